Context: an optimization exercise on an open-source flow, tuned for small area, a short achievable clock period and few clock cycles. The choices shown serve that exercise and are no tape-out recipe. Where RTL was checked, it was by simulation tests only, not by an equivalence proof against the original. The runs stand in the order in which they began. Some may have run side by side, so a run need not build on the results above it, and the first need not be the original design. Some runs may be left out. An edit can pass the tests and still lose a function that they never use. The RTL of runs 3 and 5 was laid out without a check of its function.

### flow/run.sh
#!/bin/bash
# synth_recipe.tcl (not shown) runs the flow's synth.tcl, then flattens the netlist and writes it again
# the make line also repeats each setting of config.mk as NAME=value (left out here)
make -C /OpenROAD-flow-scripts/flow DESIGN_CONFIG=/design/flow/config.mk WORK_HOME=/design/flow/orfs CLKGATE_MAP_FILE= SYNTH_SCRIPT=/design/flow/synth_recipe.tcl finish
### flow/config.mk
export PLATFORM = sky130hd
export DESIGN_NAME = crc_ip
export DESIGN_NICKNAME = crc_ip
export VERILOG_FILES = /design/flow/design.v
export SDC_FILE = /design/flow/constraint.sdc
export NUM_CORES = 4
export LEC_CHECK = 0
export CAP_MARGIN = 20
export CORE_MARGIN = 2
export CORE_UTILIZATION = 40
export SLEW_MARGIN = 20
### flow/constraint.sdc
create_clock -name core_clock -period 10.0 [get_ports {HCLK}]
set_input_delay 2.0000 -clock core_clock [delete_from_list [all_inputs] [get_ports {HCLK}]]
set_output_delay 2.0000 -clock core_clock [all_outputs]
set_load 0.01 [all_outputs]
### flow/design.v
module crc_ip
(
	output [31:0] HRDATA,
	output HREADYOUT,
	output HRESP,
	input [31:0] HWDATA,
	input [31:0] HADDR,
	input [ 2:0] HSIZE,
	input [ 1:0] HTRANS,
	input HWRITE,
	input HSElx,
	input HREADY,
	input HRESETn,
	input HCLK
);
wire [31:0] crc_poly_out;
wire [31:0] crc_out;
wire [31:0] crc_init_out;
wire [ 7:0] crc_idr_out;
wire buffer_full;
wire read_wait;
wire [31:0] bus_wr;
wire [ 1:0] crc_poly_size;
wire [ 1:0] bus_size;
wire [ 1:0] rev_in_type;
wire rev_out_type;
wire crc_init_en;
wire crc_idr_en;
wire crc_poly_en;
wire buffer_write_en;
wire reset_chain;
wire reset_pending;
host_interface HOST_INTERFACE
(
	.HRDATA          ( HRDATA          ),
	.HREADYOUT       ( HREADYOUT       ),
	.HRESP           ( HRESP           ),
	.bus_wr          ( bus_wr          ),
	.crc_poly_size   ( crc_poly_size   ),
	.bus_size        ( bus_size        ),
	.rev_in_type     ( rev_in_type     ),
	.rev_out_type    ( rev_out_type    ),
	.crc_init_en     ( crc_init_en     ),
	.crc_idr_en      ( crc_idr_en      ),
	.crc_poly_en     ( crc_poly_en     ),
	.buffer_write_en ( buffer_write_en ),
	.reset_chain     ( reset_chain     ),
	.reset_pending   ( reset_pending   ),
	.HWDATA          ( HWDATA          ),
	.HADDR           ( HADDR           ),
	.HSIZE           ( HSIZE           ),
	.HTRANS          ( HTRANS          ),
	.HWRITE          ( HWRITE          ),
	.HSElx           ( HSElx           ),
	.HREADY          ( HREADY          ),
	.HRESETn         ( HRESETn         ),
	.HCLK            ( HCLK            ),
	.crc_poly_out    ( crc_poly_out    ),
	.crc_out         ( crc_out         ),
	.crc_init_out    ( crc_init_out    ),
	.crc_idr_out     ( crc_idr_out     ),
	.buffer_full     ( buffer_full     ),
	.read_wait       ( read_wait       )
);
crc_unit CRC_UNIT
(
	.crc_poly_out    ( crc_poly_out    ),
	.crc_out         ( crc_out         ),
	.crc_init_out    ( crc_init_out    ),
	.crc_idr_out     ( crc_idr_out     ),
	.buffer_full     ( buffer_full     ),
	.read_wait       ( read_wait       ),
	.bus_wr          ( bus_wr          ),
	.crc_poly_size   ( crc_poly_size   ),
	.bus_size        ( bus_size        ),
	.rev_in_type     ( rev_in_type     ),
	.rev_out_type    ( rev_out_type    ),
	.crc_init_en     ( crc_init_en     ),
	.crc_idr_en      ( crc_idr_en      ),
	.crc_poly_en     ( crc_poly_en     ),
	.buffer_write_en ( buffer_write_en ),
	.reset_chain     ( reset_chain     ),
	.reset_pending   ( reset_pending   ),
	.clk             ( HCLK            ),
	.rst_n           ( HRESETn         )
);
endmodule
module host_interface
(
	output [31:0] HRDATA,
	output HREADYOUT,
	output HRESP,
	output [31:0] bus_wr,
	output [ 1:0] crc_poly_size,
	output [ 1:0] bus_size,
	output [ 1:0] rev_in_type,
	output rev_out_type,
	output crc_init_en,
	output crc_idr_en,
	output crc_poly_en,
	output buffer_write_en,
	output reset_chain,
	input [31:0] HWDATA,
	input [31:0] HADDR,
	input [ 2:0] HSIZE,
	input [ 1:0] HTRANS,
	input HWRITE,
	input HSElx,
	input HREADY,
	input HRESETn,
	input HCLK,
	input [31:0] crc_poly_out,
	input [31:0] crc_out,
	input [31:0] crc_init_out,
	input [ 7:0] crc_idr_out,
	input buffer_full,
	input reset_pending,
	input read_wait
);
localparam RESET_CRC_CR = 6'h00;
localparam CRC_DR   = 3'h0;
localparam CRC_IDR  = 3'h1;
localparam CRC_CR   = 3'h2;
localparam CRC_INIT = 3'h4;
localparam CRC_POL  = 3'h5;
localparam IDLE    = 2'b00;
localparam BUSY    = 2'b01;
localparam NON_SEQ = 2'b10;
localparam SEQ     = 2'b11;
localparam OK    = 1'b0;
localparam ERROR = 1'b1;
reg [2:0] haddr_pp;
reg [2:0] hsize_pp;
reg [1:0] htrans_pp;
reg hwrite_pp;
reg hselx_pp;
reg [4:0] crc_cr_ff;
wire [31:0] crc_cr_rd;
wire crc_dr_sel;
wire crc_init_sel;
wire crc_idr_sel;
wire crc_poly_sel;
wire crc_cr_sel;
wire ahb_enable;
wire write_en;
wire read_en;
wire crc_cr_en;
wire sample_bus;
wire buffer_read_en;
always @(posedge HCLK)
	begin
		if(!HRESETn)
			begin
				hselx_pp <= 1'b0;
			end
		else
			if(sample_bus)
				begin
					haddr_pp  <= HADDR[4:2];
					hsize_pp  <= HSIZE;
					htrans_pp <= HTRANS;
					hwrite_pp <= HWRITE;
					hselx_pp  <= HSElx;
				end
	end
assign ahb_enable = (htrans_pp == NON_SEQ);
assign write_en = hselx_pp &&  hwrite_pp && ahb_enable;
assign read_en  = hselx_pp && !hwrite_pp && ahb_enable;
assign crc_dr_sel   = (haddr_pp == CRC_DR  );
assign crc_init_sel = (haddr_pp == CRC_INIT);
assign crc_idr_sel  = (haddr_pp == CRC_IDR );
assign crc_poly_sel = (haddr_pp == CRC_POL );
assign crc_cr_sel   = (haddr_pp == CRC_CR  );
assign buffer_write_en = crc_dr_sel   && write_en;
assign crc_init_en     = crc_init_sel && write_en;
assign crc_idr_en      = crc_idr_sel  && write_en;
assign crc_poly_en     = crc_poly_sel && write_en;
assign crc_cr_en       = crc_cr_sel   && write_en;
assign buffer_read_en = crc_dr_sel && read_en;
assign bus_size = hsize_pp;
assign bus_wr = HWDATA;
assign HREADYOUT = !((buffer_write_en && buffer_full   ) ||
                     (buffer_read_en  && read_wait     ) ||
                     (crc_init_en     && reset_pending ) );
assign sample_bus = HREADYOUT && HREADY;
assign HRESP = OK;
assign crc_cr_rd = {24'h0, crc_cr_ff[4:0], 3'h0};
assign HRDATA = ({32{crc_dr_sel  }} & crc_out             ) |
                ({32{crc_init_sel}} & crc_init_out        ) |
                ({32{crc_idr_sel }} & {24'h0, crc_idr_out}) |
                ({32{crc_poly_sel}} & crc_poly_out        ) |
                ({32{crc_cr_sel  }} & crc_cr_rd           ) ;
always @(posedge HCLK)
	begin
		if(!HRESETn)
			crc_cr_ff <= RESET_CRC_CR;
		else
			if(crc_cr_en)
				crc_cr_ff <= {HWDATA[7], HWDATA[6:5], HWDATA[4:3]};
	end
assign reset_chain   = (crc_cr_en && HWDATA[0]);
assign crc_poly_size = crc_cr_ff[1:0];
assign rev_in_type   = crc_cr_ff[3:2];
assign rev_out_type  = crc_cr_ff[4];
endmodule
module crc_unit
(
 output [31:0] crc_poly_out,
 output [31:0] crc_out,
 output [31:0] crc_init_out,
 output [7:0] crc_idr_out,
 output buffer_full,
 output read_wait,
 output reset_pending,
 input [31:0] bus_wr,
 input [ 1:0] crc_poly_size,
 input [ 1:0] bus_size,
 input [ 1:0] rev_in_type,
 input rev_out_type,
 input crc_init_en,
 input crc_idr_en,
 input crc_poly_en,
 input buffer_write_en,
 input reset_chain,
 input clk,
 input rst_n
);
wire [ 1:0] size_in;
wire [ 1:0] byte_sel;
wire clear_crc_init;
wire set_crc_init;
wire bypass_byte0;
wire bypass_size;
wire crc_out_en;
wire byte_en;
wire buffer_en;
assign buffer_en = buffer_write_en && !buffer_full;
crc_datapath DATAPATH
(
 .crc_out            ( crc_out        ),
 .size_out           ( size_in        ),
 .crc_idr_out        ( crc_idr_out    ),
 .crc_poly_out       ( crc_poly_out   ),
 .crc_init_out       ( crc_init_out   ),
 .bus_wr             ( bus_wr         ), 
 .rev_in_type        ( rev_in_type    ),
 .rev_out_type       ( rev_out_type   ),
 .buffer_en          ( buffer_en      ),
 .byte_en            ( byte_en        ),
 .crc_init_en        ( crc_init_en    ),
 .crc_out_en         ( crc_out_en     ),
 .crc_idr_en         ( crc_idr_en     ),
 .crc_poly_en        ( crc_poly_en    ),
 .buffer_rst         ( clear_crc_init ),
 .bypass_byte0       ( bypass_byte0   ),
 .bypass_size        ( bypass_size    ),
 .byte_sel           ( byte_sel       ),
 .size_in            ( bus_size       ),
 .clear_crc_init_sel ( clear_crc_init ),
 .set_crc_init_sel   ( set_crc_init   ),
 .crc_poly_size      ( crc_poly_size  ),
 .clk                ( clk            ),
 .rst_n              ( rst_n          )
);
crc_control_unit CONTROL_UNIT
(
 .byte_en            ( byte_en          ),
 .crc_out_en         ( crc_out_en       ),
 .byte_sel           ( byte_sel         ),
 .bypass_byte0       ( bypass_byte0     ),
 .buffer_full        ( buffer_full      ),
 .read_wait          ( read_wait        ),
 .bypass_size        ( bypass_size      ),
 .set_crc_init_sel   ( set_crc_init     ),
 .clear_crc_init_sel ( clear_crc_init   ),
 .size_in            ( size_in          ),
 .write              ( buffer_write_en  ),
 .reset_chain        ( reset_chain      ),
 .reset_pending      ( reset_pending    ),
 .clk                ( clk              ),
 .rst_n              ( rst_n            )
);
endmodule
module crc_datapath
(
 output [31:0] crc_out,
 output [ 1:0] size_out,
 output [ 7:0] crc_idr_out,
 output [31:0] crc_poly_out,
 output [31:0] crc_init_out,
 input [31:0] bus_wr,  
 input [ 1:0] rev_in_type,  
 input rev_out_type,
 input buffer_en,
 input byte_en,
 input crc_init_en,
 input crc_out_en,
 input crc_idr_en,
 input crc_poly_en,
 input buffer_rst,
 input bypass_byte0,
 input bypass_size,
 input [1:0] byte_sel,
 input [1:0] size_in,
 input clear_crc_init_sel,
 input set_crc_init_sel,
 input [1:0] crc_poly_size,
 input clk,
 input rst_n
);
localparam RESET_BUFFER       = 32'hffffffff;
localparam RESET_BYTE         = 32'hffffffff;
localparam RESET_BF_SIZE      = 2'b10;
localparam RESET_SIZE         = 2'b10;
localparam RESET_CRC_INIT_SEL = 1'b0;
localparam RESET_CRC_INIT     = 32'hffffffff;
localparam RESET_CRC_OUT      = 32'h0;
localparam RESET_CRC_IDR      = 8'h0;
localparam RESET_CRC_POLY     = 32'h04c11db7;
localparam BYTE_0 = 2'b00; 
localparam BYTE_1 = 2'b01; 
localparam BYTE_2 = 2'b10; 
localparam BYTE_3 = 2'b11; 
localparam POLY_SIZE_32 = 2'b00;
localparam POLY_SIZE_16 = 2'b01;
localparam POLY_SIZE_8  = 2'b10;
localparam POLY_SIZE_7  = 2'b11;
reg [31:0] buffer_ff;
reg [31:0] byte_ff;
reg [31:0] crc_init_ff;
reg [31:0] crc_out_ff;
reg [31:0] crc_poly_ff;
reg [ 7:0] crc_idr_ff;
reg [ 1:0] bf_size_ff;
reg [ 1:0] size_ff;
reg crc_init_sel_ff;
reg [7:0] crc_data_in;
reg crc_poly_size_7; 
reg crc_poly_size_8; 
reg crc_poly_size_16;
reg crc_poly_size_32;
wire [31:0] bus_reversed;
wire [31:0] crc_init_mux;
wire [31:0] crc_unit_out;
wire [31:0] crc_poly_size_in;
wire [31:0] crc_out_rev;
wire [ 7:0] byte0_in;
wire [ 7:0] byte1_in;
wire [ 7:0] byte2_in;
wire [ 7:0] byte3_in;
wire [ 7:0] byte0_mux_out;
bit_reversal 
#(
 .DATA_SIZE ( 32 )
)REV_IN
(
 .data_out ( bus_reversed    ),
 .data_in  ( bus_wr          ),
 .rev_type ( rev_in_type     )
);
always @(posedge clk)
 begin
  if(!rst_n)
   begin
    buffer_ff  <= RESET_BUFFER; 
    byte_ff    <= RESET_BYTE; 
   end 
  else
   begin
    if(buffer_en)
     buffer_ff <= bus_reversed;
    if(byte_en)
     byte_ff <= buffer_ff;
   end
 end
always @(posedge clk)
 begin
  if(!rst_n)
   begin
    bf_size_ff <= RESET_BF_SIZE;
    size_ff    <= RESET_SIZE;
   end 
  else
   begin
    if(buffer_en)
     bf_size_ff <= size_in;
    else
     if(buffer_rst)
      bf_size_ff <= RESET_BF_SIZE;
    if(byte_en)
     size_ff <= bf_size_ff;
   end
 end
assign size_out = (bypass_size) ? bf_size_ff : size_ff;
assign byte0_in = byte_ff[ 7: 0];
assign byte1_in = byte_ff[15: 8];
assign byte2_in = byte_ff[23:16];
assign byte3_in = byte_ff[31:24];
assign byte0_mux_out = (bypass_byte0) ? buffer_ff[7:0] : byte0_in;
always @(*)
 begin
  crc_data_in = 32'h0;
  case(byte_sel)
   BYTE_0: crc_data_in = byte0_mux_out;
   BYTE_1: crc_data_in = byte1_in;
   BYTE_2: crc_data_in = byte2_in;
   BYTE_3: crc_data_in = byte3_in;
   default:crc_data_in = 32'h0;
  endcase
 end
always @(posedge clk)
 begin
  if(!rst_n)
   crc_init_sel_ff <= RESET_CRC_INIT_SEL;
  else
   begin
    if(clear_crc_init_sel)
     crc_init_sel_ff <= 1'b0;
    else
     if(set_crc_init_sel)
      crc_init_sel_ff <= 1'b1;
   end
 end
assign crc_init_out = crc_init_ff;
always @(posedge clk)
 begin
  if(!rst_n)
   crc_init_ff <= RESET_CRC_INIT;
  else
   if(crc_init_en) 
    crc_init_ff <= bus_wr;
	 else
	   if(buffer_rst)
			 crc_init_ff <= RESET_CRC_INIT;
 end
always @(posedge clk)
 begin
  if(!rst_n)
   crc_out_ff <= RESET_CRC_OUT;
  else
   if(crc_out_en) 
    crc_out_ff <= crc_unit_out;
 end
assign crc_idr_out = crc_idr_ff;
always @(posedge clk)
 begin
  if(!rst_n)
   crc_idr_ff <= RESET_CRC_IDR;
  else
   if(crc_idr_en) 
    crc_idr_ff <= bus_wr[7:0];
 end
assign crc_poly_out = crc_poly_ff;
always @(posedge clk)
 begin
  if(!rst_n)
   crc_poly_ff <= RESET_CRC_POLY;
  else
   if(crc_poly_en) 
    crc_poly_ff <= bus_wr;
 end
assign crc_init_mux = (crc_init_sel_ff) ? crc_out_ff : crc_init_ff;
always @(*)
 begin
  crc_poly_size_7  = 1'b0;
  crc_poly_size_8  = 1'b0;
  crc_poly_size_16 = 1'b0;
  crc_poly_size_32 = 1'b0;
  case(crc_poly_size)
   POLY_SIZE_7 : crc_poly_size_7  = 1'b1;
   POLY_SIZE_8 : crc_poly_size_8  = 1'b1;
   POLY_SIZE_16: crc_poly_size_16 = 1'b1;
   POLY_SIZE_32: crc_poly_size_32 = 1'b1;
  endcase
 end
assign crc_poly_size_in = {crc_poly_size_32, 15'h0, crc_poly_size_16, 7'h0, crc_poly_size_8, crc_poly_size_7, 6'h0};
crc_parallel
#(
 .CRC_SIZE   ( 32 ),
 .FRAME_SIZE ( 8  )
)CRC_UNIT
(
 .crc_out       ( crc_unit_out     ),
 .data_in       ( crc_data_in      ),
 .crc_init      ( crc_init_mux     ),
 .crc_poly      ( crc_poly_ff      ),
 .crc_poly_size ( crc_poly_size_in )
);
generate
 genvar i;
 for(i = 0; i < 32; i = i + 1)
  assign crc_out_rev[i] = crc_out_ff[31 - i];
endgenerate
assign crc_out = (rev_out_type) ? crc_out_rev : crc_out_ff;
endmodule
module crc_control_unit
(
 output reg [1:0] byte_sel,
 output bypass_byte0,
 output buffer_full,
 output read_wait,
 output bypass_size,
 output set_crc_init_sel,
 output clear_crc_init_sel,
 output crc_out_en,
 output byte_en,
 output reset_pending,
 input [1:0] size_in,
 input write,
 input reset_chain,
 input clk,
 input rst_n
);
localparam EMPTY   = 2'b00;
localparam WRITE_1 = 2'b01;
localparam WRITE_2 = 2'b10;
localparam BYPASS  = 2'b11;
localparam IDLE   = 3'b100;
localparam BYTE_0 = 3'b000;
localparam BYTE_1 = 3'b001;
localparam BYTE_2 = 3'b010;
localparam BYTE_3 = 3'b011;
localparam NO_RESET = 3'b000;
localparam RESET    = 3'b001;
localparam WAIT     = 3'b010;
localparam WRITE    = 3'b011;
localparam RESET_2  = 3'b100;
localparam BYTE      = 2'b00;
localparam HALF_WORD = 2'b01;
localparam WORD      = 2'b10;
reg [1:0] state_full;
reg [2:0] state_byte;
reg [2:0] state_reset;
reg [1:0] next_state_full;
reg [2:0] next_state_byte;
reg [2:0] next_state_reset;
wire last_byte;
wire has_data;
always @(posedge clk)
 begin
  if(!rst_n)
   state_full <= EMPTY;
  else
   state_full <= next_state_full;
 end
assign last_byte = (size_in == BYTE      && state_byte == BYTE_0) ||
                   (size_in == HALF_WORD && state_byte == BYTE_1) ||
                   (size_in == WORD      && state_byte == BYTE_3) ;
always @(*)
 begin
  next_state_full = state_full;
  case(state_full)
   EMPTY  : next_state_full = (write) ? WRITE_1 : EMPTY;
   WRITE_1: 
    begin
     if(last_byte)
      begin
       if(!write)
        next_state_full = EMPTY;
      end
     else
      begin
       if(write)
        next_state_full = WRITE_2;
      end
    end
   WRITE_2:
    begin
     if(last_byte)
      next_state_full = (write) ? BYPASS : WRITE_1;
    end
   BYPASS :
    begin
     if(last_byte && !write)
      next_state_full = WRITE_1;
    end
  endcase
 end
assign buffer_full = (state_full == WRITE_2 && !last_byte) ||
                     (state_full == BYPASS  && !last_byte);
assign read_wait = (state_byte != IDLE);
assign bypass_byte0 = (state_full != BYPASS); 
assign has_data = (state_full == WRITE_2) ||
                  (state_full == BYPASS ) ;
always @(posedge clk)
 begin
  if(!rst_n)
   state_byte <= IDLE;
  else
   state_byte <= next_state_byte;
 end
always @(*)
 begin
  next_state_byte = state_byte;
  case(state_byte)
   IDLE: next_state_byte = (write) ? BYTE_0 : IDLE;
   BYTE_0:
    begin
     if(size_in == BYTE)
      begin
       if(!write && !has_data)
        next_state_byte = IDLE;
      end
     else
      begin
       next_state_byte = BYTE_1;
      end
    end
   BYTE_1:
    begin
     if(size_in == HALF_WORD)
      begin
       if(has_data || (write && !buffer_full))
        next_state_byte = BYTE_0;
       else
        next_state_byte = IDLE;
      end
     else
      begin
       next_state_byte = BYTE_2;
      end
    end
   BYTE_2:
    begin
     next_state_byte = BYTE_3;
    end
   BYTE_3:
    begin
     if(has_data || (write && !buffer_full))
      next_state_byte = BYTE_0;
     else
      next_state_byte = IDLE;
    end
  endcase
 end
always @(*)
 begin
  byte_sel = 2'b00;
  case(state_byte)
   BYTE_0: byte_sel = BYTE_0;
   BYTE_1: byte_sel = BYTE_1;
   BYTE_2: byte_sel = BYTE_2;
   BYTE_3: byte_sel = BYTE_3;
  endcase
 end
assign bypass_size = !( (state_full != BYPASS && state_byte != BYTE_0) ||
                        (state_full == BYPASS)
                      );
assign crc_out_en = (state_byte != IDLE);
assign byte_en = (state_byte == BYTE_0 && (size_in == HALF_WORD || size_in == WORD) && state_full != BYPASS) ||
                 (last_byte && has_data);
always @(posedge clk)
 begin
  if(!rst_n)
   state_reset <= NO_RESET;
  else
   state_reset <= next_state_reset;
 end
always @(*)
 begin
  next_state_reset = state_reset;
  case(state_reset)
   NO_RESET:
    begin
     if((reset_chain && !has_data && state_byte != IDLE && !last_byte) || (reset_chain && has_data && last_byte))
      next_state_reset = RESET;
     if(reset_chain  && has_data && !last_byte)
      next_state_reset = WAIT;
    end
   RESET:
    begin
     if(last_byte)
      next_state_reset = NO_RESET;
     else
      next_state_reset = (write) ? WRITE : RESET;
    end
   WAIT:
    begin
     if(last_byte)
      next_state_reset = (write) ? WRITE : RESET;
     else
      next_state_reset = WAIT;
    end
   WRITE:
    begin
     if(reset_chain)
      next_state_reset = (last_byte) ? RESET : RESET_2;
     else
      next_state_reset = (last_byte) ? NO_RESET : WRITE;
    end
   RESET_2:
    begin
     if(last_byte)
      next_state_reset = (write) ? WRITE : RESET;
     else
      next_state_reset = RESET_2;
    end
  endcase
 end
assign set_crc_init_sel = (state_byte == BYTE_0);
assign clear_crc_init_sel = (state_reset == NO_RESET && last_byte && reset_chain) ||
                            (state_byte  == IDLE     && reset_chain             ) ||
                            (state_reset == RESET    && last_byte               ) ||
                            (state_reset == WRITE    && last_byte               ) ||
                            (state_reset == RESET_2  && last_byte               ) ;
assign reset_pending = (state_reset != NO_RESET);
endmodule
module crc_parallel
#(
	parameter CRC_SIZE      = 8,          
	parameter FRAME_SIZE    = 8           
)(
	output [CRC_SIZE   - 1 : 0] crc_out,
	input  [FRAME_SIZE - 1 : 0] data_in,
	input  [CRC_SIZE   - 1 : 0] crc_init,
	input  [CRC_SIZE   - 1 : 0] crc_poly,
	input  [CRC_SIZE   - 1 : 0] crc_poly_size
);
localparam ENABLE  = {CRC_SIZE{1'b1}};
localparam DISABLE = {CRC_SIZE{1'b0}};
wire [CRC_SIZE - 1 : 0] crc_comb_out[0 : FRAME_SIZE];
wire [CRC_SIZE - 1 : 0] poly_sel    [1 : CRC_SIZE - 1];
wire [CRC_SIZE - 1 : 0] sel_out     [0 : CRC_SIZE - 1];
wire [CRC_SIZE - 1 : 0] crc_init_sel[0 : CRC_SIZE - 1];
wire [CRC_SIZE - 1 : 0] poly_mux;
wire [CRC_SIZE - 1 : 0] crc_poly_size_reversed;
wire [CRC_SIZE - 1 : 0] crc_init_justified;
assign poly_mux[0] = crc_poly[0];
generate
  genvar k;
	for(k = 1; k < CRC_SIZE; k = k + 1)
		begin
			assign poly_sel[CRC_SIZE - k] = crc_poly_size >> (k - 1);
			assign poly_mux[k] = |(crc_poly & poly_sel[k]);
		end
endgenerate
generate
	genvar l;
	for(l = 0; l < CRC_SIZE; l = l + 1)
		begin
			assign crc_poly_size_reversed[l] = crc_poly_size[CRC_SIZE - 1 - l];
			assign sel_out[l] = crc_poly_size_reversed << l;
			assign crc_out[l] = |(sel_out[l] & crc_comb_out[FRAME_SIZE]);
		end
endgenerate
generate
	genvar m;
	for(m = CRC_SIZE - 1; m >= 0; m = m - 1)
		begin
			assign crc_init_sel[m] = crc_poly_size >> (CRC_SIZE - 1 - m);
			assign crc_init_justified[m] = |(crc_init & crc_init_sel[m]);
		end
endgenerate
assign crc_comb_out[0] = crc_init_justified;
generate
	genvar i;
	for(i = 0; i < FRAME_SIZE; i = i + 1)
		begin
			crc_comb 
			#(
				.CRC_SIZE      ( CRC_SIZE      ),
				.MASK          ( ENABLE        )
			) CRC_COMB
			(
				.crc_out       ( crc_comb_out[i + 1]           ),
				.data_in       ( data_in[FRAME_SIZE - 1 - i]   ),
				.crc_in        ( crc_comb_out[i]               ),
				.crc_poly      ( poly_mux                      ),
				.crc_poly_size ( crc_poly_size[CRC_SIZE - 2:0] )
			);
		end
endgenerate
endmodule
module crc_comb
#(
	parameter CRC_SIZE      = 8,          
 	parameter MASK          = 8'hff       
)(
	output [CRC_SIZE - 1 : 0] crc_out,    
	input                    data_in,     
	input [CRC_SIZE - 1 : 0] crc_in,      
	input [CRC_SIZE - 1 : 0] crc_poly,    
  input [CRC_SIZE - 2 : 0] crc_poly_size
);
wire [CRC_SIZE - 2 : 0] MASK_REVERSED;
wire [CRC_SIZE - 1 : 0] feedback;
wire [CRC_SIZE - 2 : 0] crc_in_masked;
wire [CRC_SIZE - 2 : 0] crc_poly_size_reversed;
generate
  genvar i;
  for(i = 0; i < CRC_SIZE - 1; i = i + 1)
    begin
			assign crc_poly_size_reversed[i] = crc_poly_size[CRC_SIZE - 2 - i];
   		assign MASK_REVERSED[i] = MASK[CRC_SIZE - 2 - i]; 
		end
endgenerate
assign feedback = crc_poly & {CRC_SIZE{crc_in[CRC_SIZE - 1] ^ data_in}};
assign crc_in_masked = crc_in[CRC_SIZE - 2 : 0] & (~(crc_poly_size_reversed[CRC_SIZE - 2 : 0] & MASK_REVERSED)); 
assign crc_out = {crc_in_masked ^ feedback[CRC_SIZE - 1 : 1], feedback[0]}; 
endmodule
module bit_reversal
#(
	parameter DATA_SIZE = 32
)
(
	output [DATA_SIZE - 1 : 0] data_out,
	input  [DATA_SIZE - 1 : 0] data_in,
	input  [1 : 0] rev_type
);
localparam NO_REVERSE = 2'b00; 
localparam BYTE       = 2'b01;
localparam HALF_WORD  = 2'b10;
localparam WORD       = 2'b11;
localparam TYPES = 4;
wire [DATA_SIZE - 1 : 0] data_reversed[0 : 3];
assign data_reversed[NO_REVERSE] = data_in;  
generate
	genvar i, rtype;
	for(rtype = 1 ; rtype < TYPES; rtype = rtype + 1)
		for(i = 0; i < DATA_SIZE; i = i + 1)
			begin
				if(i < ((DATA_SIZE/4) * (2 ** (rtype - 1))))
					assign data_reversed[rtype][i] = data_in[((DATA_SIZE/4) * (2 ** (rtype - 1)))*((i/((DATA_SIZE/4) * (2 ** (rtype - 1)))) + 1) - 1 - i];
				else
					assign data_reversed[rtype][i] = data_in[((DATA_SIZE/4) * (2 ** (rtype - 1)))*((i/((DATA_SIZE/4) * (2 ** (rtype - 1)))) + 1) - 1 - (i%(((DATA_SIZE/4) * (2 ** (rtype - 1)))*(i/((DATA_SIZE/4) * (2 ** (rtype - 1))))))];
			end
endgenerate
assign data_out = data_reversed[rev_type];
endmodule
==> results of run 1 <==
synth_stat cells, drive strengths merged, types with 4 or more instances:
library cell  instances  area share (%)
o2111ai               4            0.22
nor3                 66             2.2
buf                  54             1.8
a211oi               27             1.4
o21ai               101             3.3
nand3               113             3.5
ha                    5            0.39
nand2               453              11
and2                  9            0.35
nor2b                 8            0.31
o221ai                4            0.26
a221oi                5            0.31
and3                  7            0.27
a21oi               119             3.7
mux4                 51             7.1
edfxtp                8             1.5
mux2                 25             1.8
inv                  11            0.26
a21o                  4            0.19
xnor2               185              10
a22oi                25             1.2
a2bb2oi              13            0.75
or3                   7            0.30
or2                   4            0.16
mux2i               110             7.1
dfxtp               187              23
a2111oi               6            0.53
nor4                  6            0.35
o21a                  5            0.23
xor2                 18            0.98
o22ai                20            0.78
nor2                199             4.7
a31oi                 4            0.19
xnor3                17             2.4
a311oi                6            0.43
clkbuf              131             3.1
cell usage in the layout, fill, tap and decap left out, drive strengths merged, types with 5 or more instances in the layout:
cell,count
clkinv,7
clkdlybuf4s50,75
a22oi,25
and3,7
dfxtp,187
and2,9
nor2b,8
a2111oi,6
o21a,5
clkbuf,19
nand3,113
xnor3,17
nor3,66
nor2,199
a311oi,6
a211oi,27
nand2,453
mux4,51
a221oi,5
xor2,18
nor4,6
edfxtp,8
o21ai,101
o22ai,20
xnor2,185
a2bb2oi,13
mux2i,110
ha,5
buf,46
a21oi,119
mux2,25
inv,16
or3,7
state kept, by name (all words and copies together), names as in the netlist, 5 cells and up:
signal	cells
CRC_UNIT.DATAPATH.buffer_ff	32
CRC_UNIT.DATAPATH.byte_ff	32
CRC_UNIT.DATAPATH.crc_init_ff	32
CRC_UNIT.DATAPATH.crc_out_ff	32
CRC_UNIT.DATAPATH.crc_poly_ff	32
CRC_UNIT.DATAPATH.crc_idr_ff	8
HOST_INTERFACE.crc_cr_ff	5
per-layer routing:
layer	vias up	wire, um	track usage, %
met5	-	69	1.31
met1	7508	23700	36.6
met3	167	5740	4.88
met2	902	26500	44.4
met4	2	2430	11.4
li1	7181	-	-
cells by family (layout without fill, tap and decap cells):
group           count (synthesis)  after routing  share of synthesized area, %
buf+inv                       198            166                          5.18
mux                           186            186                          16.0
simple gates                  893            893                          23.8
flops                         195            195                          24.7
compound gates                391            391                          16.3
other cells                     1              1                        0.0233
xor+xnor                      220            220                          13.5
fa+ha+maj                       5              5                         0.388
worst register-to-register path, delay by kind of cell, from the launching register on:
kind / cells / cell delay (ns)
flops: 1 / 0.82
mux: 2 / 0.71
buf+inv: 2 / 0.79
compound gates: 11 / 4.23
xor+xnor: 1 / 0.22
simple gates: 2 / 0.78
worst paths after layout:
path                                startpoint                               to  cells past startpoint
setup reg to reg   HOST_INTERFACE.crc_cr_ff[0]  CRC_UNIT.DATAPATH.crc_out_ff[3]                     18
hold / removal    CRC_UNIT.DATAPATH.size_ff[0]     CRC_UNIT.DATAPATH.size_ff[0]                      2
setup / recovery   HOST_INTERFACE.crc_cr_ff[0]  CRC_UNIT.DATAPATH.crc_out_ff[3]                     18
hold reg to reg   CRC_UNIT.DATAPATH.size_ff[0]     CRC_UNIT.DATAPATH.size_ff[0]                      2
metrics by stage:
| step | std cells | util, % | setup WS [ns] | cell area [um2] |
|---|---|---|---|---|
| 2_1_floorplan | 2089 | - | 4.81 | 16100 |
| 3_3_place_gp | 2549 | 43.1 | 2.56 | 17100 |
| 3_5_place_dp | 2549 | 43.1 | 2.48 | 17100 |
| 4_1_cts | 2581 | 44.6 | 2.43 | 17700 |
| 5_1_grt | 2582 | 44.7 | 1.93 | 17700 |
| 6_report | 2582 | 44.7 | 2.35 | 17700 |
final cells by class:
cell class / instances / share of cell area, %
clock inverter: 13 / 0.945
timing repair buffer: 121 / 6.20
tap: 525 / 3.70
inverter: 13 / 0.275
multi-input combinational: 1696 / 63.9
clock buffer: 19 / 2.50
sequential: 195 / 22.5
==> results.toml, run 1 <==
[run_status]
status = "timing/DRC/antenna clean"

[global_route]
grt_pass1_wl_mm = 89.2
grt_pass1_vias = 14700
track_usage_pct = 27.7
antenna_found_initial = 1
overflow = 0
grt_max_degree = 92

[floorplan]
start_util_pct = 40.5
die_w_um = 205
io_pins = 108
dieArea_um2 = 41900
core_area_um2 = 39700
rows = 73
die_y_um = 205

[run]
timing.max_cap.violations = 0

[critical_path]
crit_buf_inv = 2
path_delay_family = "compound AO/OA/AOI/OAI gates"
crit_path_max_fanout = 36
crit_path_top_delay_cell = "o31a_1"
critPathLaunchType = "flop"
path_class = "flop to flop"
crit_arrival_ns = 7.98
cp_data_required_time_ns = 10.33
crit_chain = "buf_4 -> mux4_2 -> mux2i_4 -> a21boi_4 -> o22ai_1 -> a2111oi_1 -> o31ai_1 -> nand2_2 -> o21ai_2 -> a211oi_2 -> o21ai_1 -> a211oi_1 -> o31a_1 -> buf_4 -> o21ai_1 -> xnor2_1 -> a2111oi_0 -> nor3_1"
end_kind = "flop"
cpPeakStageDelay_ns = 0.85
r2r_setup_slack_ns = 2.35

[cts]
root_buffer = "clkbuf_16"
clk_latency_ns = 0.46
cts_resized = 0
cts_made_buffers = 17
cts_tree = "built"
h-tree-depth = 4
clock_sink_count = 195
post_cts_buffers = 0
hold_buffers = 0
clock_path_buffers = 2
path_clk_slew_ns = 0.09

[timing]
max_freq_ghz = 0.131
slew_headroom_pct = 26.6
hold_violations = 0
finClkSkew_ns = 0.0165
tightest_slew_ns = 1.09
timing.hold.ws_ns = 0.457
slew_violations = 0
period_needed_ns = 7.65
period_share_pct = 76.5
setup_viol = 0
rsz0062_at_grt = "false"
fin_tns_setup_ns = 0

[logic_synthesis]
async_reset_ff_share_pct = 0
syn_area_um2 = 16100
synth_seq_area_share_pct = 24.7
yosys_most_used_dff = "dfxtp_1"
ys_types = 108
ys_ff_latch = 195
netlist_instances = 2089
synth_edf_count = 8
synth_warnings = 5
syn-num-nets = 2168
syn_avg_cell_area_um2 = 7.71

[finish]
n_fill_cell = 3992
ff_latch_area_um2 = 3990
nets = 2123
multiInputGateArea_um2 = 11300
drive_above_1_share_pct = 10.5
diodes = 0
syn_to_final_growth_pct = 10.1

[drt]
wl_per_cell_um = 22.6
drt-pass1-iter-count = 6
antenna_left = 0
first_iter_violations = 1971
via_count = 15800
avgViaCountPerCell = 6.10
remaining_drc_errors = 0
drt-total-wl_mm = 58.4

[placement]
dpl.hpwl_mm = 40.6
gp_congestion = 0.943
port_buffers = 76

[worst_hold_path]
hp-class = "flop to flop"
Testbench counts, summed over its fixed seeds: cycles 26,042.
Power of run 1 is not shown: the default activity estimate is doubtful for this run.
==> run 2, diff against run 1 <==
==> flow/design.v (replaced) <==
module crc_ip
(
	output [31:0] HRDATA,
	output HREADYOUT,
	output HRESP,
	input [31:0] HWDATA,
	input [31:0] HADDR,
	input [ 2:0] HSIZE,
	input [ 1:0] HTRANS,
	input HWRITE,
	input HSElx,
	input HREADY,
	input HRESETn,
	input HCLK
);
localparam K  = 32;       
localparam KB = K / 8;    
localparam [2:0] A_DR   = 3'd0;
localparam [2:0] A_IDR  = 3'd1;
localparam [2:0] A_CR   = 3'd2;
localparam [2:0] A_INIT = 3'd4;
localparam [2:0] A_POL  = 3'd5;
reg       dp_valid;
reg       dp_write;
reg [2:0] dp_addr;
reg [1:0] dp_size;
always @(posedge HCLK)
	if (!HRESETn)
		dp_valid <= 1'b0;
	else if (HREADY) begin
		dp_valid <= HSElx && (HTRANS == 2'b10);
		dp_write <= HWRITE;
		dp_addr  <= HADDR[4:2];
		dp_size  <= HSIZE[1:0];
	end
reg  [4:0]  cr;           
reg  [7:0]  idr;
reg  [31:0] init_r;
reg  [31:0] pol_r;
reg  [31:0] res_r;        
reg         chain;        
reg  [31:0] dreg;         
reg  [2:0]  drem;         
reg  [K-1:1] q_r;         
wire dvalid = (drem != 3'd0);
wire [2:0] mbytes = (drem > KB) ? KB[2:0] : drem;
wire last_chunk = (drem <= KB);
wire wr     = dp_valid &&  dp_write;
wire sel_dr = (dp_addr == A_DR);
wire dr_ok  = !dvalid || last_chunk;
assign HREADYOUT = !(dp_valid && sel_dr && (dp_write ? !dr_ok : dvalid));
assign HRESP = 1'b0;
wire wr_dr   = wr && sel_dr && dr_ok;
wire wr_idr  = wr && (dp_addr == A_IDR);
wire wr_cr   = wr && (dp_addr == A_CR);
wire wr_init = wr && (dp_addr == A_INIT);
wire wr_pol  = wr && (dp_addr == A_POL);
function [31:0] rev_in;
	input [31:0] w;
	input [1:0]  t;
	integer i;
	begin
		for (i = 0; i < 32; i = i + 1)
			case (t)
				2'd0: rev_in[i] = w[i];
				2'd1: rev_in[i] = w[(i / 8) * 8 + 7 - (i % 8)];
				2'd2: rev_in[i] = w[(i / 16) * 16 + 15 - (i % 16)];
				default: rev_in[i] = w[31 - i];
			endcase
	end
endfunction
wire [31:0] din   = rev_in(HWDATA, cr[3:2]);
wire [31:0] mleft = {din[7:0], din[15:8], din[23:16], din[31:24]};
reg [5:0] sh;             
always @(*)
	case (cr[1:0])
		2'd0: sh = 6'd0;
		2'd1: sh = 6'd16;
		2'd2: sh = 6'd24;
		default: sh = 6'd25;
	endcase
wire [31:0] pp  = pol_r << sh;
wire [31:0] c0  = chain ? res_r : init_r;
wire [31:0] c0a = c0 << sh;
wire [31:0] x   = c0a ^ dreg;
reg [K-1:0] bv;
always @(*) begin
	bv = x[31 -: K];
	if (K > 8  && mbytes == 3'd1) bv = x[31:24];
	if (K > 16 && mbytes == 3'd2) bv = x[31:16];
end
wire [K-1:0] b;
genvar gi, gj;
generate
	for (gi = 0; gi < K; gi = gi + 1) begin : g_b
		assign b[gi] = bv[K - 1 - gi];
	end
endgenerate
wire [K-1:0] q = {q_r, 1'b1};
wire [K-1:0] f;
generate
	for (gi = 0; gi < K; gi = gi + 1) begin : g_f
		wire [gi:0] t;
		for (gj = 0; gj <= gi; gj = gj + 1) begin : g_t
			assign t[gj] = q[gj] & b[gi - gj];
		end
		assign f[gi] = ^t;
	end
endgenerate
reg [31:0] keep;
always @(*) begin
	keep = 32'h0;
	if (K > 8  && mbytes == 3'd1) keep = c0a << 8;
	if (K > 16 && mbytes == 3'd2) keep = c0a << 16;
	if (K == 8) keep = c0a << 8;
end
wire [31:0] cn;
generate
	for (gj = 0; gj < 32; gj = gj + 1) begin : g_c
		localparam integer LO = (K - 1 - gj > 0) ? K - 1 - gj : 0;
		wire [K-1:0] t;
		for (gi = 0; gi < K; gi = gi + 1) begin : g_t
			if (gi >= LO)
				assign t[gi] = f[gi] & pp[gj - (K - 1 - gi)];
			else
				assign t[gi] = 1'b0;
		end
		assign cn[gj] = (^t) ^ keep[gj];
	end
endgenerate
wire [31:0] res_next = cn >> sh;
function [K-1:0] recip;
	input [31:0] p;
	reg [32:0] a;
	reg [K-1:0] r;
	reg [31:0] tv;
	integer j, m, i, k;
	begin
		a[0] = 1'b1;
		for (j = 1; j <= 32; j = j + 1)
			a[j] = p[32 - j];
		r = {K{1'b0}};
		r[0] = 1'b1;
		for (m = 1; m < K; m = m * 2)
			for (i = m; i < 2 * m && i < K; i = i + 1) begin
				tv = 32'h0;
				for (k = 0; k <= i / 2; k = k + 1)
					tv[k] = r[k] & a[i - 2 * k];
				r[i] = ^tv;
			end
		recip = r;
	end
endfunction
wire [K-1:0] q_next = recip(pp);
always @(posedge HCLK)
	q_r <= q_next[K-1:1];
always @(posedge HCLK)
	if (!HRESETn) begin
		cr     <= 5'h00;
		idr    <= 8'h00;
		init_r <= 32'hffffffff;
		pol_r  <= 32'h04c11db7;
		res_r  <= 32'h0;
		chain  <= 1'b0;
		drem   <= 3'd0;
	end else begin
		if (wr_cr)
			cr <= HWDATA[7:3];
		if (wr_idr)
			idr <= HWDATA[7:0];
		if (wr_pol)
			pol_r <= HWDATA;
		if (wr_init)
			init_r <= HWDATA;
		else if (wr_cr && HWDATA[0])
			init_r <= 32'hffffffff;
		if (dvalid) begin
			res_r <= res_next;
			chain <= 1'b1;
		end
		if (wr_cr && HWDATA[0])
			chain <= 1'b0;
		if (wr_dr)
			drem <= (dp_size == 2'd0) ? 3'd1 : (dp_size == 2'd1) ? 3'd2 : 3'd4;
		else if (dvalid)
			drem <= drem - mbytes;
	end
generate
	if (K == 32) begin : g_d32
		always @(posedge HCLK)
			dreg <= mleft;
	end else begin : g_dk
		always @(posedge HCLK)
			if (wr_dr)
				dreg <= mleft;
			else if (dvalid)
				dreg <= dreg << K;
	end
endgenerate
wire [31:0] res_rev;
generate
	for (gi = 0; gi < 32; gi = gi + 1) begin : g_rev
		assign res_rev[gi] = res_r[31 - gi];
	end
endgenerate
reg [31:0] rdata;
always @(*)
	case (dp_addr)
		A_DR:    rdata = cr[4] ? res_rev : res_r;
		A_IDR:   rdata = {24'h0, idr};
		A_CR:    rdata = {24'h0, cr, 3'b000};
		A_INIT:  rdata = init_r;
		A_POL:   rdata = pol_r;
		default: rdata = 32'h0;
	endcase
assign HRDATA = rdata;
endmodule
==> run 2 against run 1 <==
Effect of this change:
- still clean
- sequential share of layout area down 10 points
- final cell count increased by 79%
- fmax fell by 2.1%
- clock-buffer cell count fell by 1
- synthesized area grew 78%
- synthesized cell count increased by 81%
- die area is 76% higher
- non-clock buffer count is 63 higher
- via count increased by 73%
==> results.toml, run 2 <==
[floorplan]
io_pins = 108
start_util_pct = 40.2
core_area_um2 = 71100
rows = 98
dieArea_um2 = 73600
die_w_um = 271
die_y_um = 271

[cts]
hold_buffers = 0
clk_latency_ns = 0.49
clock_path_buffers = 2
cts_tree = "built"
path_clk_slew_ns = 0.08
post_cts_buffers = 0
root_buffer = "clkbuf_16"
h-tree-depth = 4
cts_resized = 0
clock_sink_count = 183
cts_made_buffers = 17

[logic_synthesis]
synth_edf_count = 6
synth_warnings = 1
synth_seq_area_share_pct = 13.0
synth.most_common_cell = "nand2_1"
synth_top_area_share_pct = 21.4
yosys.area.top_type = "xnor2_1"
syn-num-nets = 3868
yosys-top-cells-count = "968 x nand2_1, 699 x xnor2_1, 373 x nor2_1"
syn_avg_cell_area_um2 = 7.55
ys_ff_latch = 183
ys_types = 92
async_reset_ff_share_pct = 0
syn_area_um2 = 28600
synthTopCellsByArea = "xnor2_1 21%, nand2_1 13%, dfxtp_1 12%"
yosys_most_used_dff = "dfxtp_1"
netlist_instances = 3789

[global_route]
grt_pass1_vias = 25300
grt_pass1_wl_mm = 172
grt_max_degree = 60
track_usage_pct = 31.0
antenna_found_initial = 1
overflow = 0

[critical_path]
end_kind = "flop"
path_class = "flop to flop"
cp_data_required_time_ns = 10.34
crit_path_max_fanout = 20
crit_arrival_ns = 8.15
critPathLaunchType = "flop"

[finish]
final_common_cell = "nand2_1"
drive_above_1_share_pct = 9.14
final_cell_mix = "968 x nand2_1, 694 x xnor2_1, 364 x nor2_1"
syn_to_final_growth_pct = 6.89
nets = 3734
diodes = 0

[timing]
period_needed_ns = 7.81
hold_violations = 0
tightest_slew_ns = 1.21
fin_tns_setup_ns = 0
finClkSkew_ns = 0.0207
slew_violations = 0
slew_headroom_pct = 19.4
rsz0062_at_grt = "false"
setup_viol = 0
period_share_pct = 78.1
max_freq_ghz = 0.128

[drt]
avgViaCountPerCell = 5.89
wl_per_cell_um = 25.3
remaining_drc_errors = 0
drt-total-wl_mm = 117
antenna_left = 0
first_iter_violations = 3616
via_count = 27200
drt-pass1-iter-count = 6

[run]
timing.max_cap.violations = 0

[worst_hold_path]
hp-class = "flop to flop"

[run_status]
status = "timing/DRC/antenna clean"

[placement]
gp_congestion = 0.977
dpl.hpwl_mm = 79.5
port_buffers = 76
[run 2: cell types whose count changed in the layout (fill, tap and decap cells not counted), moves of 72 or more]
cell,delta
nand3_1,-72
nor2_1,+166
xor2_1,+206
xnor3_1,+115
xnor2_1,+512
nand2_1,+517
[run 2: stage by stage]
stage / hold slack (ns) / area [um2] / std cells / setup slack [ns] / utilization, %
finish: 0.483 / 30600 / 4617 / 2.19 / 43.0
global route: 0.494 / 30600 / 4617 / 2.06 / 43.0
CTS: 0.476 / 30600 / 4617 / 2.43 / 43.0
detailed placement: 0.465 / 30000 / 4586 / 2.44 / 42.1
global placement: 0.462 / 30000 / 4586 / 2.48 / 42.1
floorplan: 0.443 / 28600 / 3789 / 5.20 / -
[run 2: layout make-up]
type / count / area, um2
Timing Repair Buffer: 184 / 1570
Sequential cell: 183 / 3730
Clock buffer: 18 / 450
Tap cell: 950 / 1190
Inverter: 23 / 86.3
Fill cell: 7234 / 40600
Multi-Input combinational cell: 3246 / 23400
Clock inverter: 13 / 154
[run 2: logic make-up (layout without fill, tap and decap cells)]
family                     Yosys count  count (layout)  share of synthesized area, %
AOI/OAI and AO/OA                  407             407                          9.42
other                                1               1                        0.0131
buffers and inverters              360             238                          5.62
muxes                              192             192                          9.24
DFF                                183             183                          13.0
adders and majority gates            5               5                         0.219
xor gates and xnor gates          1079            1079                          40.3
and+or+nand+nor                   1562            1562                          22.1
[run 2: worst max-delay path, stage by stage (launching register included)]
cell and delay [ns]:
dfxtp_2 0.78, buf_4 0.31, mux2_1 0.39, mux4_2 0.60, xor2_1 0.72, buf_4 0.31
a21o_1 0.55, nand2_1 0.14, xnor2_1 0.32, xnor3_1 0.48, xnor3_1 1.05, buf_4 0.44
nand2_1 0.11, xor2_1 0.15, xnor3_1 0.42, xnor2_1 0.15, xnor2_1 0.35, nand2_1 0.10
o21ai_1 0.16, a31oi_1 0.11
[run 2: worst paths after layout]
path | from | endpoint | slack, ns | depth (start not counted)
max | chain | res_r[5] | 2.19 | 19
min | pol_r[21] | pol_r[21] | 0.48 | 2
max reg2reg | chain | res_r[5] | 2.19 | 19
min reg2reg | pol_r[21] | pol_r[21] | 0.48 | 2
[run 2: routing by layer]
layer / vias to the layer above / wire (um) / global-route usage, %
met5: - / 0 / 0
met4: 0 / 7850 / 17.8
met3: 407 / 13700 / 6.55
met2: 1853 / 49200 / 46.2
met1: 12900 / 45800 / 41.4
li1: 12100 / - / -
Testbench counts for the RTL of run 2, summed over its fixed seeds: cycles 8,445.
Power of run 2 is not shown: the default activity estimate is doubtful for this run.
==> run 3, diff against run 2 <==
--- a/flow/design.v
+++ b/flow/design.v
@@ -13,7 +13,7 @@
 	input HRESETn,
 	input HCLK
 );
-localparam K  = 32;       
+localparam K  = 16;       
 localparam KB = K / 8;    
 localparam [2:0] A_DR   = 3'd0;
 localparam [2:0] A_IDR  = 3'd1;
==> run 3 against run 2 <==
Effect of this change:
- synthesized cell count fell by 39%
- core utilization rose by 1.1 points
- setup slack better by 0.75 ns
- via count shrank 37%
- fmax rose by 11%
- non-clock buffer count decreased by 61
- die area is 35% lower
- critical path depth shrank 3
- hold slack improved by 0.00059 ns
- clock-buffer cell count unchanged
- global-route usage is 1.5 points lower
==> results.toml, run 3 <==
[cts]
path_clk_slew_ns = 0.08
cts_tree = "built"
post_cts_buffers = 0
cts_made_buffers = 17
h-tree-depth = 4
clk_latency_ns = 0.46
root_buffer = "clkbuf_16"
clock_sink_count = 167
hold_buffers = 0
cts_resized = 0
clock_path_buffers = 2

[logic_synthesis]
synth_edf_count = 38
syn_avg_cell_area_um2 = 7.88
syn-num-nets = 2407
netlist_instances = 2327
yosys_most_used_dff = "dfxtp_1"
synth-adder-area-share_pct = 0.409
yosys-top-cells-count = "561 x nand2_1, 339 x xnor2_1, 168 x nor2_1"
async_reset_ff_share_pct = 0
synthSimpleGateAreaFrac_pct = 21.0
yosys.area.top_type = "xnor2_1"
synthMuxAreaShare_pct = 15.1
synthXorXnorAreaFrac_pct = 26.1
synth.most_common_cell = "nand2_1"
synthTopCellsByArea = "xnor2_1 16%, dfxtp_1 14%, nand2_1 11%"
ys_types = 83
synth_seq_area_share_pct = 20.3
synth-compound-area-share_pct = 12.0
syn_area_um2 = 18300
ys_ff_latch = 167
synth_warnings = 1
synth_top_family_by_area = "XOR/XNOR gates"
synth_top_area_share_pct = 16.2

[placement]
gp_congestion = 0.967
placed_cells = 2854
dpl.hpwl_mm = 50.4
port_buffers = 76
place_area_um2 = 19400

[critical_path]
r2r_start = "chain"
end_kind = "flop"
path_delay_family = "XOR/XNOR gates"
cp_data_required_time_ns = 10.39
r2r_setup_slack_ns = 2.94
crit_buf_inv = 1
r2r_cells = 16
crit_path_max_fanout = 28
regToRegEndpoint = "res_r[0]"
crit_path_top_delay_cell = "xor2_1"
path_class = "flop to flop"
crit_chain = "buf_4 -> mux2_2 -> o22ai_1 -> nor2_4 -> xor2_1 -> mux2_2 -> nor3_1 -> xnor3_1 -> xor3_2 -> nand2_1 -> xnor2_1 -> xnor3_1 -> xnor2_1 -> a21oi_1 -> a211o_1 -> a21oi_2"
cpPeakStageDelay_ns = 0.91
crit_arrival_ns = 7.45
critPathLaunchType = "flop"

[timing]
rsz0062_at_grt = "false"
finClkSkew_ns = 0.0160
max_freq_ghz = 0.142
period_share_pct = 70.6
slew_headroom_pct = 23.5
fin_tns_setup_ns = 0
slew_violations = 0
setup_viol = 0
tightest_slew_ns = 1.14
period_needed_ns = 7.06
hold_violations = 0

[drt]
antenna_left = 0
drt-pass1-iter-count = 8
wl_met1_mm = 29.5
maxUsedRoutingLayer = "met4"
remaining_drc_errors = 0
dr_wl_met2_mm = 32.0
first_iter_violations = 2260
wl_per_cell_um = 24.4
via_count = 17200
routed-wl-met3_mm = 6.41
drt-total-wl_mm = 70.4
avgViaCountPerCell = 5.95

[run]
timing.max_cap.violations = 0

[floorplan]
dieArea_um2 = 47600
die_w_um = 218
rows = 78
io_pins = 108
core_area_um2 = 45300
die_y_um = 218
start_util_pct = 40.5

[worst_hold_path]
hold_start = "pol_r[24]"
hp-class = "flop to flop"
hold_end = "pol_r[24]"
whs_path_depth = 2

[global_route]
grt_max_degree = 58
antenna_found_initial = 0
grt_pass1_wl_mm = 106
grt_pass1_vias = 16400
track_usage_pct = 29.6
overflow = 0

[finish]
syn_to_final_growth_pct = 8.90
diodes = 0
nets = 2353
n_fill_cell = 4590
drive_above_1_share_pct = 11.3
final_common_cell = "nand2_1"
fin_area_um2 = 20000
final_cell_mix = "561 x nand2_1, 337 x xnor2_1, 164 x nor2_1"
final_cells = 2886

[run_status]
status = "timing/DRC/antenna clean"
[run 3: cell count changes in the layout (fill, tap and decap cells not counted), sizes merged, moves of 61 or more]
| cell | change |
|---|---|
| xnor3 | -97 |
| nor2 | -203 |
| buf | -61 |
| xnor2 | -367 |
| xor2 | -141 |
| nand2 | -408 |
[run 3: kinds of logic after synthesis]
group,after synthesis
xor gates and xnor gates,474
DFF,167
and+or+nand+nor,920
muxes,205
buffers and inverters,213
AOI/OAI and AO/OA,340
adders and majority gates,6
other,2
[run 3: per-stage QoR]
stage,setup slack [ns],hold slack (ns),utilization (%)
CTS,3.06,0.479,44.1
global route,2.67,0.497,44.1
detailed placement,3.06,0.468,42.8
finish,2.94,0.484,44.1
global placement,3.12,0.470,42.8
floorplan,5.33,0.443,-
[run 3: how the worst max path moves through the flow]
stage,startpoint,to,slack (ns),depth (start not counted)
2_1_floorplan,cr[0],HRDATA[3],5.33,9
3_3_place_gp,chain,res_r[0],3.12,16
3_5_place_dp,chain,res_r[0],3.06,17
4_1_cts,chain,res_r[0],3.06,17
5_1_grt,chain,res_r[0],2.67,16
6_report,chain,res_r[0],2.94,16
[run 3: routing by layer]
metal	up-vias	GRT usage, %
met4	0	10.6
met1	8362	40.3
met3	138	5.08
met5	-	0
met2	901	46.9
li1	7782	-
[run 3: area by class of cell]
cell class / count / area [um2] / area share, %
multi-input combinational: 1947 / 13700 / 68.7
sequential: 167 / 3730 / 18.7
timing repair buffer: 123 / 1110 / 5.55
tap: 600 / 751 / 3.76
clock buffer: 18 / 429 / 2.15
clock inverter: 14 / 170 / 0.852
inverter: 17 / 63.8 / 0.320
[run 3: worst min-delay path, cell delays in order (launching register included)]
cell     delay, ns
dfxtp_1       0.33
nand2_1       0.06
a21oi_1       0.05
Power of run 3 is not shown: the default activity estimate is doubtful for this run.
==> run 4, diff against run 3 <==
--- a/flow/design.v
+++ b/flow/design.v
@@ -13,7 +13,7 @@
 	input HRESETn,
 	input HCLK
 );
-localparam K  = 16;       
+localparam K  = 32;       
 localparam KB = K / 8;    
 localparam [2:0] A_DR   = 3'd0;
 localparam [2:0] A_IDR  = 3'd1;
--- a/flow/config.mk
+++ b/flow/config.mk
@@ -8,4 +8,5 @@
 export CAP_MARGIN = 20
 export CORE_MARGIN = 2
 export CORE_UTILIZATION = 40
+export SETUP_SLACK_MARGIN = 5
 export SLEW_MARGIN = 20
==> run 4 against run 3 <==
Effect of this change:
- sequential share of layout area fell by 8.4 points
- highest routed layer is now met5
- synthesized cell count increased by 63%
- clock-buffer cell count unchanged
- die area up 55%
- wire length up 91%
- synthesized area increased by 56%
- critical endpoint is now res_r[5]
- critical path depth rose by 2
- register-to-register slack gained 1.4 ns
- critical path type unchanged
- setup slack improved by 1.4 ns
==> results.toml, run 4 <==
[logic_synthesis]
synth_warnings = 1
synth.most_common_cell = "nand2_1"
yosys_most_used_dff = "dfxtp_1"
yosys.area.top_type = "xnor2_1"
ys_ff_latch = 183
synth_seq_area_share_pct = 13.0
syn_avg_cell_area_um2 = 7.55
synthTopCellsByArea = "xnor2_1 21%, nand2_1 13%, dfxtp_1 12%"
syn-num-nets = 3868
yosys-top-cells-count = "968 x nand2_1, 699 x xnor2_1, 373 x nor2_1"
async_reset_ff_share_pct = 0
ys_types = 92
syn_area_um2 = 28600
synth_top_area_share_pct = 21.4
synth_edf_count = 6
netlist_instances = 3789

[timing]
max_freq_ghz = 0.178
period_share_pct = 56.2
hold_violations = 0
period_needed_ns = 5.62
timing.hold.ws_ns = 0.483
slew_violations = 0
setup_viol = 0
rsz0062_at_grt = "true"
layout_setup_ws_ns = 4.38
tightest_slew_ns = 1.25
fin_tns_setup_ns = 0
finClkSkew_ns = 0.0224
slew_headroom_pct = 16.2

[critical_path]
regToRegEndpoint = "res_r[5]"
critPathLaunch = "chain"
r2r_start = "chain"
crit_arrival_ns = 5.96
crit_path_max_fanout = 6
path_delay_family = "XOR/XNOR gates"
cp_data_required_time_ns = 10.34
r2r_cells = 18
r2r_setup_slack_ns = 4.38
end_kind = "flop"
crit_buf_inv = 3
critPathLaunchType = "flop"
path_class = "flop to flop"
crit_top_cell = "xnor3_1"
cpPeakStageDelay_ns = 0.61
crit_chain = "buf_4 -> mux2i_4 -> buf_4 -> mux4_2 -> xnor2_4 -> buf_12 -> nor2_4 -> xnor3_1 -> xnor3_1 -> xnor3_4 -> a222oi_1 -> xor2_1 -> xnor3_1 -> xnor2_2 -> xnor2_2 -> nand2_1 -> o21ai_1 -> a31oi_1"
crit_path_top_delay_cell = "mux4_2"

[floorplan]
dieArea_um2 = 73600
rows = 98
die_y_um = 271
core_area_um2 = 71100
start_util_pct = 40.2
io_pins = 108
die_w_um = 271

[cts]
path_clk_slew_ns = 0.09
root_buffer = "clkbuf_16"
cts_made_buffers = 17
clk_latency_ns = 0.49
cts_tree = "built"
clock_sink_count = 183
h-tree-depth = 4
hold_buffers = 0
clock_path_buffers = 2

[global_route]
grt_pass1_wl_mm = 191
grt_max_degree = 60
grt_pass1_vias = 27400
antenna_found_initial = 7
track_usage_pct = 34.8
overflow = 0

[drt]
wl_per_cell_um = 27.1
via_count = 30000
avgViaCountPerCell = 6.04
drt-pass1-iter-count = 8
drt-total-wl_mm = 134
first_iter_violations = 4607
antenna_left = 0
remaining_drc_errors = 0

[run]
timing.max_cap.violations = 0

[finish]
final_cell_mix = "913 x nand2_1, 623 x xnor2_1, 348 x nor2_1"
syn_to_final_growth_pct = 27.6
n_fill_cell = 6514
nets = 4067
drive_above_1_share_pct = 24.0
final_common_cell = "nand2_1"

[placement]
dpl.hpwl_mm = 79.5
gp_congestion = 0.977
port_buffers = 76
dp_slack_ns = 2.44

[worst_hold_path]
hold_end = "pol_r[21]"
hp-class = "flop to flop"
hold_start = "pol_r[21]"
whs_path_depth = 2

[run_status]
status = "timing/DRC/antenna clean"
[run 4: repair_timing]
action	4_1_cts	5_1_grt
resized for setup	388	176
pin swaps	146	110
gates cloned	21	4
endpoints found under the hold margin	0	0
endpoints found under the setup margin	52	42
setup buffers	211	97
[run 4: layer usage]
metal / up-vias / global-route usage [%] / part of all wire, %
li1: 12800 / - / -
met2: 2351 / 50.0 / 40
met5: - / 0 / 0.0089
met1: 14200 / 44.3 / 36
met3: 645 / 11.3 / 15
met4: 2 / 23.4 / 8.5
[run 4: final cells by class]
class	instances	area [um2]	share of cell area, %
clock buffers	18	450	1.23
multi-input cells	3262	25700	70.5
well taps	950	1190	3.26
inverters	23	90.1	0.247
diodes	5	12.5	0.0343
flip-flops and latches	183	3750	10.3
clock inverters	13	154	0.422
repair buffers	501	5120	14.0
[run 4: worst max path at each step]
stage | endpoint | slack [ns] | depth (start not counted)
global route | res_r[11] | 4.34 | 22
detailed placement | res_r[5] | 2.44 | 19
CTS | res_r[5] | 4.57 | 18
floorplan | res_r[6] | 5.20 | 20
finish | res_r[5] | 4.38 | 18
global placement | res_r[5] | 2.48 | 19
[run 4: tightest hold or removal path: cells and delay by family, from the launching register on]
| family | cells | cell delay [ns] |
|---|---|---|
| flip-flops | 1 | 0.33 |
| AND/OR/NAND/NOR | 1 | 0.06 |
| AO/OA/AOI/OAI | 1 | 0.05 |
[run 4: logic make-up (layout without fill, tap and decap cells)]
group	after synthesis	in the layout	share of synthesized area [%]
xor gates and xnor gates	1079	1090	40.3
and+or+nand+nor	1562	1565	22.1
muxes	192	193	9.24
buffers and inverters	360	555	5.62
AOI/OAI and AO/OA	407	408	9.42
DFF	183	183	13.0
other	1	6	0.0131
adders and majority gates	5	5	0.219
[run 4: per-stage QoR]
step | area (um2) | utilization [%] | std cells
2_1_floorplan | 28600 | - | 3789
3_3_place_gp | 30000 | 42.1 | 4586
3_5_place_dp | 30000 | 42.1 | 4586
4_1_cts | 34700 | 48.8 | 4849
5_1_grt | 36500 | 51.3 | 4952
6_report | 36500 | 51.3 | 4955
Testbench counts for the RTL of run 4, summed over its fixed seeds: cycles 8,445.
Power of run 4 is not shown: the default activity estimate is doubtful for this run.
==> run 5, diff against run 4 <==
==> flow/design.v (replaced) <==
module crc_ip
(
	output [31:0] HRDATA,
	output HREADYOUT,
	output HRESP,
	input [31:0] HWDATA,
	input [31:0] HADDR,
	input [ 2:0] HSIZE,
	input [ 1:0] HTRANS,
	input HWRITE,
	input HSElx,
	input HREADY,
	input HRESETn,
	input HCLK
);
localparam [2:0] A_DR   = 3'd0;
localparam [2:0] A_IDR  = 3'd1;
localparam [2:0] A_CR   = 3'd2;
localparam [2:0] A_INIT = 3'd4;
localparam [2:0] A_POL  = 3'd5;
reg       dp_valid;
reg       dp_write;
reg [1:0] dp_size;
reg       s_dr, s_idr, s_cr, s_init, s_pol;    
always @(posedge HCLK)
	if (!HRESETn)
		dp_valid <= 1'b0;
	else if (HREADY) begin
		dp_valid <= HSElx && (HTRANS == 2'b10);
		dp_write <= HWRITE;
		dp_size  <= HSIZE[1:0];
		s_dr     <= (HADDR[4:2] == A_DR);
		s_idr    <= (HADDR[4:2] == A_IDR);
		s_cr     <= (HADDR[4:2] == A_CR);
		s_init   <= (HADDR[4:2] == A_INIT);
		s_pol    <= (HADDR[4:2] == A_POL);
	end
reg  [4:0]  cr;           
reg  [7:0]  idr;
reg  [31:0] init_r;
reg  [31:0] pol_r;
reg  [31:0] res_a;        
reg  [1:0]  nr;           
reg         chain;        
reg         dvalid;       
reg  [31:0] dreg;         
reg  [1:0]  dsz;          
reg         dfast;        
reg         d32, d16, d8; 
reg  [31:1] q_r;          
wire wr = dp_valid && dp_write;
reg qhold;                
assign HREADYOUT = !(dp_valid && s_dr && (dp_write ? qhold : dvalid));
assign HRESP = 1'b0;
wire wr_dr   = wr && s_dr && !qhold;
wire wr_idr  = wr && s_idr;
wire wr_cr   = wr && s_cr;
wire wr_init = wr && s_init;
wire wr_pol  = wr && s_pol;
function [5:0] shf;       
	input [1:0] ps;
	case (ps)
		2'd0: shf = 6'd0;
		2'd1: shf = 6'd16;
		2'd2: shf = 6'd24;
		default: shf = 6'd25;
	endcase
endfunction
wire [5:0] sh  = shf(cr[1:0]);
wire [5:0] shr = shf(nr);
wire [31:0] res_n = res_a >> shr;                      
wire [31:0] pp    = pol_r << sh;                       
wire [31:0] c0s   = (chain ? res_n : init_r) << sh;    
wire        fast_now = chain && (nr == cr[1:0]);
function [31:0] rev_in;
	input [31:0] w;
	input [1:0]  t;
	integer i;
	begin
		for (i = 0; i < 32; i = i + 1)
			case (t)
				2'd0: rev_in[i] = w[i];
				2'd1: rev_in[i] = w[(i / 8) * 8 + 7 - (i % 8)];
				2'd2: rev_in[i] = w[(i / 16) * 16 + 15 - (i % 16)];
				default: rev_in[i] = w[31 - i];
			endcase
	end
endfunction
wire [31:0] din   = rev_in(HWDATA, cr[3:2]);
wire [31:0] mleft = {din[7:0], din[15:8], din[23:16], din[31:24]};
wire        fast_next = dvalid || fast_now;
wire [31:0] xleft = mleft ^ (fast_next ? 32'h0 : c0s);
reg  [31:0] xr;
always @(*)
	case (dp_size)
		2'd0:    xr = {24'h0, xleft[31:24]};
		2'd1:    xr = {16'h0, xleft[31:16]};
		default: xr = xleft;
	endcase
always @(posedge HCLK) begin
	dreg  <= xr;
	dsz   <= dp_size;
	dfast <= fast_next;
	d32   <= fast_next && (dp_size != 2'd0) && (dp_size != 2'd1);
	d16   <= fast_next && (dp_size == 2'd1);
	d8    <= fast_next && (dp_size == 2'd0);
end
wire [31:0] bv;
genvar gi, gj;
generate
	for (gi = 0; gi < 32; gi = gi + 1) begin : g_bv
		wire s = (d32 & res_a[gi])
		       | ((gi < 16) ? (d16 & res_a[(gi + 16) % 32]) : 1'b0)
		       | ((gi < 8)  ? (d8  & res_a[(gi + 24) % 32]) : 1'b0);
		assign bv[gi] = dreg[gi] ^ s;
	end
endgenerate
wire [31:0] b;
generate
	for (gi = 0; gi < 32; gi = gi + 1) begin : g_b
		assign b[gi] = bv[31 - gi];
	end
endgenerate
wire [31:0] q = {q_r, 1'b1};
wire [31:0] f;
generate
	for (gi = 0; gi < 32; gi = gi + 1) begin : g_f
		wire [gi:0] t;
		for (gj = 0; gj <= gi; gj = gj + 1) begin : g_t
			assign t[gj] = q[gj] & b[gi - gj];
		end
		assign f[gi] = ^t;
	end
endgenerate
wire [31:0] c0k = dfast ? res_a : c0s;
reg  [31:0] keep;
always @(*)
	case (dsz)
		2'd0:    keep = c0k << 8;
		2'd1:    keep = c0k << 16;
		default: keep = 32'h0;
	endcase
wire [31:0] cn;
generate
	for (gj = 0; gj < 32; gj = gj + 1) begin : g_c
		wire [gj+1:0] t;
		for (gi = 31 - gj; gi < 32; gi = gi + 1) begin : g_t
			assign t[gi - (31 - gj)] = f[gi] & pp[gj - 31 + gi];
		end
		assign t[gj + 1] = keep[gj];
		assign cn[gj] = ^t;
	end
endgenerate
function [15:0] recip_lo;
	input [31:0] p;
	reg [32:0] a;
	reg [15:0] r;
	reg [15:0] tv;
	integer j, m, i, k;
	begin
		a[0] = 1'b1;
		for (j = 1; j <= 32; j = j + 1)
			a[j] = p[32 - j];
		r = 16'h0;
		r[0] = 1'b1;
		for (m = 1; m < 16; m = m * 2)
			for (i = m; i < 2 * m; i = i + 1) begin
				tv = 16'h0;
				for (k = 0; k <= i / 2; k = k + 1)
					tv[k] = r[k] & a[i - 2 * k];
				r[i] = ^tv;
			end
		recip_lo = r;
	end
endfunction
function [31:16] recip_hi;
	input [31:0] p;
	input [15:0] r;
	reg [32:0] a;
	reg [15:0] tv;
	integer j, i, k;
	begin
		a[0] = 1'b1;
		for (j = 1; j <= 32; j = j + 1)
			a[j] = p[32 - j];
		for (i = 16; i < 32; i = i + 1) begin
			tv = 16'h0;
			for (k = 0; k <= i / 2; k = k + 1)
				tv[k] = r[k] & a[i - 2 * k];
			recip_hi[i] = ^tv;
		end
	end
endfunction
wire [15:0] q_lo_next = recip_lo(pp);
wire [31:16] q_hi_next = recip_hi(pp, {q_r[15:1], 1'b1});
always @(posedge HCLK) begin
	q_r[15:1]  <= q_lo_next[15:1];
	q_r[31:16] <= q_hi_next;
end
always @(posedge HCLK)
	if (!HRESETn) begin
		cr     <= 5'h00;
		idr    <= 8'h00;
		init_r <= 32'hffffffff;
		pol_r  <= 32'h04c11db7;
		res_a  <= 32'h0;
		nr     <= 2'd0;
		chain  <= 1'b0;
		dvalid <= 1'b0;
		qhold  <= 1'b0;
	end else begin
		qhold  <= wr_cr || wr_pol;
		if (wr_cr)
			cr <= HWDATA[7:3];
		if (wr_idr)
			idr <= HWDATA[7:0];
		if (wr_pol)
			pol_r <= HWDATA;
		if (wr_init)
			init_r <= HWDATA;
		else if (wr_cr && HWDATA[0])
			init_r <= 32'hffffffff;
		if (dvalid) begin
			res_a <= cn;
			nr    <= cr[1:0];
			chain <= 1'b1;
		end
		if (wr_cr && HWDATA[0])
			chain <= 1'b0;
		dvalid <= wr_dr;
	end
wire [31:0] res_rev;
generate
	for (gi = 0; gi < 32; gi = gi + 1) begin : g_rev
		assign res_rev[gi] = res_n[31 - gi];
	end
endgenerate
assign HRDATA = ({32{s_dr & ~cr[4]}} & res_n)
              | ({32{s_dr &  cr[4]}} & res_rev)
              | ({32{s_idr}}  & {24'h0, idr})
              | ({32{s_cr}}   & {24'h0, cr, 3'b000})
              | ({32{s_init}} & init_r)
              | ({32{s_pol}}  & pol_r);
endmodule
==> run 5 against run 4 <==
Effect of this change:
- final cell count shrank 2.8%
- sequential share of layout area is 2.3 points higher
- non-clock buffer count fell by 304
- synthesized area increased by 2.3%
- first-iteration DRC count down 6.3%
- clock-buffer cell count down 1
- global-route usage is 2.2 points lower
- critical endpoint is now HRDATA[20]
==> results.toml, run 5 <==
[run_status]
status = "timing/DRC/antenna clean"

[cts]
path_clk_slew_ns = 0.09
root_buffer = "clkbuf_16"
h-tree-depth = 4
cts_made_buffers = 17
cts_tree = "built"
clock_sink_count = 192
clk_latency_ns = 0.51
clock_path_buffers = 2
hold_buffers = 0

[logic_synthesis]
synth.most_common_cell = "nand2_1"
synthTopCellsByArea = "xnor2_1 24%, dfxtp_1 13%, nand2_1 11%"
synth_warnings = 1
syn_area_um2 = 29300
async_reset_ff_share_pct = 0
ys_types = 67
synth_top_area_share_pct = 23.8
yosys_most_used_dff = "dfxtp_1"
yosys.area.top_type = "xnor2_1"
syn_avg_cell_area_um2 = 7.30
ys_ff_latch = 192
synth_edf_count = 8
yosys-top-cells-count = "853 x nand2_1, 795 x xnor2_1, 406 x o21ai_0"
netlist_instances = 4009
synth_seq_area_share_pct = 13.4
syn-num-nets = 4088

[finish]
final_common_cell = "nand2_1"
fin_area_um2 = 31400
drive_above_1_share_pct = 7.27
syn_to_final_growth_pct = 7.47
final_cell_mix = "853 x nand2_1, 792 x xnor2_1, 404 x o21ai_0"
nets = 3917

[timing]
hold_violations = 0
fin_tns_setup_ns = 0
period_share_pct = 50.7
max_freq_ghz = 0.197
tightest_slew_ns = 1.12
slew_violations = 0
setup_viol = 0
finClkSkew_ns = 0.0248
rsz0062_at_grt = "false"
period_needed_ns = 5.07
slew_headroom_pct = 24.9

[drt]
drt-total-wl_mm = 125
via_count = 29100
wl_per_cell_um = 26.0
drt-pass1-iter-count = 8
remaining_drc_errors = 0
antenna_left = 0
first_iter_violations = 4315
avgViaCountPerCell = 6.04

[critical_path]
crit_arrival_ns = 3.07
r2r_start = "d32"
crit_path_top_delay_cell = "clkdlybuf4s50_1"
r2r_setup_slack_ns = 5.10
cpPeakStageDelay_ns = 0.67
crit_path_max_fanout = 51
critPathLaunchType = "flop"
path_class = "flop to output port"
regToRegEndpoint = "res_a[19]"
r2r_cells = 16
cp_data_required_time_ns = 8.00
crit_chain = "buf_6 -> and2_1 -> a21oi_1 -> o21ai_0 -> clkdlybuf4s50_1"
end_kind = "output port"

[global_route]
antenna_found_initial = 4
grt_pass1_vias = 26900
grt_max_degree = 75
grt_pass1_wl_mm = 183
overflow = 0
track_usage_pct = 32.6

[worst_hold_path]
hold_end = "dvalid"
whs_path_depth = 1
hp-class = "flop to flop"
hold_start = "qhold"

[placement]
port_buffers = 76
place_area_um2 = 30600
gp_congestion = 1.03
dpl.hpwl_mm = 80.4

[floorplan]
start_util_pct = 40.2
rows = 99
die_w_um = 274
io_pins = 108
core_area_um2 = 72700
die_y_um = 274
dieArea_um2 = 75300

[run]
timing.max_cap.violations = 0
run 5: changes by cell type in the layout (fill, tap and decap cells not counted), moves of 63 or more:
| cell | before | now |
|---|---|---|
| buf_6 | 73 | 3 |
| o21ai_0 | 56 | 404 |
| buf_4 | 281 | 115 |
| xnor2_2 | 74 | 11 |
| xor2_1 | 205 | 276 |
| xnor2_1 | 623 | 792 |
run 5: per-stage QoR:
| step | util (%) | setup WS, ns | hold WS (ns) | cells |
|---|---|---|---|---|
| finish | 43.2 | 4.93 | 0.420 | 4815 |
| global route | 43.2 | 5.00 | 0.474 | 4810 |
| CTS | 43.1 | 5.02 | 0.420 | 4808 |
| global placement | 42.1 | 4.59 | 0.400 | 4774 |
| floorplan | - | 5.54 | 0.368 | 4009 |
| detailed placement | 42.1 | 4.54 | 0.407 | 4774 |
run 5: critical path, delay by kind of cell (launching register included):
family | cells | cell delay [ns]
AOI/OAI and AO/OA | 2 | 0.71
buffers and inverters | 2 | 1.04
and+or+nand+nor | 1 | 0.44
DFF | 1 | 0.33
run 5: cell type report:
class                      instances  area, um2
sequential                       192       3940
multi-input combinational       3387      23800
clock buffer                      17        425
fill                            7436      41300
timing repair buffer             197       1720
antenna                            5       12.5
inverter                          43        161
tap                              959       1200
clock inverter                    15        226
run 5: kinds of logic (layout without fill, tap and decap cells):
logic type               count (synthesis)  in the layout  share of synthesized area [%]
other                                    1              6                         0.0128
flip-flops                             192            192                           13.4
multiplexers                           131            131                           6.64
AND/OR/NAND/NOR                       1339           1339                           18.4
XOR/XNOR                              1193           1193                           41.2
AO/OA/AOI/OAI                          718            718                           14.2
adder cells (fa/ha/maj)                  5              5                          0.214
buffers and inverters                  430            272                           5.95
run 5: repair_timing:
action / in CTS / in global routing
setup endpoints to repair: 50 / 23
pin swaps: 0 / 2
buffers inserted: 2 / 1
resized for setup: 16 / 14
run 5: how the worst max path moves through the flow:
stage                from    endpoint  slack [ns]
floorplan           nr[0]  HRDATA[23]        5.54
CTS                   d32   res_a[29]        5.02
finish              cr[4]  HRDATA[20]        4.93
global route          d32   res_a[30]        5.00
global placement      d32   res_a[31]        4.59
detailed placement    d32   res_a[30]        4.54
run 5: routing by layer:
layer,part of all wire [%],track usage [%],up-vias,routed length [um]
met5,0,0,-,0
met4,7.2,21.0,0,9020
met3,12,6.73,482,15600
met2,42,47.6,2152,52100
met1,39,43.4,13700,48500
li1,-,-,12700,-
Power of run 5 is not shown: the default activity estimate is doubtful for this run.
==> run 6, diff against run 5 <==
--- a/flow/design.v
+++ b/flow/design.v
@@ -41,6 +41,7 @@
 reg  [31:0] pol_r;
 reg  [31:0] res_a;        
 reg  [1:0]  nr;           
+reg         res_z;        
 reg         chain;        
 reg         dvalid;       
 reg  [31:0] dreg;         
@@ -49,10 +50,11 @@
 reg         d32, d16, d8; 
 reg  [31:1] q_r;          
 wire wr = dp_valid && dp_write;
-reg qhold;                
-assign HREADYOUT = !(dp_valid && s_dr && (dp_write ? qhold : dvalid));
+reg qload;                
+reg qiter;                
+assign HREADYOUT = !(dp_valid && s_dr && (dp_write ? qload : dvalid));
 assign HRESP = 1'b0;
-wire wr_dr   = wr && s_dr && !qhold;
+wire wr_dr   = wr && s_dr && !qload;
 wire wr_idr  = wr && s_idr;
 wire wr_cr   = wr && s_cr;
 wire wr_init = wr && s_init;
@@ -98,12 +100,12 @@
 		default: xr = xleft;
 	endcase
 always @(posedge HCLK) begin
-	dreg  <= xr;
+	dreg  <= qload ? {1'b1, pp[31:1]} : xr;
 	dsz   <= dp_size;
 	dfast <= fast_next;
-	d32   <= fast_next && (dp_size != 2'd0) && (dp_size != 2'd1);
-	d16   <= fast_next && (dp_size == 2'd1);
-	d8    <= fast_next && (dp_size == 2'd0);
+	d32   <= fast_next && !qload && (dp_size != 2'd0) && (dp_size != 2'd1);
+	d16   <= fast_next && !qload && (dp_size == 2'd1);
+	d8    <= fast_next && !qload && (dp_size == 2'd0);
 end
 wire [31:0] bv;
 genvar gi, gj;
@@ -173,43 +175,35 @@
 		recip_lo = r;
 	end
 endfunction
-function [31:16] recip_hi;
-	input [31:0] p;
-	input [15:0] r;
-	reg [32:0] a;
-	reg [15:0] tv;
-	integer j, i, k;
-	begin
-		a[0] = 1'b1;
-		for (j = 1; j <= 32; j = j + 1)
-			a[j] = p[32 - j];
-		for (i = 16; i < 32; i = i + 1) begin
-			tv = 16'h0;
-			for (k = 0; k <= i / 2; k = k + 1)
-				tv[k] = r[k] & a[i - 2 * k];
-			recip_hi[i] = ^tv;
-		end
-	end
-endfunction
 wire [15:0] q_lo_next = recip_lo(pp);
-wire [31:16] q_hi_next = recip_hi(pp, {q_r[15:1], 1'b1});
-always @(posedge HCLK) begin
-	q_r[15:1]  <= q_lo_next[15:1];
-	q_r[31:16] <= q_hi_next;
-end
+wire [31:1] q_spread;
+generate
+	for (gi = 1; gi < 32; gi = gi + 1) begin : g_sp
+		if (gi % 2 == 0)
+			assign q_spread[gi] = q_lo_next[gi / 2];
+		else
+			assign q_spread[gi] = 1'b0;
+	end
+endgenerate
+always @(posedge HCLK)
+	if (qload)
+		q_r <= q_spread;
+	else if (qiter)
+		q_r <= f[31:1];
 always @(posedge HCLK)
 	if (!HRESETn) begin
 		cr     <= 5'h00;
 		idr    <= 8'h00;
 		init_r <= 32'hffffffff;
 		pol_r  <= 32'h04c11db7;
-		res_a  <= 32'h0;
-		nr     <= 2'd0;
+		res_z  <= 1'b1;
 		chain  <= 1'b0;
 		dvalid <= 1'b0;
-		qhold  <= 1'b0;
+		qload  <= 1'b1;
+		qiter  <= 1'b0;
 	end else begin
-		qhold  <= wr_cr || wr_pol;
+		qload  <= wr_cr || wr_pol;
+		qiter  <= qload;
 		if (wr_cr)
 			cr <= HWDATA[7:3];
 		if (wr_idr)
@@ -221,22 +215,26 @@
 		else if (wr_cr && HWDATA[0])
 			init_r <= 32'hffffffff;
 		if (dvalid) begin
-			res_a <= cn;
-			nr    <= cr[1:0];
+			res_z <= 1'b0;
 			chain <= 1'b1;
 		end
 		if (wr_cr && HWDATA[0])
 			chain <= 1'b0;
 		dvalid <= wr_dr;
 	end
+always @(posedge HCLK)
+	if (dvalid) begin
+		res_a <= cn;
+		nr    <= cr[1:0];
+	end
 wire [31:0] res_rev;
 generate
 	for (gi = 0; gi < 32; gi = gi + 1) begin : g_rev
 		assign res_rev[gi] = res_n[31 - gi];
 	end
 endgenerate
-assign HRDATA = ({32{s_dr & ~cr[4]}} & res_n)
-              | ({32{s_dr &  cr[4]}} & res_rev)
+assign HRDATA = ({32{s_dr & ~res_z & ~cr[4]}} & res_n)
+              | ({32{s_dr & ~res_z &  cr[4]}} & res_rev)
               | ({32{s_idr}}  & {24'h0, idr})
               | ({32{s_cr}}   & {24'h0, cr, 3'b000})
               | ({32{s_init}} & init_r)
==> run 6 against run 5 <==
Effect of this change:
- clock skew shrank 0.0079 ns
- first-iteration DRC count is essentially flat
- wire length shrank 7.8%
- fmax grew 0.48%
- clock-buffer cell count is the same
- synthesized cell count shrank 8.5%
- core utilization grew 0.19 points
- sequential share of layout area grew 2.8 points
- final cell count shrank 8.4%
- global-route usage shrank 0.24 points
- register-to-register slack lost 0.14 ns
- critical endpoint is now res_a[27]
- highest routed layer is now met5
==> results.toml, run 6 <==
[run_status]
status = "timing/DRC/antenna clean"

[logic_synthesis]
ys_types = 62
synth_top_area_share_pct = 24.1
yosys-top-cells-count = "790 x nand2_1, 742 x xnor2_1, 432 x o21ai_0"
synth_edf_count = 57
syn_avg_cell_area_um2 = 7.36
yosys_most_used_dff = "dfxtp_1"
synth_warnings = 1
ys_ff_latch = 194
synth_seq_area_share_pct = 16.5
synthTopCellsByArea = "xnor2_1 24%, nand2_1 11%, dfxtp_1 10%"
async_reset_ff_share_pct = 0
syn-num-nets = 3747
netlist_instances = 3668
synth.most_common_cell = "nand2_1"
syn_area_um2 = 27000
yosys.area.top_type = "xnor2_1"

[cts]
clock_sink_count = 194
clk_latency_ns = 0.50
clock_path_buffers = 2
path_clk_slew_ns = 0.09
root_buffer = "clkbuf_16"
cts_made_buffers = 17
h-tree-depth = 4
hold_buffers = 0
cts_tree = "built"

[floorplan]
start_util_pct = 40.3
dieArea_um2 = 69600
core_area_um2 = 67000
die_w_um = 264
die_y_um = 264
io_pins = 108
rows = 95

[drt]
first_iter_violations = 4311
wl_per_cell_um = 26.2
drt-pass1-iter-count = 6
remaining_drc_errors = 0
avgViaCountPerCell = 6.14
drt-total-wl_mm = 116
antenna_left = 0
via_count = 27100

[critical_path]
end_kind = "flop"
r2r_cells = 13
path_class = "flop to flop"
critPathLaunchType = "flop"
crit_buf_inv = 1
crit_path_max_fanout = 33
crit_arrival_ns = 5.28
r2r_setup_slack_ns = 4.96
path_delay_family = "XOR/XNOR gates"
crit_cells = 13
cp_data_required_time_ns = 10.23
crit_path_top_delay_cell = "edfxtp_1"
cpPeakStageDelay_ns = 0.79
crit_chain = "and3b_2 -> o21ai_0 -> xor2_1 -> xnor2_1 -> xnor2_1 -> xnor2_1 -> xnor3_1 -> buf_4 -> nand2_1 -> xnor2_1 -> xnor2_1 -> xnor3_1 -> xnor2_1"
crit_top_cell = "xnor2_1"

[timing]
tightest_slew_ns = 1.08
slew_violations = 0
rsz0062_at_grt = "false"
hold_violations = 0
period_share_pct = 50.4
fin_tns_setup_ns = 0
period_needed_ns = 5.04
max_freq_ghz = 0.198
setup_viol = 0
finClkSkew_ns = 0.0169
slew_headroom_pct = 27.5

[global_route]
overflow = 0
grt_pass1_vias = 24500
antenna_found_initial = 1
grt_pass1_wl_mm = 168
track_usage_pct = 32.3
grt_max_degree = 85

[finish]
syn_to_final_growth_pct = 7.84
final_common_cell = "nand2_1"
diodes = 0
n_fill_cell = 6968
final_cell_mix = "790 x nand2_1, 737 x xnor2_1, 431 x o21ai_0"
fin_area_um2 = 29100
nets = 3605
drive_above_1_share_pct = 6.95
multiInputGateArea_um2 = 21200
ff_latch_area_um2 = 4470

[run]
timing.max_cap.violations = 0

[worst_hold_path]
whs_path_depth = 2
hp-class = "flop to flop"

[placement]
place_area_um2 = 28300
dpl.hpwl_mm = 75.2
port_buffers = 76
gp_congestion = 1.04
[run 6: changes by cell type after synthesis, sizes merged, moves of 20 or more]
| cell | previous run | this run |
|---|---|---|
| nor2 | 348 | 189 |
| nand2 | 853 | 791 |
| xnor2 | 807 | 750 |
| xnor3 | 103 | 53 |
| edfxtp | 8 | 57 |
| dfxtp | 184 | 137 |
| mux2i | 77 | 38 |
| a21boi | 16 | 44 |
| a21oi | 88 | 62 |
| buf | 84 | 63 |
| o221ai | 1 | 21 |
| xor2 | 276 | 256 |
[run 6: layout make-up]
type	count	area share (%)
inverters	30	0.387
clock buffers	17	1.46
flip-flops and latches	194	15.3
repair buffers	192	5.71
clock inverters	15	0.679
multi-input cells	3091	72.7
well taps	873	3.75
[run 6: logic make-up after synthesis]
logic type	count (synthesis)	synth area share, %
AND/OR/NAND/NOR	1158	17.7
XOR/XNOR	1060	37.4
AO/OA/AOI/OAI	781	17.3
buffers and inverters	383	5.59
flip-flops	194	16.5
multiplexers	86	5.33
adder cells (fa/ha/maj)	5	0.232
other	1	0.0139
[run 6: metal layers]
layer	track usage [%]	up-vias	routed length, um
li1	-	11900	-
met1	43.0	12700	45100
met2	47.4	2009	47800
met3	7.05	472	14300
met4	20.2	2	8350
met5	0	-	16
[run 6: worst paths after layout]
kind | start | end
min reg2reg | pol_r[20] | pol_r[20]
max reg2reg | res_a[19] | res_a[27]
min | pol_r[20] | pol_r[20]
max | res_a[19] | res_a[27]
[run 6: what timing repair did]
action                                  in CTS  in global routing
setup buffers                                0                  7
gates resized for setup                     11                 10
endpoints found under the setup margin      45                 12
[run 6: worst reg2reg max path, stage by stage (launching register included)]
cell and delay [ns]:
edfxtp_1 0.79, and3b_2 0.64, o21ai_0 0.21, xor2_1 0.21
xnor2_1 0.20, xnor2_1 0.12, xnor2_1 0.45, xnor3_1 0.31
buf_4 0.42, nand2_1 0.19, xnor2_1 0.20, xnor2_1 0.14
xnor3_1 0.42, xnor2_1 0.47
[run 6: metrics by stage]
stage,hold slack [ns],setup WS [ns],cells,util (%)
3_3_place_gp,0.473,4.67,4373,42.3
4_1_cts,0.489,5.01,4405,43.2
6_report,0.502,4.96,4412,43.4
3_5_place_dp,0.478,4.68,4373,42.3
5_1_grt,0.525,5.01,4412,43.4
2_1_floorplan,0.368,5.20,3668,-
Testbench counts for the RTL of run 6, summed over its fixed seeds: cycles 8,445.
Power of run 6 is not shown: the default activity estimate is doubtful for this run.
==> run 7, diff against run 6 <==
--- a/flow/config.mk
+++ b/flow/config.mk
@@ -7,6 +7,6 @@
 export LEC_CHECK = 0
 export CAP_MARGIN = 20
 export CORE_MARGIN = 2
-export CORE_UTILIZATION = 40
+export CORE_UTILIZATION = 65
 export SETUP_SLACK_MARGIN = 5
 export SLEW_MARGIN = 20
==> run 7 against run 6 <==
Effect of this change:
- setup slack improved by 0.12 ns
- fmax increased by 2.4%
- critical path depth increased by 1
- wire length increased by 4.1%
- hold slack improved by 0.0018 ns
- final cell count decreased by 7.4%
- highest routed layer unchanged
==> results.toml, run 7 <==
[finish]
syn_to_final_growth_pct = 6.36
nets = 3615
drive_above_1_share_pct = 6.90
final_cells = 4085
final_common_cell = "nand2_1"
final_cell_mix = "790 x nand2_1, 738 x xnor2_1, 431 x o21ai_0"

[logic_synthesis]
ys_ff_latch = 194
syn_area_um2 = 27000
syn-num-nets = 3747
async_reset_ff_share_pct = 0
synthTopCellsByArea = "xnor2_1 24%, nand2_1 11%, dfxtp_1 10%"
synth_warnings = 1
yosys.area.top_type = "xnor2_1"
synth.most_common_cell = "nand2_1"
synth_edf_count = 57
yosys_most_used_dff = "dfxtp_1"
syn_avg_cell_area_um2 = 7.36
netlist_instances = 3668
ys_types = 62
synth_seq_area_share_pct = 16.5
synth_top_area_share_pct = 24.1
yosys-top-cells-count = "790 x nand2_1, 742 x xnor2_1, 432 x o21ai_0"

[cts]
cts_made_buffers = 17
h-tree-depth = 4
path_clk_slew_ns = 0.09
hold_buffers = 0
cts_tree = "built"
root_buffer = "clkbuf_16"
clock_path_buffers = 2
clock_sink_count = 194
clk_latency_ns = 0.50

[timing]
hold_violations = 0
rsz0062_at_grt = "false"
timing.hold.ws_ns = 0.504
slew_violations = 0
finClkSkew_ns = 0.0154
tightest_slew_ns = 1.16
layout_setup_ws_ns = 5.08
fin_tns_setup_ns = 0
period_share_pct = 49.2
period_needed_ns = 4.92
setup_viol = 0
max_freq_ghz = 0.203
slew_headroom_pct = 20.3

[drt]
via_count = 29200
first_iter_violations = 5390
wl_per_cell_um = 29.4
drt-total-wl_mm = 120
remaining_drc_errors = 0
drt-pass1-iter-count = 10
antenna_left = 0
avgViaCountPerCell = 7.15

[critical_path]
critPathLaunchType = "flop"
r2r_cells = 14
crit_arrival_ns = 5.16
crit_path_max_fanout = 33
path_class = "flop to flop"
end_kind = "flop"
cp_data_required_time_ns = 10.23

[floorplan]
start_util_pct = 66.0
die_w_um = 208
rows = 74
io_pins = 108
die_y_um = 208
dieArea_um2 = 43200
core_area_um2 = 40900

[run_status]
status = "timing/DRC/antenna clean"

[global_route]
grt_pass1_wl_mm = 177
track_usage_pct = 54.3
antenna_found_initial = 6
overflow = 0
grt_pass1_vias = 28000
grt_max_degree = 88

[placement]
gp_congestion = 1.06
dp_slack_ns = 4.75
placed_cells = 4039
port_buffers = 76
dpl.hpwl_mm = 78.2

[worst_hold_path]
hp-class = "flop to flop"
whs_path_depth = 2

[run]
timing.max_cap.violations = 0
==> run 7: cell types whose count changed in the layout (fill, tap and decap cells not counted), sizes merged <==
cell,previous run,this run
buf,117,127
diode,0,4
==> run 7: cell families (layout without fill, tap and decap cells) <==
kind of cell	Yosys count	count (layout)	share of synthesized area, %
buffers and inverters	383	264	5.59
and+or+nand+nor	1158	1158	17.7
AOI/OAI and AO/OA	781	781	17.3
xor gates and xnor gates	1060	1060	37.4
DFF	194	194	16.5
adders and majority gates	5	5	0.232
other	1	5	0.0139
muxes	86	86	5.33
==> run 7: area by class of cell <==
cell class                 instances  area [um2]
clock inverter                    15         215
tap                              532         666
sequential                       194        4460
antenna                            4        10.0
inverter                          30         113
multi-input combinational       3091       21100
timing repair buffer             202        1730
clock buffer                      17         425
fill                            3305       12200
==> run 7: worst max-delay path: stages, from the launching register on <==
cell,delay (ns)
edfxtp_1,0.88
and3b_2,0.44
buf_4,0.32
o21ai_0,0.14
xnor2_1,0.21
xnor2_1,0.15
xnor2_1,0.11
xnor2_1,0.31
xnor3_1,0.28
buf_4,0.47
nand2_1,0.13
xnor2_1,0.29
xnor2_2,0.15
xnor3_1,0.33
xnor3_1,0.41
==> run 7: timing repair <==
item,CTS,global route
setup endpoints to repair,17,20
gates cloned,0,0
resized for setup,7,7
setup buffers,0,10
pin swaps,0,1
==> run 7: stage by stage <==
step	utilization (%)	area, um2
after floorplan	-	27000
after global placement	68.2	27900
after detailed placement	68.3	27900
after CTS	69.9	28600
after global routing	70.2	28700
final	70.2	28700
==> run 7: layer usage <==
layer	GRT usage, %	wire (um)
met5	0	37
met1	65.1	39100
met2	77.7	48500
met4	40.0	11400
met3	22.7	21100
==> run 7: worst paths after layout <==
check / from / to / slack, ns
max: res_a[30] / res_a[30] / 5.08
min: pol_r[16] / pol_r[16] / 0.50
max reg2reg: res_a[30] / res_a[30] / 5.08
min reg2reg: pol_r[16] / pol_r[16] / 0.50
Power of run 7 is not shown: the default activity estimate is doubtful for this run.
==> run 8, diff against run 7 <==
--- a/flow/design.v
+++ b/flow/design.v
@@ -22,6 +22,9 @@
 reg       dp_write;
 reg [1:0] dp_size;
 reg       s_dr, s_idr, s_cr, s_init, s_pol;    
+reg       r_drn, r_drr;   
+wire      resz_next;      
+wire      rev_next;       
 always @(posedge HCLK)
 	if (!HRESETn)
 		dp_valid <= 1'b0;
@@ -34,6 +37,8 @@
 		s_cr     <= (HADDR[4:2] == A_CR);
 		s_init   <= (HADDR[4:2] == A_INIT);
 		s_pol    <= (HADDR[4:2] == A_POL);
+		r_drn    <= (HADDR[4:2] == A_DR) && !resz_next && !rev_next;
+		r_drr    <= (HADDR[4:2] == A_DR) && !resz_next &&  rev_next;
 	end
 reg  [4:0]  cr;           
 reg  [7:0]  idr;
@@ -59,6 +64,8 @@
 wire wr_cr   = wr && s_cr;
 wire wr_init = wr && s_init;
 wire wr_pol  = wr && s_pol;
+assign resz_next = res_z && !dvalid && !wr_dr;
+assign rev_next  = wr_cr ? HWDATA[7] : cr[4];
 function [5:0] shf;       
 	input [1:0] ps;
 	case (ps)
@@ -233,8 +240,8 @@
 		assign res_rev[gi] = res_n[31 - gi];
 	end
 endgenerate
-assign HRDATA = ({32{s_dr & ~res_z & ~cr[4]}} & res_n)
-              | ({32{s_dr & ~res_z &  cr[4]}} & res_rev)
+assign HRDATA = ({32{r_drn}} & res_n)
+              | ({32{r_drr}} & res_rev)
               | ({32{s_idr}}  & {24'h0, idr})
               | ({32{s_cr}}   & {24'h0, cr, 3'b000})
               | ({32{s_init}} & init_r)
--- a/flow/config.mk
+++ b/flow/config.mk
@@ -7,6 +7,6 @@
 export LEC_CHECK = 0
 export CAP_MARGIN = 20
 export CORE_MARGIN = 2
-export CORE_UTILIZATION = 65
+export CORE_UTILIZATION = 40
 export SETUP_SLACK_MARGIN = 5
 export SLEW_MARGIN = 20
==> run 8 against run 7 <==
Effect of this change:
- first-iteration DRC count decreased by 16%
- synthesized cell count decreased by 0.76%
- wire length decreased by 1.6%
- die area increased by 62%
- global-route usage decreased by 22 points
- via count decreased by 6.9%
- sequential cell count increased by 2
- critical path type is now flop to output port
==> results.toml, run 8 <==
[run_status]
status = "timing/DRC/antenna clean"

[timing]
slew_violations = 0
hold_violations = 0
slew_headroom_pct = 25.2
period_needed_ns = 4.98
period_share_pct = 49.8
setup_viol = 0
max_freq_ghz = 0.201
rsz0062_at_grt = "true"
tightest_slew_ns = 1.12
fin_tns_setup_ns = 0
finClkSkew_ns = 0.0312

[critical_path]
cp_data_required_time_ns = 8.00
end_kind = "output port"
crit_arrival_ns = 2.98
crit_path_max_fanout = 21
r2r_setup_slack_ns = 5.04
critPathLaunchType = "flop"
path_class = "flop to output port"

[worst_hold_path]
hp-class = "flop to flop"

[global_route]
grt_max_degree = 85
top_usage_layer = "met2"
grt_pass1_wl_mm = 171
overflow = 0
track_usage_pct = 32.8
grt_pass1_vias = 25000
grtUsageMet2_pct = 49.4
grt_use_met3_pct = 8.43
use_met1_pct = 42.3
antenna_found_initial = 4

[drt]
via_count = 27200
antenna_left = 0
wl_per_cell_um = 26.9
avgViaCountPerCell = 6.17
first_iter_violations = 4518
drt-pass1-iter-count = 10
drt-total-wl_mm = 118
remaining_drc_errors = 0

[placement]
port_buffers = 76
dpl.hpwl_mm = 76.0
gp_congestion = 1.02

[logic_synthesis]
ys_types = 62
yosys.area.top_type = "xnor2_1"
ys_ff_latch = 196
synth_warnings = 1
netlist_instances = 3640
synth_top_area_share_pct = 23.8
synth_edf_count = 59
syn_area_um2 = 27100
synthTopCellsByArea = "xnor2_1 24%, nand2_1 10%, dfxtp_1 10%"
synth_seq_area_share_pct = 16.6
synth.most_common_cell = "xnor2_1"
yosys-top-cells-count = "736 x xnor2_1, 734 x nand2_1, 423 x o21ai_0"
syn_avg_cell_area_um2 = 7.45
syn-num-nets = 3719
yosys_most_used_dff = "dfxtp_1"
async_reset_ff_share_pct = 0

[floorplan]
rows = 95
start_util_pct = 40.4
die_w_um = 264
die_y_um = 264
io_pins = 108
dieArea_um2 = 69900
core_area_um2 = 67200

[cts]
root_buffer = "clkbuf_16"
clock_path_buffers = 2
hold_buffers = 0
clock_sink_count = 196
cts_tree = "built"
clk_latency_ns = 0.53
h-tree-depth = 4
path_clk_slew_ns = 0.10
cts_made_buffers = 17

[finish]
drive_above_1_share_pct = 7.65
syn_to_final_growth_pct = 7.89
final_common_cell = "nand2_1"
nets = 3594
final_cell_mix = "734 x nand2_1, 732 x xnor2_1, 420 x o21ai_0"

[run]
timing.max_cap.violations = 0
run 8: routing by layer:
metal  routed length, um  vias up  share of wire, %
met1               44300    12700                37
met3               15800      502                13
met4                8190        2               6.9
li1                    -    11900                 -
met5                  13        -             0.011
met2               50000     2079                42
run 8: repair_timing:
action | in CTS | in global routing
resized for setup | 9 | 12
setup buffers | 1 | 16
endpoints found under the setup margin | 36 | 20
pin swaps | 0 | 3
run 8: logic make-up after synthesis:
kind of cell	share of synthesized area, %
buf+inv	5.80
compound gates	16.8
mux	5.35
flops	16.6
fa+ha+maj	0.231
other cells	0.0138
xor+xnor	37.4
simple gates	17.8
run 8: layout make-up:
class	instances	area, um2
fillers	6811	37900
multi-input cells	3069	21100
flip-flops and latches	196	4520
repair buffers	206	1790
well taps	873	1090
clock buffers	17	425
clock inverters	15	211
inverters	25	93.8
diodes	2	5.00
run 8: path summary, 6_finish.rpt:
check                 start          to  cells after the start
setup / recovery      nr[0]  HRDATA[21]                      6
hold reg to reg       res_z       res_z                      2
setup reg to reg  res_a[30]   res_a[23]                     13
hold / removal        res_z       res_z                      2
run 8: stage by stage:
| stage | worst slack [ns] | instances | instance area [um2] | hold WS [ns] | util, % |
|---|---|---|---|---|---|
| 2_1_floorplan | 5.63 | 3640 | 27100 | 0.368 | - |
| 3_3_place_gp | 4.70 | 4352 | 28400 | 0.450 | 42.3 |
| 3_5_place_dp | 4.65 | 4352 | 28400 | 0.453 | 42.3 |
| 4_1_cts | 4.98 | 4385 | 29100 | 0.476 | 43.3 |
| 5_1_grt | 4.98 | 4401 | 29300 | 0.484 | 43.6 |
| 6_report | 5.02 | 4403 | 29300 | 0.475 | 43.6 |
run 8: worst max-delay path: stages, from the launching register on:
cell and delay [ns]:
edfxtp_1 0.36, buf_6 0.25, nor2_1 0.13, and2_2 0.38, a222oi_1 0.55, o21ai_1 0.23, clkdlybuf4s50_1 0.53
Testbench counts for the RTL of run 8, summed over its fixed seeds: cycles 8,445.
Power of run 8 is not shown: the default activity estimate is doubtful for this run.
==> run 9, diff against run 8 <==
==> flow/flow/run.sh (new file) <==
#!/bin/bash
# The standard layout (standard.sh), with plain buffers on the ports in
# place of the delay buffers the port buffering picks by default.
set -euo pipefail
export BUFFER_PORTS_ARGS="-buffer_cell sky130_fd_sc_hd__buf_1"
bash standard.sh > standard.log 2>&1
==> flow/standard.sh (new file) <==
#!/bin/bash
# synth_recipe.tcl (not shown) runs the flow's synth.tcl, then flattens the netlist and writes it again
# the make line also repeats each setting of config.mk as NAME=value (left out here)
make -C /OpenROAD-flow-scripts/flow DESIGN_CONFIG=/design/flow/config.mk WORK_HOME=/design/flow/orfs CLKGATE_MAP_FILE= SYNTH_SCRIPT=/design/flow/synth_recipe.tcl "${@:-finish}"
removed: flow/run.sh
==> run 9 against run 8 <==
Effect of this change:
- largest cell class unchanged
- register-to-register slack improved by 0.06 ns
- sequential cell count unchanged
- die area unchanged
- via count increased by 0.14%
- critical path type is now flop to flop
- clock skew decreased by 0.0090 ns
==> results.toml, run 9 <==
[run_status]
status = "timing/DRC/antenna clean"

[critical_path]
r2r_cells = 13
crit_buf_inv = 1
r2r_setup_slack_ns = 5.10
crit_chain = "and3b_2 -> o21ai_0 -> xor2_1 -> xnor2_1 -> xnor2_1 -> xnor2_1 -> xnor3_1 -> buf_4 -> nand2_1 -> xnor2_1 -> xnor3_1 -> xnor2_1 -> xnor2_1"
crit_path_max_fanout = 33
crit_top_cell = "xnor2_1"
cp_data_required_time_ns = 10.24
path_delay_family = "XOR/XNOR gates"
r2r_start = "res_a[22]"
regToRegEndpoint = "res_a[26]"
path_class = "flop to flop"
crit_arrival_ns = 5.14
cpPeakStageDelay_ns = 0.86
critPathLaunchType = "flop"
crit_path_top_delay_cell = "edfxtp_1"
end_kind = "flop"

[floorplan]
io_pins = 108
die_w_um = 264
die_y_um = 264
dieArea_um2 = 69900
core_area_um2 = 67200
rows = 95
start_util_pct = 40.4

[cts]
h-tree-depth = 4
cts_made_buffers = 17
clock_path_buffers = 2
clk_latency_ns = 0.50
path_clk_slew_ns = 0.10
root_buffer = "clkbuf_16"
clock_sink_count = 196
hold_buffers = 0
cts_tree = "built"

[global_route]
overflow = 0
antenna_found_initial = 3
grt_pass1_vias = 24700
grt_max_degree = 85
grt_pass1_wl_mm = 171
track_usage_pct = 32.7

[timing]
rsz0062_at_grt = "true"
period_share_pct = 49.0
finClkSkew_ns = 0.0221
tightest_slew_ns = 1.20
fin_tns_setup_ns = 0
slew_violations = 0
period_needed_ns = 4.90
max_freq_ghz = 0.204
slew_headroom_pct = 20.3
hold_violations = 0
setup_viol = 0

[logic_synthesis]
synth_warnings = 1
yosys-top-cells-count = "736 x xnor2_1, 734 x nand2_1, 423 x o21ai_0"
syn_area_um2 = 27100
syn-num-nets = 3719
syn_avg_cell_area_um2 = 7.45
netlist_instances = 3640
yosys_most_used_dff = "dfxtp_1"
ys_ff_latch = 196
yosys.area.top_type = "xnor2_1"
synth_top_area_share_pct = 23.8
synth.most_common_cell = "xnor2_1"
ys_types = 62
synthTopCellsByArea = "xnor2_1 24%, nand2_1 10%, dfxtp_1 10%"
synth_edf_count = 59
synth_seq_area_share_pct = 16.6
async_reset_ff_share_pct = 0

[placement]
port_buffers = 76
dpl.hpwl_mm = 75.0
gp_congestion = 1.01
placed_cells = 4353
place_area_um2 = 27900

[drt]
avgViaCountPerCell = 6.19
via_count = 27200
drt-total-wl_mm = 118
antenna_left = 0
remaining_drc_errors = 0
wl_per_cell_um = 26.8
drt-pass1-iter-count = 10
first_iter_violations = 4255

[finish]
final_common_cell = "nand2_1"
drive_above_1_share_pct = 7.52
nets = 3590
fin_area_um2 = 28700
final_cells = 4400
syn_to_final_growth_pct = 5.85
final_cell_mix = "734 x nand2_1, 732 x xnor2_1, 422 x o21ai_0"
n_fill_cell = 6903

[run]
timing.max_cap.violations = 0

[worst_hold_path]
hp-class = "flop to flop"
hold_end = "res_z"
whs_path_depth = 2
hold_start = "res_z"
==> run 9: cell types whose count changed in the layout (fill, tap and decap cells not counted), sizes merged <==
cell           before  now
buf               130  200
clkbuf             18   19
clkdlybuf4s50      75    0
clkinv              7    9
diode               2    3
inv                33   31
==> run 9: kinds of logic (layout without fill, tap and decap cells) <==
group / after synthesis / count (layout) / synth area share [%]
xor+xnor: 1059 / 1059 / 37.4
mux: 87 / 87 / 5.35
flops: 196 / 196 / 16.6
compound gates: 765 / 765 / 16.8
fa+ha+maj: 5 / 5 / 0.231
other cells: 1 / 4 / 0.0138
simple gates: 1152 / 1152 / 17.8
buf+inv: 375 / 259 / 5.80
==> run 9: worst max path at each step <==
| stage | endpoint | startpoint | cells after the start | slack [ns] |
|---|---|---|---|---|
| CTS | res_a[23] | res_a[29] | 13 | 5.02 |
| global route | res_a[30] | res_a[22] | 13 | 4.98 |
| floorplan | q_r[30] | cr[0] | 17 | 5.63 |
| global placement | res_a[26] | d32 | 14 | 4.80 |
| finish | res_a[26] | res_a[22] | 13 | 5.10 |
| detailed placement | res_a[26] | d32 | 14 | 4.82 |
==> run 9: worst register-to-register path: stages, from the launching register on <==
cell	delay, ns
edfxtp_1	0.86
and3b_2	0.64
o21ai_0	0.18
xor2_1	0.22
xnor2_1	0.19
xnor2_1	0.10
xnor2_1	0.47
xnor3_1	0.31
buf_4	0.51
nand2_1	0.18
xnor2_1	0.23
xnor3_1	0.44
xnor2_1	0.15
xnor2_1	0.16
==> run 9: per-layer routing <==
layer | wire, um | global-route usage [%]
met1 | 45200 | 42.5
met2 | 49200 | 48.4
met3 | 15400 | 8.60
met4 | 8030 | 19.7
met5 | 0 | 0
==> run 9: area by class of cell <==
class	instances	area [um2]	area share, %
multi-input cells	3069	21100	73.6
diodes	3	7.51	0.0261
clock inverters	15	199	0.693
flip-flops and latches	196	4520	15.7
inverters	25	93.8	0.327
repair buffers	202	1250	4.36
well taps	873	1090	3.80
clock buffers	17	425	1.48
==> run 9: metrics by stage <==
step                hold slack, ns  setup WS [ns]  util [%]
floorplan                    0.368           5.63         -
global placement             0.434           4.80      41.6
detailed placement           0.446           4.82      41.6
CTS                          0.467           5.02      42.5
global route                 0.481           4.98      42.7
finish                       0.464           5.10      42.8
==> run 9: timing repair <==
action,in CTS,in global routing
pin swaps,0,0
buffers inserted,0,12
gates resized for setup,7,9
setup endpoints to repair,9,22
Power of run 9 is not shown: the default activity estimate is doubtful for this run.

==> afterwards: timing with drivers on the ports <==
How much do the figures lean on ideal ports? The routed layouts below were timed once more, with nothing changed but the port constraints. Step 1: set_driving_cell puts a clkbuf_16 on HCLK and a buf_2 on each other input, an assumption about the parent block. Step 2 also shifts input and output timing later by t, the mid clock arrival at the registers, as if the neighbouring blocks saw the same clock. Slacks: no drivers / after step 1 / after step 2; pairs: no drivers / after step 1.
run	shift t [ns]	setup slack, ns	hold slack, ns	clock arrival spread, ns
run 1	0.493	2.350 / 2.350 / 2.350	0.457 / 0.457 / 0.457	0.016 / 0.017
run 2	0.540	2.186 / 2.186 / 2.186	0.483 / 0.483 / 0.483	0.021 / 0.021
run 3	0.496	2.940 / 2.940 / 2.940	0.484 / 0.484 / 0.484	0.017 / 0.017
run 4	0.537	4.377 / 4.377 / 4.377	0.483 / 0.483 / 0.483	0.022 / 0.022
run 5	0.561	4.932 / 4.865 / 5.095	0.420 / 0.420 / 0.420	0.025 / 0.025
run 6	0.569	4.956 / 4.956 / 4.956	0.502 / 0.502 / 0.502	0.017 / 0.017
run 7	0.555	5.076 / 5.057 / 5.076	0.504 / 0.504 / 0.504	0.015 / 0.016
run 8	0.567	5.025 / 4.968 / 5.043	0.475 / 0.475 / 0.475	0.031 / 0.031
run 9	0.543	5.099 / 5.069 / 5.099	0.464 / 0.464 / 0.464	0.022 / 0.022
After both steps every run listed still meets setup and hold.
